What follows belongs to an exercise in optimizing a design on an open flow for small area; a production flow would make more cautious choices. RTL that was checked went through simulation tests only; none was proved equivalent to the original. Runs are listed by start time; runs that overlapped did not see each other's results, and the first one shown may already differ from the original design. Not every run is shown, and edits may drop behaviour that the tests do not exercise. For run 5, only the layout was checked, not whether the RTL still works. The clock cells of runs 4 to 7 come from the design's own scripts or RTL, not from TritonCTS. The flow treats the clock pin as an ideal source. Dropping or thinning the clock tree relies on that and would not hold on a real chip. Power is estimated from default activity; no workload was simulated.

==> flow/config.mk <==
export PLATFORM = sky130hd
export DESIGN_NAME = tbot
export DESIGN_NICKNAME = tbot
export VERILOG_FILES = /design/flow/design.v
export SDC_FILE = /design/flow/constraint.sdc
export NUM_CORES = 4
export LEC_CHECK = 0
export ABC_AREA = 1
export CAP_MARGIN = 20
export CORE_MARGIN = 2
export CORE_UTILIZATION = 40
export PLACE_DENSITY = 0.6
export SLEW_MARGIN = 20
==> flow/constraint.sdc <==
create_clock -name core_clock -period 10.0 [get_ports {clock}]
set_input_delay 2.0000 -clock core_clock [delete_from_list [all_inputs] [get_ports {clock}]]
set_output_delay 2.0000 -clock core_clock [all_outputs]
set_load 0.01 [all_outputs]
==> flow/design.v <==
module signal(clk, reset, en, signal, led);
input clk, reset, en;
output reg signal;
output led;
localparam [9:0] CT_RST  = 10'b1010111110;
localparam [9:0] CT_MASK = 10'b1111111000;
localparam [9:0] CT_END  = 10'b1010101000;
reg [9:0] ct;
wire ct_end = ((ct & CT_MASK) == CT_END);
wire clr = ~reset | (~en & ct_end);
always @(posedge clk)
    if (clr)     ct <= CT_RST;
    else if (~en) ct <= {~ct[8:0], ~(ct[9] ^ ct[6])};
always @(posedge clk)
    if (~reset | en) signal <= 1'b0;
    else if (ct_end) signal <= ~signal;
assign led = signal;
endmodule
module stepper(clock, en, reset, dir, stepperPins);
input clock, reset, dir, en;
output reg [3:0] stepperPins;
localparam [9:0] C3_RST = 10'b0010100110;
localparam [9:0] C3_POL = 10'b1010101010;
reg [9:0] c3;
wire [9:0] s3 = c3 ^ C3_POL;           
wire z9 = (s3[8:0] == 9'd0);
wire ready = z9 & ~s3[9];               
wire fb = (s3[9] ^ s3[6]) & ~z9;
wire stp = ready & en;
wire clr = ~reset | stp;
always @(posedge clock)
    if (clr) c3 <= C3_RST;
    else     c3 <= {~c3[8:0], fb};
reg [2:0] step;
reg [2:0] up, dn;
always @(*)
    case (step)
        3'd0: begin up = 3'd1; dn = 3'd7; end
        3'd1: begin up = 3'd2; dn = 3'd0; end
        3'd2: begin up = 3'd3; dn = 3'd1; end
        3'd3: begin up = 3'd4; dn = 3'd2; end
        3'd4: begin up = 3'd5; dn = 3'd3; end
        3'd5: begin up = 3'd6; dn = 3'd4; end
        3'd6: begin up = 3'd7; dn = 3'd5; end
        default: begin up = 3'd0; dn = 3'd6; end
    endcase
always @(posedge clock)
    if (~reset)   step <= 3'd0;
    else if (stp) step <= dir ? up : dn;
always @(*)
    case (step)
        3'd0: stepperPins = 4'b1000;
        3'd1: stepperPins = 4'b1100;
        3'd2: stepperPins = 4'b0100;
        3'd3: stepperPins = 4'b0110;
        3'd4: stepperPins = 4'b0010;
        3'd5: stepperPins = 4'b0011;
        3'd6: stepperPins = 4'b0001;
        default: stepperPins = 4'b1001;
    endcase
endmodule
module tbot(clock, m1_en, reset, m1_dir, m1_led, m1_stepperPins, m2_en, m2_dir, m2_led, m2_stepperPins, machine_on, sig, led);
input clock, reset;
input m1_dir, m2_dir, m1_en, m2_en;
output [2:0] m1_led;
output [2:0] m2_led;
output [3:0] m1_stepperPins;
output [3:0] m2_stepperPins;
input machine_on;
output sig, led;
localparam [19:0] C1_RST  = 20'b11010111111111011001;
localparam [19:0] C1_MASK = 20'b11111111111110110110;
localparam [19:0] C1_END  = 20'b10101010101010100010;
reg [19:0] c1;
wire c1_end = ((c1 & C1_MASK) == C1_END);
wire c1_clr = ~reset | c1_end;
always @(posedge clock)
    if (c1_clr) c1 <= C1_RST;
    else        c1 <= {~c1[18:0], ~(c1[19] ^ c1[16])};
reg [2:0] sec_n;
wire sec_inc = c1_end | (sec_n == 3'b000);
always @(posedge clock)
    if (~reset)       sec_n <= 3'b111;
    else if (sec_inc) sec_n <= {sec_n[2] ^ ~(sec_n[1] | sec_n[0]), sec_n[1] ^ ~sec_n[0], ~sec_n[0]};
assign m1_led = sec_n;
assign m2_led = sec_n;
stepper s1(.clock(clock), .en(m1_en), .reset(reset), .dir(m1_dir), .stepperPins(m1_stepperPins));
stepper s2(.clock(clock), .en(m2_en), .reset(reset), .dir(m2_dir), .stepperPins(m2_stepperPins));
signal signal(.clk(clock), .reset(reset), .en(machine_on), .signal(sig), .led(led));
endmodule
==> flow/run.sh <==
#!/bin/bash
# synth_recipe.tcl (not shown) runs the flow's synth.tcl, then flattens the netlist and writes it again
# the make line also repeats each setting of config.mk as NAME=value (left out here)
make -C /OpenROAD-flow-scripts/flow DESIGN_CONFIG=/design/flow/config.mk WORK_HOME=/design/flow/orfs CLKGATE_MAP_FILE= SYNTH_SCRIPT=/design/flow/synth_recipe.tcl finish
==> run notes, run 1 <==
- Outcome: finished clean
- Critical path peak fanout: 4
- Cells after Synth: 286
- Row count: 27
- TritonCTS Buffers: 9
- Max Fclk: 0.255 GHz
- R2R depth: 9
- Clock transition at the registers of the reported paths: 70 ps
- CTS Buffer Depth: 2
- Detailed Routing Iterations Pass 1: 4
- Reg-to-reg endpoint: s2.c3[0]
- Switching share of power: 0.239
- Non-filler cells, final: 387
- Register area: 1200 um^2
- Sequential area share after synthesis: 0.524
- M1 GR Usage: 0.168
- Clock skew after layout: 6.37 ps
- Post-Place Cells: 371
- I/O Pins: 23
- P_sw: 119 uW
- GP Congestion: 0.748
- H-Tree Depth: 3
- Slew margin rel.: 0.481
- Cell variety after synth: 24
- Util after Layout: 0.497
- Critical path data required time: 8000 ps
- Die W: 79.7 um
- Startpoint types: flip-flop
- RR Startpoint: s2.c3[7]
- Yosys top cell area share: 0.524
- Total number of vias: 1,729
- Leak Pwr: 0.00125 uW
- Final hold violation count: 0
- Fin area: 2740 um^2
- Final setup fails: 0
- Initial antenna violation count: 0
- Met2 Resource Use GR: 0.214
- Clock tree sinks: 60
- Met3 Track Usage GR: 0.0622
- Post CTS Setup Buffer Count: 0
- Type of the worst min-delay path: reg2reg
- Chip Height: 79.7 um
- Final Cycle Share: 0.393
- Layer with the highest usage: met2
- Hold path startpoint: c1[6]
- Synthesized cell area: 2290 um^2
- Max Cap Viol: 0
- Endpoint, Worst Hold: c1[7]
- Buffers on Ports: 22
- Setup WS post-layout: 6070 ps
- Ant diodes: 0
- Setup TNS: 0 ps
- Ratio of cells with drive above 1 in the final layout: 0.0921
- Filler cell count: 557
- RSZ-0062 raised after global routing: no
- Max-slew violation total from the final report: 0
- Vias in the first global route: 1,628
- Area of the multi-input gates: 896 um^2
- Root Buffer: clkbuf_8
- Starting Density: 0.416
- Total grt overflow: 0
- Tmin final: 3930 ps
- Worst Setup End Kind: output pin
- Power density over the cells: 182 nW/um^2
- Initial drt markers: 47
- Final #Nets: 323
- Routed wire per std cell: 9.81 um
- Die area: 6350 um^2
- Routed WL: 3.80 mm
- Hpwl dp: 2.67 mm
- Syn-to-layout area delta: 19.4%
- Yosys reg bits: 60
- Worst VDD drop: 0.0994 mV
- Clk pwr share: 0.426
- Comb pwr share: 0.055
- Detail Route Antenna Nets: 0
- CTS tree: done
- Place WS: 6350 ps
- Power Internal: 379 uW
- Global-route wire length before repair: 6.81 mm
- Hold-fix buffers at CTS: 0
- Drt drc: 0
- Via density: 4.47
- Arr. time, crit path: 1930 ps
- Crit Path Category: reg2out
- Synth Area per Inst: 8.01 um^2
- Area post-placement: 2540 um^2
- Worst-margin pin slew: 776 ps
- PostCTS Resize Cnt: 0
- Depth of the worst hold-timing path: 1
- R2r setup slk: 8570 ps
- Synth top area cells: dfxtp_1 52%, nand2_1 9.2%, nor2_1 7.7%, inv_1 5.4%, nand3_1 4.4%
- Largest net degree at the start of global routing: 21
- Area leader, netlist: dfxtp_1
- Clock Latency Late Sink: 330 ps
- Ys Warns: 3
- Net Count, Synth: 299
- GRT Total Usage: 0.140
- Sequential share of power: 0.519
- Core area: 5510 um^2
## power by group through the flow
stage	Combinational, uW	Sequential, uW	Clock [uW]
3_3_place_gp	27.3	264	0
2_1_floorplan	21.1	262	0
6_report	27.4	259	212
3_5_place_dp	27.7	264	0
4_1_cts	28.0	259	219
5_1_grt	32.3	260	231
## cells by family (layout without fill, tap and decap cells)
logic type,Yosys count,in the layout,share of synthesized area
compound gates,23,23,0.0508
xor+xnor,6,6,0.0229
fa+ha+maj,6,6,0.0328
buf+inv,43,72,0.0847
flops,60,60,0.524
simple gates,148,148,0.285
## worst max path at each step
stage | slack [ps] | from | end
CTS | 6050 | s1.step[0] | m1_stepperPins[3]
floorplan | 7000 | s1.step[0] | m1_stepperPins[0]
global placement | 6350 | reset | s2.c3[0]
detailed placement | 6350 | reset | s2.c3[0]
finish | 6070 | s1.step[0] | m1_stepperPins[3]
global route | 5920 | s1.step[0] | m1_stepperPins[0]
## placed cells by master, fill, tap and decap left out, types with 2 or more instances in the layout
cell	synthesis	routed
xnor2_1	3	3
inv_6	0	2
nand2_2	8	8
a21oi_1	13	13
clkbuf_8	0	9
nor2_1	47	47
nand2_1	56	56
nor3_1	2	2
o21ai_0	9	9
xor2_1	3	3
nand3b_1	2	2
clkinvlp_4	0	3
or2_1	2	2
nand4_1	7	7
clkdlybuf4s50_1	0	22
ha_1	6	6
nor2_2	2	2
nand3_1	20	20
inv_1	33	33
dfxtp_1	60	60
## sequential cells by signal, summed over array words and instances (netlist names)
name           count
c1                20
s1.c3             10
s1.step            3
s2.c3             10
s2.step            3
sec_n              3
signal.ct         10
signal.signal      1
## critical path, cell delays in order (launching register included)
cell             delay, ps
dfxtp_1                390
inv_1                  100
ha_1                   260
inv_1                   70
nand4_1                120
o21ai_0                110
clkdlybuf4s50_1        560
## stage by stage
step                      total power (uW)  hold WS, ps
final                                  498          386
after floorplan                        283          358
after detailed placement               292          372
after global routing                   523          403
after global placement                 291          364
after CTS                              506          389
## cell type report
type	instances	area share
tap	72	0.0329
timing repair buffer	22	0.0805
inverter	34	0.0476
clock inverter	7	0.0274
clock buffer	9	0.0453
sequential	60	0.439
multi-input combinational	183	0.327
## cells in the mapped netlist
cell and instances:
xor2_1 3, nor2_2 2, a31oi_1 1, buf_8 1, xnor2_1 3, buf_2 3, inv_1 33, nor2_1 47
or2_1 2, nand3b_1 2, a21oi_1 13, buf_1 1, nor3_1 2, ha_1 6, nand2_4 1, o21ai_0 9
nand3_2 1, buf_4 4, dfxtp_1 60, nand4_1 7, nand3_1 20, inv_4 1, nand2_1 56, nand2_2 8
## routing by layer
| metal | routed length [um] | vias to the layer above |
|---|---|---|
| met5 | 0 | - |
| met2 | 1620 | 36 |
| met4 | 49 | 0 |
| met1 | 1940 | 749 |
| met3 | 189 | 4 |
| li1 | - | 940 |
==> run 2, diff against run 1 <==
==> flow/flow/run.sh (new file) <==
#!/bin/bash
# Own flow: the standard layout, logged to a file.
bash standard.sh > standard.log 2>&1
==> flow/standard.sh (new file) <==
#!/bin/bash
# synth_recipe.tcl (not shown) runs the flow's synth.tcl, then flattens the netlist and writes it again
# the make line also repeats each setting of config.mk as NAME=value (left out here)
make -C /OpenROAD-flow-scripts/flow DESIGN_CONFIG=/design/flow/config.mk WORK_HOME=/design/flow/orfs CLKGATE_MAP_FILE= SYNTH_SCRIPT=/design/flow/synth_recipe.tcl "${@:-finish}"
removed: flow/run.sh
==> run 2 against run 1 <==
First-iteration DRC count unchanged. Sequential share of layout area unchanged. Synthesized cell count unchanged. Critical endpoint unchanged. Die area unchanged. Via count unchanged. Final area unchanged. Final cell count unchanged. Still clean on timing, DRC and antenna. Critical path type unchanged.
==> run notes, run 2 <==
- Outcome: finished clean
- Starting Density: 0.416
- Setup TNS: 0 ps
- Detailed Routing Iterations Pass 1: 4
- GRT Total Usage: 0.140
- R2r setup slk: 8570 ps
- Worst-margin pin slew: 776 ps
- Hpwl dp: 2.67 mm
- Initial drt markers: 47
- Non-filler cells, final: 387
- Worst Setup End Kind: output pin
- Slew margin rel.: 0.481
- Routed wire per std cell: 9.81 um
- Ant diodes: 0
- Endpoint, Worst Hold: c1[7]
- Max-slew violation total from the final report: 0
- Ys async rst share: 0
- Worst VDD drop: 0.0994 mV
- Area of the multi-input gates: 896 um^2
- Tmin final: 3930 ps
- Synth top area cells: dfxtp_1 52%, nand2_1 9.2%, nor2_1 7.7%, inv_1 5.4%, nand3_1 4.4%
- Final setup fails: 0
- Chip Height: 79.7 um
- Final Cycle Share: 0.393
- Area leader, netlist: dfxtp_1
- Synthesized cell area: 2290 um^2
- Reg-to-reg endpoint: s2.c3[0]
- Total grt overflow: 0
- Post-synth EDFFs: 0
- Leak Pwr: 0.00125 uW
- Final #Nets: 323
- Ratio of cells with drive above 1 in the final layout: 0.0921
- TritonCTS Buffers: 9
- Clock transition at the registers of the reported paths: 70 ps
- Initial antenna violation count: 0
- Root Buffer: clkbuf_8
- R2R depth: 9
- Most used DFF post-synth: dfxtp_1
- RSZ-0062 raised after global routing: no
- Core area: 5510 um^2
- Register area: 1200 um^2
- Largest net degree at the start of global routing: 21
- Critical path data required time: 8000 ps
- Critical path peak fanout: 4
- Ys Warns: 3
- Net Count, Synth: 299
- Global-route wire length before repair: 6.81 mm
- CTS Buffer Depth: 2
- Drt drc: 0
- Detail Route Antenna Nets: 0
- Most common cell in the netlist: dfxtp_1
- H-Tree Depth: 3
- Hold-fix buffers at CTS: 0
- Cell variety after synth: 24
- Routed WL: 3.80 mm
- Sequential area share after synthesis: 0.524
- Startpoint types: flip-flop
- Max Fclk: 0.255 GHz
- Clock skew after layout: 6.37 ps
- Die area: 6350 um^2
- RR Startpoint: s2.c3[7]
- Max reg flops: 20
- Total number of vias: 1,729
- Final hold violation count: 0
- Die W: 79.7 um
- Syn-to-layout area delta: 19.4%
- Post CTS Setup Buffer Count: 0
- Depth of the worst hold-timing path: 1
- Yosys top cell area share: 0.524
- Post-Place Cells: 371
- PostCTS Resize Cnt: 0
- GP Congestion: 0.748
- Arr. time, crit path: 1930 ps
- Power density over the cells: 182 nW/um^2
- Most frequent cells in the layout: 60 x dfxtp_1, 56 x nand2_1, 47 x nor2_1, 33 x inv_1, 22 x clkdlybuf4s50_1
- Top reg by flops: c1
- Cells after Synth: 286
- Vias in the first global route: 1,628
- Buffers on Ports: 22
- Row count: 27
- I/O Pins: 23
- Yosys reg bits: 60
- Most frequent cells after synthesis: 60 x dfxtp_1, 56 x nand2_1, 47 x nor2_1, 33 x inv_1, 20 x nand3_1
- Filler cell count: 557
- Synth Area per Inst: 8.01 um^2
- Type of the worst min-delay path: reg2reg
- Crit Path Category: reg2out
- CTS tree: done
- Clock tree sinks: 60
- Hold path startpoint: c1[6]
- Clock Latency Late Sink: 330 ps
- Via density: 4.47
- Most common cell after layout, fill and taps aside: dfxtp_1
- Max Cap Viol: 0
-- run 2: cell counts after synthesis --
Identical to the previous run, type by type.
-- run 2: layout make-up --
type / instances / share of cell area
clock buffer: 9 / 0.0453
clock inverter: 7 / 0.0274
tap: 72 / 0.0329
timing repair buffer: 22 / 0.0805
inverter: 34 / 0.0476
multi-input combinational: 183 / 0.327
sequential: 60 / 0.439
-- run 2: worst max-delay path, stage by stage, from the launching register on --
cell             delay [ps]
dfxtp_1                 390
inv_1                   100
ha_1                    260
inv_1                    70
nand4_1                 120
o21ai_0                 110
clkdlybuf4s50_1         560
-- run 2: worst max path at each step --
stage | from | end | slack, ps | cells after the start
after floorplan | s1.step[0] | m1_stepperPins[0] | 7000 | 4
after global placement | reset | s2.c3[0] | 6350 | 5
after detailed placement | reset | s2.c3[0] | 6350 | 5
after CTS | s1.step[0] | m1_stepperPins[3] | 6050 | 6
after global routing | s1.step[0] | m1_stepperPins[0] | 5920 | 5
final | s1.step[0] | m1_stepperPins[3] | 6070 | 6
-- run 2: kinds of logic after synthesis --
family | Yosys count | synth area share
adder cells (fa/ha/maj) | 6 | 0.0328
AO/OA/AOI/OAI | 23 | 0.0508
buffers and inverters | 43 | 0.0847
flip-flops | 60 | 0.524
AND/OR/NAND/NOR | 148 | 0.285
XOR/XNOR | 6 | 0.0229
-- run 2: power by group --
part / leakage, uW / internal (uW) / switching, uW
combinational: 0.000667 / 11.9 / 15.6
clock: 0.0000923 / 116 / 96.0
sequential: 0.000496 / 251 / 7.29
total: 0.00125 / 379 / 119
-- run 2: layer usage --
layer,vias up,global-route usage,share of wire
li1,940,-,-
met1,749,0.168,0.51
met2,36,0.214,0.43
met3,4,0.0622,0.050
met4,0,0.0638,0.013
met5,-,0,0
-- run 2: metrics by stage --
stage / hold slack (ps) / util / worst slack, ps / total power (uW) / cell area [um^2]
after floorplan: 358 / - / 7000 / 283 / 2290
after global placement: 364 / 0.461 / 6350 / 291 / 2540
after detailed placement: 372 / 0.461 / 6350 / 292 / 2540
after CTS: 389 / 0.497 / 6050 / 506 / 2740
after global routing: 403 / 0.497 / 5920 / 523 / 2740
final: 386 / 0.497 / 6070 / 498 / 2740
==> run 3, diff against run 2 <==
==> flow/flow/run.sh (replaced) <==
#!/bin/bash
# Own flow: the standard layout (standard.sh) with three changes that only
# affect how the same design is laid out:
#  1. synthesis maps with an area-oriented ABC script (flow/abc_area2.script);
#     everything else in synthesis, flops included, is the standard synthesis.
#  2. port buffers are the minimum-size buffer (every port is still buffered).
#  3. the clock tree uses larger sink clusters and no dummy loads.
# Each tool's output goes to a log file in this folder (and ORFS's own logs).
set -euo pipefail
W=$PWD

# The standard flow's synthesis script, with ABC's script replaced
sed -e "s|^source \$::env(SCRIPTS_DIR)/synth_preamble.tcl\$|&\nset abc_args [lreplace \$abc_args 1 1 $W/flow/abc_area2.script]|" \
    "$FLOW_HOME/scripts/synth.tcl" > "$W/synth_mod.tcl"
grep -q abc_area2 "$W/synth_mod.tcl"
sed -e "s|^source \$::env(SCRIPTS_DIR)/synth.tcl\$|source $W/synth_mod.tcl|" \
    "$W/synth_recipe.tcl" > "$W/my_synth.tcl"
grep -q synth_mod "$W/my_synth.tcl"

export BUFFER_PORTS_ARGS="-buffer_cell sky130_fd_sc_hd__buf_1"
export CTS_ARGS="-sink_clustering_enable -repair_clock_nets -dont_use_dummy_load -sink_clustering_size 30 -sink_clustering_max_diameter 100 -buf_list sky130_fd_sc_hd__clkbuf_8"

bash standard.sh SYNTH_SCRIPT="$W/my_synth.tcl" finish > "$W/standard.log" 2>&1
==> flow/flow/abc_area2.script (new file) <==
strash
dch
amap
topo
==> run 3 against run 2 <==
Die area is 7.0% lower. Utilization is 3.0 points lower. Worst setup slack better by 180 ps. Worst hold slack worse by 12 ps. Area after synthesis is 7.3% lower. Final cell count is 16% lower. Register-to-register slack worse by 730 ps. Clock skew is 15 ps higher. Non-clock buffer count stayed put. Synthesized cell count is 21% lower.
==> run notes, run 3 <==
- Outcome: finished clean
- Ys async rst share: 0
- Routed wire per std cell: 10.8 um
- Slew margin rel.: 0.463
- Row count: 26
- Worst Setup End Kind: output pin
- Power density over the cells: 181 nW/um^2
- Global-route wire length before repair: 6.02 mm
- Ys Warns: 3
- Clock skew after layout: 21.4 ps
- Root Buffer: clkbuf_8
- TritonCTS Buffers: 9
- Drt drc: 0
- Total number of vias: 1,561
- Register area: 1200 um^2
- PostCTS Resize Cnt: 0
- Type of the worst min-delay path: reg2reg
- Synth top area cells: dfxtp_1 57%, nor2_1 5.8%, clkinv_1 5.3%, ha_1 3.5%, nand3_1 2.8%
- Tmin final: 3740 ps
- RSZ-0062 raised after global routing: no
- Max Fclk: 0.267 GHz
- Post CTS Setup Buffer Count: 0
- Hold-fix buffers at CTS: 0
- Top reg by flops: c1
- Most used DFF post-synth: dfxtp_1
- Die W: 76.9 um
- CTS tree: done
- RR Startpoint: c1[5]
- Largest net degree at the start of global routing: 21
- Crit Path Category: reg2out
- Vias in the first global route: 1,404
- Clock tree sinks: 60
- Max reg flops: 20
- Most frequent cells in the layout: 60 x dfxtp_1, 33 x nor2_1, 30 x clkinv_1, 22 x buf_1, 13 x nand2_1
- Final hold violation count: 0
- Worst VDD drop: 0.0991 mV
- GP Congestion: 0.696
- Final Cycle Share: 0.374
- Chip Height: 76.9 um
- Initial antenna violation count: 0
- Hpwl dp: 2.53 mm
- Leak Pwr: 0.000900 uW
- Cells after Synth: 227
- Sequential area share after synthesis: 0.566
- Detailed Routing Iterations Pass 1: 4
- Cell variety after synth: 27
- Util after Layout: 0.467
- Most common cell in the netlist: dfxtp_1
- Yosys reg bits: 60
- Starting Density: 0.416
- Clock Latency Late Sink: 330 ps
- Post-synth EDFFs: 0
- Detail Route Antenna Nets: 0
- Area leader, netlist: dfxtp_1
- Area of the multi-input gates: 779 um^2
- Core area: 5110 um^2
- Synthesized cell area: 2120 um^2
- Clock transition at the registers of the reported paths: 50 ps
- Startpoint types: flip-flop
- GRT Total Usage: 0.132
- Filler cell count: 506
- Syn-to-layout area delta: 12.4%
- Max Cap Viol: 0
- Ant diodes: 0
- H-Tree Depth: 3
- Worst-margin pin slew: 806 ps
- Yosys top cell area share: 0.566
- Routed WL: 3.51 mm
- Most common cell after layout, fill and taps aside: dfxtp_1
- Most frequent cells after synthesis: 60 x dfxtp_1, 33 x nor2_1, 30 x clkinv_1, 13 x nand2_1, 12 x nand3_1
- Die area: 5910 um^2
- Arr. time, crit path: 1740 ps
- CTS Buffer Depth: 2
- Setup TNS: 0 ps
- Via density: 4.82
- Final setup fails: 0
- Hold path startpoint: c1[6]
- Worst setup path start: s1.step[0]
- Ratio of cells with drive above 1 in the final layout: 0.0354
- Buffers on Ports: 22
- I/O Pins: 23
- Initial drt markers: 98
- Synth Area per Inst: 9.35 um^2
- Final #Nets: 269
- Critical path data required time: 8000 ps
- Critical path peak fanout: 4
- Max-slew violation total from the final report: 0
- Total grt overflow: 0
- Net Count, Synth: 240
[run 3: changes by cell type in the layout (fill, tap and decap cells not counted), moves of 9 or more]
| cell | delta |
|---|---|
| buf_1 | +22 |
| clkdlybuf4s50_1 | -22 |
| clkinv_1 | +30 |
| inv_1 | -33 |
| nand2_1 | -43 |
| nor2_1 | -14 |
| or2_0 | +9 |
[run 3: critical path, cell delays in order, from the launching register on]
cell      delay, ps
dfxtp_1         380
clkinv_1        140
ha_1            210
nor2_1          230
nand2_1         110
o22ai_1         190
buf_1           170
[run 3: cells by family after synthesis]
| logic type | after synthesis | synth area share |
|---|---|---|
| AND/OR/NAND/NOR | 86 | 0.194 |
| buffers and inverters | 34 | 0.0672 |
| adder cells (fa/ha/maj) | 6 | 0.0354 |
| AO/OA/AOI/OAI | 41 | 0.138 |
| flip-flops | 60 | 0.566 |
[run 3: stage by stage]
step	instances	setup slack (ps)	instance area, um^2	hold WS [ps]	total power [uW]
CTS	324	6240	2390	376	440
finish	324	6260	2390	374	433
global placement	315	6020	2260	359	284
global route	324	6050	2390	392	453
floorplan	227	6830	2120	356	276
detailed placement	315	5950	2260	368	284
[run 3: final cells by class]
type / count / share of cell area
clock buffers: 9 / 0.0519
inverters: 30 / 0.0472
multi-input cells: 133 / 0.327
flip-flops and latches: 60 / 0.503
well taps: 70 / 0.0367
repair buffers: 22 / 0.0346
[run 3: path summary, 6_finish.rpt]
path                                          end  slack (ps)  cells after the start
worst max-delay path            m1_stepperPins[0]        6260                      6
worst max register to register             c1[13]        7840                      5
worst min register to register              c1[7]         370                      1
worst min-delay path                        c1[7]         370                      1
[run 3: report_power, final]
group          total (uW)  leakage [uW]  internal, uW  switching, uW
clock network         154     0.0000647          79.6           74.7
logic                20.7      0.000340          8.17           12.5
registers             258      0.000496           252           6.42
[run 3: metal layers]
layer | global-route usage | routed length (um)
met2 | 0.192 | 1470
met1 | 0.160 | 1740
met5 | 0 | 0
met4 | 0.0709 | 72
met3 | 0.0612 | 229
==> run 4, diff against run 3 <==
==> flow/flow/run.sh (replaced) <==
#!/bin/bash
# Own flow: the standard layout (standard.sh) with changes that only
# affect how the same design is laid out:
#  1. synthesis maps with an area-oriented ABC script (flow/abc_area2.script);
#     everything else in synthesis, flops included, is the standard synthesis.
#  2. port buffers are the minimum-size buffer (every port is still buffered).
#  3. after CTS, the clock tree is rebuilt as CLK_LEAVES buffers fed by the
#     clock port, each driving an equal share of the flops (flow/build_clk.tcl).
# Each tool's output goes to a log file in this folder (and ORFS's own logs).
set -euo pipefail
W=$PWD
export FLOW_FLOW_DIR=$W/flow

# The standard flow's synthesis script, with ABC's script replaced
sed -e "s|^source \$::env(SCRIPTS_DIR)/synth_preamble.tcl\$|&\nset abc_args [lreplace \$abc_args 1 1 $W/flow/abc_area2.script]|" \
    "$FLOW_HOME/scripts/synth.tcl" > "$W/synth_mod.tcl"
grep -q abc_area2 "$W/synth_mod.tcl"
sed -e "s|^source \$::env(SCRIPTS_DIR)/synth.tcl\$|source $W/synth_mod.tcl|" \
    "$W/synth_recipe.tcl" > "$W/my_synth.tcl"
grep -q synth_mod "$W/my_synth.tcl"

export BUFFER_PORTS_ARGS="-buffer_cell sky130_fd_sc_hd__buf_1"
export CTS_ARGS="-sink_clustering_enable -repair_clock_nets -dont_use_dummy_load -buf_list sky130_fd_sc_hd__clkbuf_8"
export POST_CTS_TCL=$W/flow/post_cts.tcl
export CLK_LEAVES=${CLK_LEAVES:-3}
export CLK_LEAF_CELL=${CLK_LEAF_CELL:-sky130_fd_sc_hd__clkbuf_8}

bash standard.sh SYNTH_SCRIPT="$W/my_synth.tcl" finish > "$W/standard.log" 2>&1
==> flow/flow/build_clk.tcl (new file) <==
# Replace the clock tree with K leaf buffers driven straight from the clock
# port: the flops are split into K groups by position (balanced, sorted along
# the longer axis of the core), each group driven by one buffer at its centroid.
proc build_clock_tree {k cell} {
  set db [ord::get_db]
  set block [ord::get_db_block]
  set master [$db findMaster $cell]
  if {$master == "NULL"} { error "no master $cell" }
  set clkbt [$block findBTerm clock]
  set clknet [$clkbt getNet]
  # 1. remove any existing buffers in the clock network, moving their sinks up
  set changed 1
  while {$changed} {
    set changed 0
    foreach it [$clknet getITerms] {
      set inst [$it getInst]
      if {![string match clkbuf_* [$inst getName]]} continue
      set out [[$inst findITerm X] getNet]
      foreach s [$out getITerms] {
        if {[$s getInst] == $inst} continue
        $s disconnect
        $s connect $clknet
      }
      odb::dbInst_destroy $inst
      odb::dbNet_destroy $out
      set changed 1
      break
    }
  }
  # 2. the sinks: flip-flop clock pins
  set sinks {}
  foreach it [$clknet getITerms] {
    lappend sinks [list [lindex [$it getAvgXY] 1] [lindex [$it getAvgXY] 2] $it]
  }
  set n [llength $sinks]
  # split into k groups: sort by y, cut into rows of groups, then by x
  set sinks [lsort -real -index 1 $sinks]
  set groups {}
  set per [expr {int(ceil(double($n) / $k))}]
  for {set g 0} {$g < $k} {incr g} {
    lappend groups [lrange $sinks [expr {$g * $per}] [expr {($g + 1) * $per - 1}]]
  }
  set i 0
  foreach grp $groups {
    if {[llength $grp] == 0} continue
    set sx 0; set sy 0
    foreach s $grp { set sx [expr {$sx + [lindex $s 0]}]; set sy [expr {$sy + [lindex $s 1]}] }
    set cx [expr {int($sx / [llength $grp])}]
    set cy [expr {int($sy / [llength $grp])}]
    set inst [odb::dbInst_create $block $master clkbuf_leaf_$i]
    $inst setLocation $cx $cy
    $inst setPlacementStatus PLACED
    set net [odb::dbNet_create $block clknet_leaf_$i]
    $net setSigType CLOCK
    [$inst findITerm A] connect $clknet
    [$inst findITerm X] connect $net
    foreach s $grp {
      set it [lindex $s 2]
      $it disconnect
      $it connect $net
    }
    incr i
  }
  puts "build_clock_tree: $i buffers of $cell for $n sinks"
}
==> flow/flow/post_cts.tcl (new file) <==
# POST_CTS hook: replace TritonCTS's tree (an H-tree of 8 leaf buffers plus a
# root for only 60 flops) with a few leaf buffers driven from the clock port.
source $::env(FLOW_FLOW_DIR)/build_clk.tcl
build_clock_tree $::env(CLK_LEAVES) $::env(CLK_LEAF_CELL)
detailed_placement
check_placement -verbose
estimate_parasitics -placement
report_clock_skew
--- a/flow/config.mk
+++ b/flow/config.mk
@@ -8,6 +8,6 @@
 export ABC_AREA = 1
 export CAP_MARGIN = 20
 export CORE_MARGIN = 2
-export CORE_UTILIZATION = 40
-export PLACE_DENSITY = 0.6
+export CORE_UTILIZATION = 70
+export PLACE_DENSITY = 0.8
 export SLEW_MARGIN = 20
==> run 4 against run 3 <==
Die area fell by 41%. Sequential share of layout area grew 2.9 points. Final area down 5.5%. Synthesized cell count is the same. Via count rose by 3.5%. Critical path depth decreased by 2. Utilization grew 33 points. Maximum frequency is 2.1% lower. Flip-flop and latch count unchanged.
==> run notes, run 4 <==
- Detail Route Antenna Nets: 0
- Switching share of power: 0.210
- Most common cell in the netlist: dfxtp_1
- Sequential share of power: 0.710
- Synth top area cells: dfxtp_1 57%, nor2_1 5.8%, clkinv_1 5.3%, ha_1 3.5%, nand3_1 2.8%
- R2R depth: 5
- Crit Path Category: in2reg
- Tmin final: 3820 ps
- Slew margin rel.: 0.484
- Critical path data required time: 10,060 ps
- Clk pwr share: 0.231
- Max Cap Viol: 0
- Post-synth EDFFs: 0
- Most frequent cells in the layout: 60 x dfxtp_1, 33 x nor2_1, 30 x clkinv_1, 22 x buf_1, 13 x nand2_1
- P_sw: 76.3 uW
- Total grt overflow: 0
- Comb pwr share: 0.059
- Top reg by flops: c1
- Synthesized cell area: 2120 um^2
- Sequential area share after synthesis: 0.566
- Hpwl dp: 2.82 mm
- Clock skew after layout: 6.92 ps
- Final hold slack: 389 ps
- RSZ-0062 raised after global routing: no
- Routed wire per std cell: 14.2 um
- Drt drc: 0
- Clock Latency Late Sink: 170 ps
- Buffers on Ports: 22
- Total number of vias: 1,615
- Initial drt markers: 144
- Starting Density: 0.751
- Util after Layout: 0.797
- Die area: 3490 um^2
- Met3 Track Usage GR: 0.0284
- Most used DFF post-synth: dfxtp_1
- Ant diodes: 0
- Routed WL: 3.96 mm
- Final Cycle Share: 0.382
- Ratio of cells with drive above 1 in the final layout: 0.0121
- Type of the worst min-delay path: reg2reg
- Worst VDD drop: 0.135 mV
- Most frequent cells after synthesis: 60 x dfxtp_1, 33 x nor2_1, 30 x clkinv_1, 13 x nand2_1, 12 x nand3_1
- Yosys top cell area share: 0.566
- Final setup fails: 0
- Vias in the first global route: 1,575
- Non-filler cells, final: 279
- Max Fclk: 0.262 GHz
- GP Congestion: 0.770
- Setup TNS: 0 ps
- Worst Setup End Kind: flip-flop
- Depth of the worst hold-timing path: 1
- Place WS: 6030 ps
- Final #Nets: 263
- Area leader, netlist: dfxtp_1
- Setup WS post-layout: 6180 ps
- Critical path peak fanout: 20
- Max-slew violation total from the final report: 0
- Detailed Routing Iterations Pass 1: 4
- Post-Place Cells: 276
- Core area: 2830 um^2
- Power density over the cells: 161 nW/um^2
- Global-route wire length before repair: 6.61 mm
- Yosys reg bits: 60
- Startpoint types: input pin
- Row count: 19
- Arr. time, crit path: 3890 ps
- Die W: 59.1 um
- Most common cell after layout, fill and taps aside: dfxtp_1
- Ys async rst share: 0
- Via density: 5.79
- Largest net degree at the start of global routing: 21
- I/O Pins: 23
- Max reg flops: 20
- M1 GR Usage: 0.307
- Met2 Resource Use GR: 0.432
- Syn-to-layout area delta: 6.25%
- Worst-margin pin slew: 773 ps
- Final hold violation count: 0
- Initial antenna violation count: 0
- GRT Total Usage: 0.242
- Cell variety after synth: 27
- Layer with the highest usage: met2
- Power Internal: 287 uW
- Clock transition at the registers of the reported paths: 110 ps
- Leak Pwr: 0.000857 uW
- Chip Height: 59.1 um
- Cells after Synth: 227
- Synth Area per Inst: 9.35 um^2
- Outcome: finished clean
- Clock tree sinks: 60
- Net Count, Synth: 240
- Filler cell count: 197
- Ys Warns: 3
## run 4: cell counts after synthesis
Identical to the previous run, type by type.
## run 4: critical path: stages
cell,delay (ps)
buf_1,520
clkinv_1,440
or2_0,590
or2_0,330
## run 4: area by class of cell
| cell class | count | area (um^2) | share of cell area |
|---|---|---|---|
| Sequential cell | 60 | 1200 | 0.532 |
| Multi-Input combinational cell | 133 | 779 | 0.346 |
| Inverter | 30 | 113 | 0.0499 |
| Timing Repair Buffer | 22 | 82.6 | 0.0366 |
| Buffer | 3 | 41.3 | 0.0183 |
| Tap cell | 31 | 38.8 | 0.0172 |
## run 4: path summary, 6_finish.rpt
check	end	slack, ps	startpoint
max	c1[19]	6180	reset
min	c1[4]	390	c1[3]
max reg2reg	c1[19]	7810	c1[5]
min reg2reg	c1[4]	390	c1[3]
## run 4: logic make-up (layout without fill, tap and decap cells)
logic type | after synthesis | after routing | synth area share
AOI/OAI and AO/OA | 41 | 41 | 0.138
buffers and inverters | 34 | 55 | 0.0672
adders and majority gates | 6 | 6 | 0.0354
and+or+nand+nor | 86 | 86 | 0.194
DFF | 60 | 60 | 0.566
## run 4: stage by stage
stage,total power [uW],cell area (um^2)
floorplan,276,2120
global placement,282,2210
detailed placement,284,2210
global route,378,2260
finish,364,2260
## run 4: power by group through the flow
stage / combinational [uW] / sequential, uW / clock [uW]
6_report: 21.5 / 258 / 83.8
5_1_grt: 24.7 / 260 / 93.8
3_5_place_dp: 21.2 / 263 / 0
3_3_place_gp: 19.6 / 263 / 0
2_1_floorplan: 14.7 / 261 / 0
## run 4: layer usage
metal  up-vias  share of wire
met4         0          0.013
met1       757           0.44
met2        35           0.51
li1        818              -
met5         -              0
met3         5          0.035
==> run 5, diff against run 4 <==
==> flow/design.v (replaced) <==
module signal(clk, reset, en, signal, led);
input clk, reset, en;
output reg signal;
output led;
reg  [9:0] ct;
wire [9:0] ct_d;
wire hold, shift_n, fb_n, sig_d;
k_ct_ctl ctl(.q(ct), .en(en), .reset(reset), .t(signal), .hold(hold), .shift_n(shift_n), .fb_n(fb_n), .t_d(sig_d));
o2bb2aig ct_g_0(.A1_N(ct[0]), .A2_N(hold), .B1(shift_n), .B2(fb_n), .Y(ct_d[0]));
o2bb2aig ct_g_1(.A1_N(ct[1]), .A2_N(hold), .B1(shift_n), .B2(ct[0]), .Y(ct_d[1]));
o2bb2aig ct_g_2(.A1_N(ct[2]), .A2_N(hold), .B1(shift_n), .B2(ct[1]), .Y(ct_d[2]));
o2bb2aig ct_g_3(.A1_N(ct[3]), .A2_N(hold), .B1(shift_n), .B2(ct[2]), .Y(ct_d[3]));
o2bb2aig ct_g_4(.A1_N(ct[4]), .A2_N(hold), .B1(shift_n), .B2(ct[3]), .Y(ct_d[4]));
o2bb2aig ct_g_5(.A1_N(ct[5]), .A2_N(hold), .B1(shift_n), .B2(ct[4]), .Y(ct_d[5]));
o2bb2aig ct_g_6(.A1_N(ct[6]), .A2_N(hold), .B1(shift_n), .B2(ct[5]), .Y(ct_d[6]));
o2bb2aig ct_g_7(.A1_N(ct[7]), .A2_N(hold), .B1(shift_n), .B2(ct[6]), .Y(ct_d[7]));
o2bb2aig ct_g_8(.A1_N(ct[8]), .A2_N(hold), .B1(shift_n), .B2(ct[7]), .Y(ct_d[8]));
o2bb2aig ct_g_9(.A1_N(ct[9]), .A2_N(hold), .B1(shift_n), .B2(ct[8]), .Y(ct_d[9]));
always @(posedge clk) begin
    ct <= ct_d;
    signal <= sig_d;
end
assign led = signal;
endmodule
module k_ct_ctl(input [9:0] q, input en, input reset, input t, output hold, output shift_n, output fb_n, output t_d);
wire ct_end = q[9] & q[8] & q[7] & q[6] & ~q[5] & q[3] & q[2] & ~q[1];    
assign hold = en & reset;
assign shift_n = en | ~reset | ct_end;
assign fb_n = ~(q[9] ^ q[6]);
assign t_d = reset & ~en & (t ^ ct_end);
endmodule
module stepper(clock, en, reset, dir, stepperPins);
input clock, reset, dir, en;
output [3:0] stepperPins;
reg  [9:0] c3;
wire [9:0] c3_d;
wire stp, clr, clr_n, fb_n;
k_c3_ctl ctl(.q(c3), .en(en), .reset(reset), .stp(stp), .clr(clr), .clr_n(clr_n), .fb_n(fb_n));
nor2g  c3_g_0(.A(fb_n), .B(clr), .Y(c3_d[0]));
nand2g c3_g_1(.A(c3[0]), .B(clr_n), .Y(c3_d[1]));
nand2g c3_g_2(.A(c3[1]), .B(clr_n), .Y(c3_d[2]));
nor2g  c3_g_3(.A(c3[2]), .B(clr), .Y(c3_d[3]));
nor2g  c3_g_4(.A(c3[3]), .B(clr), .Y(c3_d[4]));
nand2g c3_g_5(.A(c3[4]), .B(clr_n), .Y(c3_d[5]));
nor2g  c3_g_6(.A(c3[5]), .B(clr), .Y(c3_d[6]));
nand2g c3_g_7(.A(c3[6]), .B(clr_n), .Y(c3_d[7]));
nor2g  c3_g_8(.A(c3[7]), .B(clr), .Y(c3_d[8]));
nor2g  c3_g_9(.A(c3[8]), .B(clr), .Y(c3_d[9]));
always @(posedge clock)
    c3 <= c3_d;
reg  [2:0] step;
wire [2:0] step_d;
k_pos pos(.step(step), .stp(stp), .dir(dir), .reset(reset), .d(step_d), .pins(stepperPins));
always @(posedge clock)
    step <= step_d;
endmodule
module k_c3_ctl(input [9:0] q, input en, input reset, output stp, output clr, output clr_n, output fb_n);
wire [9:0] s = q ^ 10'b1010101010;    
wire z9 = ~|s[8:0];
wire ready = z9 & ~s[9];                    
wire fb = (s[9] ^ s[6]) & ~z9;              
assign stp = ready & en;
assign clr = ~reset | stp;
assign clr_n = ~clr;
assign fb_n = ~(fb ^ 0);
endmodule
module k_pos(input [2:0] step, input stp, input dir, input reset, output [2:0] d, output reg [3:0] pins);
reg [2:0] up, dn;
always @(*)
    case (step)
        3'd0:    begin up = 3'd3; dn = 3'd4; pins = 4'b1000; end   
        3'd1:    begin up = 3'd2; dn = 3'd5; pins = 4'b0010; end   
        3'd2:    begin up = 3'd6; dn = 3'd1; pins = 4'b0011; end   
        3'd3:    begin up = 3'd7; dn = 3'd0; pins = 4'b1100; end   
        3'd4:    begin up = 3'd0; dn = 3'd6; pins = 4'b1001; end   
        3'd5:    begin up = 3'd1; dn = 3'd7; pins = 4'b0110; end   
        3'd6:    begin up = 3'd4; dn = 3'd2; pins = 4'b0001; end   
        default: begin up = 3'd5; dn = 3'd3; pins = 4'b0100; end   
    endcase
assign d = ~reset ? 3'd0 : stp ? (dir ? up : dn) : step;
endmodule
module tbot(clock, m1_en, reset, m1_dir, m1_led, m1_stepperPins, m2_en, m2_dir, m2_led, m2_stepperPins, machine_on, sig, led);
input clock, reset;
input m1_dir, m2_dir, m1_en, m2_en;
output [2:0] m1_led;
output [2:0] m2_led;
output [3:0] m1_stepperPins;
output [3:0] m2_stepperPins;
input machine_on;
output sig, led;
reg  [19:0] c1;
wire [19:0] c1_d;
wire c1_end_n, c1_clr;
k_c1_end c1_e(.q(c1), .end_n(c1_end_n));             
nand2g   c1_c(.A(reset), .B(c1_end_n), .Y(c1_clr));   
nor2g  c1_g_0(.A(c1_fb_n), .B(c1_clr), .Y(c1_d[0]));
nor2g  c1_g_1(.A(c1[0]), .B(c1_clr), .Y(c1_d[1]));
nor2g  c1_g_2(.A(c1[1]), .B(c1_clr), .Y(c1_d[2]));
nor2g  c1_g_3(.A(c1[2]), .B(c1_clr), .Y(c1_d[3]));
nor2g  c1_g_4(.A(c1[3]), .B(c1_clr), .Y(c1_d[4]));
nor2g  c1_g_5(.A(c1[4]), .B(c1_clr), .Y(c1_d[5]));
nor2g  c1_g_6(.A(c1[5]), .B(c1_clr), .Y(c1_d[6]));
nor2g  c1_g_7(.A(c1[6]), .B(c1_clr), .Y(c1_d[7]));
nor2g  c1_g_8(.A(c1[7]), .B(c1_clr), .Y(c1_d[8]));
nor2g  c1_g_9(.A(c1[8]), .B(c1_clr), .Y(c1_d[9]));
nor2g  c1_g_10(.A(c1[9]), .B(c1_clr), .Y(c1_d[10]));
nor2g  c1_g_11(.A(c1[10]), .B(c1_clr), .Y(c1_d[11]));
nor2g  c1_g_12(.A(c1[11]), .B(c1_clr), .Y(c1_d[12]));
nor2g  c1_g_13(.A(c1[12]), .B(c1_clr), .Y(c1_d[13]));
nor2g  c1_g_14(.A(c1[13]), .B(c1_clr), .Y(c1_d[14]));
nor2g  c1_g_15(.A(c1[14]), .B(c1_clr), .Y(c1_d[15]));
nor2g  c1_g_16(.A(c1[15]), .B(c1_clr), .Y(c1_d[16]));
nor2g  c1_g_17(.A(c1[16]), .B(c1_clr), .Y(c1_d[17]));
nor2g  c1_g_18(.A(c1[17]), .B(c1_clr), .Y(c1_d[18]));
nor2g  c1_g_19(.A(c1[18]), .B(c1_clr), .Y(c1_d[19]));
wire c1_fb_n = ~(c1[19] ^ c1[16]);
always @(posedge clock)
    c1 <= c1_d;
reg  [2:0] sec_n;
wire [2:0] sec_d;
k_sec sec(.sec_n(sec_n), .c1_end_n(c1_end_n), .reset(reset), .d(sec_d));
always @(posedge clock)
    sec_n <= sec_d;
assign m1_led = sec_n;
assign m2_led = sec_n;
stepper s1(.clock(clock), .en(m1_en), .reset(reset), .dir(m1_dir), .stepperPins(m1_stepperPins));
stepper s2(.clock(clock), .en(m2_en), .reset(reset), .dir(m2_dir), .stepperPins(m2_stepperPins));
signal signal(.clk(clock), .reset(reset), .en(machine_on), .signal(sig), .led(led));
endmodule
module k_c1_end(input [19:0] q, output end_n);
assign end_n = ~(q[19] & q[18] & q[17] & q[16] & q[15] & ~q[14] & q[13] & ~q[12] & ~q[11] & q[10] & q[9] & ~q[8] & q[7] & ~q[6] & q[5] & q[4] & ~q[3] & ~q[2] & q[1]);
endmodule
module k_sec(input [2:0] sec_n, input c1_end_n, input reset, output [2:0] d);
wire inc = ~c1_end_n | (sec_n == 3'b000);
assign d = ~reset ? 3'b111 : inc ? sec_n - 3'd1 : sec_n;
endmodule
module nor2g(input A, input B, output Y);
assign Y = ~(A | B);
endmodule
module nand2g(input A, input B, output Y);
assign Y = ~(A & B);
endmodule
module o2bb2aig(input A1_N, input A2_N, input B1, input B2, output Y);
assign Y = ~((~A1_N | ~A2_N) & (B1 | B2));
endmodule
--- a/flow/flow/run.sh
+++ b/flow/flow/run.sh
@@ -1,8 +1,11 @@
 #!/bin/bash
 # Own flow: the standard layout (standard.sh) with changes that only
 # affect how the same design is laid out:
-#  1. synthesis maps with an area-oriented ABC script (flow/abc_area2.script);
-#     everything else in synthesis, flops included, is the standard synthesis.
+#  1. synthesis: the standard synthesis, except that the small
+#     combinational modules of the design (k_* and the single gates *g) are
+#     mapped one by one (kept as hierarchy until the standard flow's final flatten), and
+#     ABC maps with an area-oriented script (flow/abc_area2.script).  The
+#     flops are the standard synthesis's.
 #  2. port buffers are the minimum-size buffer (every port is still buffered).
 #  3. after CTS, the clock tree is rebuilt as CLK_LEAVES buffers fed by the
 #     clock port, each driving an equal share of the flops (flow/build_clk.tcl).
@@ -19,10 +22,15 @@
     "$W/synth_recipe.tcl" > "$W/my_synth.tcl"
 grep -q synth_mod "$W/my_synth.tcl"
 
+# the design's modules to keep through mapping
+yosys -p "read_verilog -sv $FLOW_DESIGN; hierarchy -top $FLOW_TOP; ls" > "$W/modules.log" 2>&1
+KEEP=$(sed -n '/modules:/,$p' "$W/modules.log" | awk 'NF==1{print $1}' | grep -E '^(k_[A-Za-z0-9_]*|nor2g|nand2g|o2bb2aig|a2bb2oig)$' | tr '\n' ' ')
+echo "kept modules: $KEEP" > "$W/keep.log"
+
 export BUFFER_PORTS_ARGS="-buffer_cell sky130_fd_sc_hd__buf_1"
 export CTS_ARGS="-sink_clustering_enable -repair_clock_nets -dont_use_dummy_load -buf_list sky130_fd_sc_hd__clkbuf_8"
 export POST_CTS_TCL=$W/flow/post_cts.tcl
 export CLK_LEAVES=${CLK_LEAVES:-3}
 export CLK_LEAF_CELL=${CLK_LEAF_CELL:-sky130_fd_sc_hd__clkbuf_8}
 
-bash standard.sh SYNTH_SCRIPT="$W/my_synth.tcl" finish > "$W/standard.log" 2>&1
+bash standard.sh SYNTH_SCRIPT="$W/my_synth.tcl" SYNTH_KEEP_MODULES="$KEEP" finish > "$W/standard.log" 2>&1
==> flow/flow/abc_area2.script (replaced) <==
strash
 dc2
 dch
 amap
 topo
==> run 5 against run 4 <==
Still clean on timing, DRC and antenna. Flip-flop and latch count unchanged. Final area is 7.5% lower. Global-route usage shrank 2.0 points. Largest cell class unchanged.
==> run notes, run 5 <==
- Max reg flops: 20
- Final hold violation count: 0
- Global-route wire length before repair: 5.75 mm
- Filler cell count: 198
- RSZ-0062 raised after global routing: no
- Startpoint types: input pin
- Most used DFF post-synth: dfxtp_1
- Vias in the first global route: 1,387
- Setup TNS: 0 ps
- Util after Layout: 0.770
- Total number of vias: 1,444
- Synthesized cell area: 1950 um^2
- Outcome: finished clean
- Non-filler cells, final: 262
- Drt drc: 0
- Critical path data required time: 10,090 ps
- Leak Pwr: 0.000793 uW
- Ys Warns: 4
- Routed WL: 3.32 mm
- Clock tree sinks: 60
- Syn-to-layout area delta: 6.79%
- GP Congestion: 0.782
- Die W: 56.8 um
- Initial antenna violation count: 0
- Clock Latency Late Sink: 170 ps
- Sequential area share after synthesis: 0.615
- Critical path peak fanout: 13
- Most common cell in the netlist: dfxtp_1
- Routed wire per std cell: 12.7 um
- Net Count, Synth: 219
- Final Cycle Share: 0.320
- Power density over the cells: 174 nW/um^2
- Ratio of cells with drive above 1 in the final layout: 0.0130
- Synth top area cells: dfxtp_1 61%, nor2_1 7.5%, nand2_1 5.2%, o21ai_0 4.6%, clkinv_1 3.6%
- Tmin final: 3200 ps
- Ys async rst share: 0
- Synth Area per Inst: 9.31 um^2
- Clock transition at the registers of the reported paths: 110 ps
- Slew margin rel.: 0.482
- Hpwl dp: 2.37 mm
- Crit Path Category: in2reg
- Row count: 19
- GRT Total Usage: 0.222
- Worst-margin pin slew: 769 ps
- Ant diodes: 0
- Worst Setup End Kind: flip-flop
- Type of the worst min-delay path: reg2reg
- Via density: 5.51
- R2R depth: 7
- Clock skew after layout: 8.30 ps
- Post-synth EDFFs: 0
- Cells after Synth: 210
- Yosys top cell area share: 0.615
- Chip Height: 56.8 um
- Max-slew violation total from the final report: 0
- Depth of the worst hold-timing path: 1
- Initial drt markers: 34
- Final hold slack: 394 ps
- Arr. time, crit path: 3280 ps
- Final #Nets: 242
- Cell variety after synth: 23
- Die area: 3230 um^2
- Area of the multi-input gates: 652 um^2
- Buffers on Ports: 22
- Most frequent cells after synthesis: 60 x dfxtp_1, 39 x nor2_1, 27 x nand2_1, 19 x clkinv_1, 18 x o21ai_0
- Final setup fails: 0
- Detailed Routing Iterations Pass 1: 4
- Core area: 2710 um^2
- Register area: 1200 um^2
- Starting Density: 0.721
- I/O Pins: 23
- Largest net degree at the start of global routing: 21
- Area leader, netlist: dfxtp_1
- Detail Route Antenna Nets: 0
- Total grt overflow: 0
- Yosys reg bits: 60
- Max Fclk: 0.313 GHz
- Max Cap Viol: 0
- Worst VDD drop: 0.197 mV
- Most common cell after layout, fill and taps aside: dfxtp_1
- Post-Place Cells: 259
- Top reg by flops: c1
- Most frequent cells in the layout: 60 x dfxtp_1, 39 x nor2_1, 27 x nand2_1, 22 x buf_1, 19 x clkinv_1
## run 5: changes by cell type in the layout (fill, tap and decap cells not counted), moves of 3 or more
| cell | previous run | this run |
|---|---|---|
| nand3_1 | 12 | 4 |
| ha_1 | 6 | 2 |
| o32ai_1 | 3 | 0 |
| a221oi_1 | 4 | 0 |
| o21ai_0 | 7 | 18 |
| nand2_1 | 13 | 27 |
| nand2b_1 | 7 | 0 |
| nor3_1 | 4 | 0 |
| or2_0 | 9 | 0 |
| nor2_1 | 33 | 39 |
| clkinv_1 | 30 | 19 |
| o211ai_1 | 5 | 0 |
## run 5: final timing paths
check                start      endpoint  slack, ps
setup / recovery     reset  signal.ct[3]       6800
hold / removal       c1[0]         c1[1]        390
setup reg to reg  s2.c3[0]      s2.c3[7]       7810
hold reg to reg      c1[0]         c1[1]        390
## run 5: critical path, cell delays in order
cell and delay [ps]:
buf_1 360, clkinv_1 180, or3_1 520, o21ai_0 210
## run 5: power breakdown
group,switching (uW),internal [uW],leakage [uW]
clock network,55.5,28.1,0.0000216
registers,8.50,253,0.000498
logic,10.7,6.70,0.000273
total,74.7,288,0.000793
## run 5: per-layer routing
| layer | global-route usage | share of wire | vias up |
|---|---|---|---|
| met5 | 0 | 0 | - |
| met3 | 0.0207 | 0.027 | 5 |
| met1 | 0.279 | 0.45 | 667 |
| li1 | - | - | 750 |
| met2 | 0.400 | 0.51 | 22 |
| met4 | 0.0698 | 0.010 | 0 |
## run 5: cell families after synthesis
| kind of cell | share of synthesized area |
|---|---|
| flip-flops | 0.615 |
| buffers and inverters | 0.0519 |
| AO/OA/AOI/OAI | 0.133 |
| adder cells (fa/ha/maj) | 0.0128 |
| AND/OR/NAND/NOR | 0.188 |
## run 5: layout make-up
| class | count | area share |
|---|---|---|
| plain buffers | 3 | 0.0198 |
| inverters | 19 | 0.0342 |
| multi-input cells | 127 | 0.312 |
| flip-flops and latches | 60 | 0.576 |
| well taps | 31 | 0.0186 |
| repair buffers | 22 | 0.0396 |
## run 5: stage by stage
step                      cell area, um^2  total power [uW]  setup WS, ps
after floorplan                      1950               276          7130
after global placement               2050               281          6700
after detailed placement             2050               284          6610
after global routing                 2090               374          6550
final                                2090               362          6800
## run 5: modules after synthesis (local to each module, per instance), a selection
| module | times used | flops+latches | cells inside | cell area (um^2) |
|---|---|---|---|---|
| nand2g | 9 | 0 | 1 | 3.75 |
| k_c1_end | 1 | 0 | 7 | 53.8 |
| o2bb2aig | 10 | 0 | 2 | 8.76 |
| tbot | 1 | 60 | 66 | 1240 |
| nor2g | 32 | 0 | 1 | 3.75 |
| k_sec | 1 | 0 | 10 | 72.6 |
| k_ct_ctl | 1 | 0 | 10 | 53.8 |
==> run 6, diff against run 5 <==
--- a/flow/design.v
+++ b/flow/design.v
@@ -5,7 +5,13 @@
 reg  [9:0] ct;
 wire [9:0] ct_d;
 wire hold, shift_n, fb_n, sig_d;
-k_ct_ctl ctl(.q(ct), .en(en), .reset(reset), .t(signal), .hold(hold), .shift_n(shift_n), .fb_n(fb_n), .t_d(sig_d));
+wire ct_end;    
+wire ct_m_0, ct_m_1, ct_m_2;
+nand3g ct_m_0_g(.A(ct[9]), .B(ct[7]), .C(ct[3]), .Y(ct_m_0));
+nand3g ct_m_1_g(.A(ct[8]), .B(ct[6]), .C(ct[2]), .Y(ct_m_1));
+nor4g ct_m_2_g(.A(ct[5]), .B(ct[1]), .C(ct_m_0), .D(ct_m_1), .Y(ct_m_2));
+assign ct_end = ct_m_2;
+k_ct_ctl ctl(.qa(ct[9]), .qb(ct[6]), .ct_end(ct_end), .en(en), .reset(reset), .t(signal), .hold(hold), .shift_n(shift_n), .fb_n(fb_n), .t_d(sig_d));
 o2bb2aig ct_g_0(.A1_N(ct[0]), .A2_N(hold), .B1(shift_n), .B2(fb_n), .Y(ct_d[0]));
 o2bb2aig ct_g_1(.A1_N(ct[1]), .A2_N(hold), .B1(shift_n), .B2(ct[0]), .Y(ct_d[1]));
 o2bb2aig ct_g_2(.A1_N(ct[2]), .A2_N(hold), .B1(shift_n), .B2(ct[1]), .Y(ct_d[2]));
@@ -22,11 +28,10 @@
 end
 assign led = signal;
 endmodule
-module k_ct_ctl(input [9:0] q, input en, input reset, input t, output hold, output shift_n, output fb_n, output t_d);
-wire ct_end = q[9] & q[8] & q[7] & q[6] & ~q[5] & q[3] & q[2] & ~q[1];    
+module k_ct_ctl(input qa, input qb, input ct_end, input en, input reset, input t, output hold, output shift_n, output fb_n, output t_d);
 assign hold = en & reset;
 assign shift_n = en | ~reset | ct_end;
-assign fb_n = ~(q[9] ^ q[6]);
+assign fb_n = ~(qa ^ qb);
 assign t_d = reset & ~en & (t ^ ct_end);
 endmodule
 module stepper(clock, en, reset, dir, stepperPins);
@@ -35,7 +40,15 @@
 reg  [9:0] c3;
 wire [9:0] c3_d;
 wire stp, clr, clr_n, fb_n;
-k_c3_ctl ctl(.q(c3), .en(en), .reset(reset), .stp(stp), .clr(clr), .clr_n(clr_n), .fb_n(fb_n));
+wire z9;    
+wire c3_m_0, c3_m_1, c3_m_2, c3_m_3, c3_m_4;
+nor3g c3_m_0_g(.A(c3[8]), .B(c3[4]), .C(c3[0]), .Y(c3_m_0));
+nor2g c3_m_1_g(.A(c3[6]), .B(c3[2]), .Y(c3_m_1));
+nand3g c3_m_2_g(.A(c3[7]), .B(c3[3]), .C(c3_m_0), .Y(c3_m_2));
+nand3g c3_m_3_g(.A(c3[5]), .B(c3[1]), .C(c3_m_1), .Y(c3_m_3));
+nor2g c3_m_4_g(.A(c3_m_2), .B(c3_m_3), .Y(c3_m_4));
+assign z9 = c3_m_4;
+k_c3_ctl ctl(.q9(c3[9]), .qa(c3[6]), .z9(z9), .en(en), .reset(reset), .stp(stp), .clr(clr), .clr_n(clr_n), .fb_n(fb_n));
 nor2g  c3_g_0(.A(fb_n), .B(clr), .Y(c3_d[0]));
 nand2g c3_g_1(.A(c3[0]), .B(clr_n), .Y(c3_d[1]));
 nand2g c3_g_2(.A(c3[1]), .B(clr_n), .Y(c3_d[2]));
@@ -54,11 +67,10 @@
 always @(posedge clock)
     step <= step_d;
 endmodule
-module k_c3_ctl(input [9:0] q, input en, input reset, output stp, output clr, output clr_n, output fb_n);
-wire [9:0] s = q ^ 10'b1010101010;    
-wire z9 = ~|s[8:0];
-wire ready = z9 & ~s[9];                    
-wire fb = (s[9] ^ s[6]) & ~z9;              
+module k_c3_ctl(input q9, input qa, input z9, input en, input reset, output stp, output clr, output clr_n, output fb_n);
+wire s9 = q9 ^ 1, sa = qa ^ 0;    
+wire ready = z9 & ~s9;                           
+wire fb = (s9 ^ sa) & ~z9;                       
 assign stp = ready & en;
 assign clr = ~reset | stp;
 assign clr_n = ~clr;
@@ -91,7 +103,15 @@
 reg  [19:0] c1;
 wire [19:0] c1_d;
 wire c1_end_n, c1_clr;
-k_c1_end c1_e(.q(c1), .end_n(c1_end_n));             
+wire c1_m_0, c1_m_1, c1_m_2, c1_m_3, c1_m_4, c1_m_5, c1_m_6;
+nand4g c1_m_0_g(.A(c1[19]), .B(c1[16]), .C(c1[10]), .D(c1[5]), .Y(c1_m_0));
+nand4g c1_m_1_g(.A(c1[18]), .B(c1[15]), .C(c1[9]), .D(c1[4]), .Y(c1_m_1));
+nand4g c1_m_2_g(.A(c1[17]), .B(c1[13]), .C(c1[7]), .D(c1[1]), .Y(c1_m_2));
+nor4g c1_m_3_g(.A(c1[14]), .B(c1[8]), .C(c1[2]), .D(c1_m_2), .Y(c1_m_3));
+nor3g c1_m_4_g(.A(c1[12]), .B(c1[6]), .C(c1_m_0), .Y(c1_m_4));
+nor3g c1_m_5_g(.A(c1[11]), .B(c1[3]), .C(c1_m_1), .Y(c1_m_5));
+nand3g c1_m_6_g(.A(c1_m_3), .B(c1_m_4), .C(c1_m_5), .Y(c1_m_6));
+assign c1_end_n = c1_m_6;
 nand2g   c1_c(.A(reset), .B(c1_end_n), .Y(c1_clr));   
 nor2g  c1_g_0(.A(c1_fb_n), .B(c1_clr), .Y(c1_d[0]));
 nor2g  c1_g_1(.A(c1[0]), .B(c1_clr), .Y(c1_d[1]));
@@ -127,12 +147,12 @@
 stepper s2(.clock(clock), .en(m2_en), .reset(reset), .dir(m2_dir), .stepperPins(m2_stepperPins));
 signal signal(.clk(clock), .reset(reset), .en(machine_on), .signal(sig), .led(led));
 endmodule
-module k_c1_end(input [19:0] q, output end_n);
-assign end_n = ~(q[19] & q[18] & q[17] & q[16] & q[15] & ~q[14] & q[13] & ~q[12] & ~q[11] & q[10] & q[9] & ~q[8] & q[7] & ~q[6] & q[5] & q[4] & ~q[3] & ~q[2] & q[1]);
-endmodule
 module k_sec(input [2:0] sec_n, input c1_end_n, input reset, output [2:0] d);
-wire inc = ~c1_end_n | (sec_n == 3'b000);
-assign d = ~reset ? 3'b111 : inc ? sec_n - 3'd1 : sec_n;
+wire inc = ~c1_end_n | ~(sec_n[0] | sec_n[1] | sec_n[2]);
+wire inc0 = inc & ~sec_n[0];
+assign d[0] = ~reset | (sec_n[0] ^ inc);
+assign d[1] = ~reset | (sec_n[1] ^ inc0);
+assign d[2] = ~reset | (sec_n[2] ^ (inc0 & ~sec_n[1]));
 endmodule
 module nor2g(input A, input B, output Y);
 assign Y = ~(A | B);
@@ -140,6 +160,21 @@
 module nand2g(input A, input B, output Y);
 assign Y = ~(A & B);
 endmodule
+module invg(input A, output Y);
+assign Y = ~A;
+endmodule
+module nand3g(input A, input B, input C, output Y);
+assign Y = ~(A & B & C);
+endmodule
+module nand4g(input A, input B, input C, input D, output Y);
+assign Y = ~(A & B & C & D);
+endmodule
+module nor3g(input A, input B, input C, output Y);
+assign Y = ~(A | B | C);
+endmodule
+module nor4g(input A, input B, input C, input D, output Y);
+assign Y = ~(A | B | C | D);
+endmodule
 module o2bb2aig(input A1_N, input A2_N, input B1, input B2, output Y);
 assign Y = ~((~A1_N | ~A2_N) & (B1 | B2));
 endmodule
--- a/flow/flow/run.sh
+++ b/flow/flow/run.sh
@@ -24,7 +24,7 @@
 
 # the design's modules to keep through mapping
 yosys -p "read_verilog -sv $FLOW_DESIGN; hierarchy -top $FLOW_TOP; ls" > "$W/modules.log" 2>&1
-KEEP=$(sed -n '/modules:/,$p' "$W/modules.log" | awk 'NF==1{print $1}' | grep -E '^(k_[A-Za-z0-9_]*|nor2g|nand2g|o2bb2aig|a2bb2oig)$' | tr '\n' ' ')
+KEEP=$(sed -n '/modules:/,$p' "$W/modules.log" | awk 'NF==1{print $1}' | grep -E '^(k_[A-Za-z0-9_]*|nor2g|nand2g|o2bb2aig|a2bb2oig|invg|nand3g|nand4g|nor3g|nor4g)$' | tr '\n' ' ')
 echo "kept modules: $KEEP" > "$W/keep.log"
 
 export BUFFER_PORTS_ARGS="-buffer_cell sky130_fd_sc_hd__buf_1"
--- a/flow/config.mk
+++ b/flow/config.mk
@@ -7,7 +7,7 @@
 export LEC_CHECK = 0
 export ABC_AREA = 1
 export CAP_MARGIN = 20
-export CORE_MARGIN = 2
-export CORE_UTILIZATION = 70
+export CORE_AREA = 2 2 60 60
+export DIE_AREA = 0 0 62 62
 export PLACE_DENSITY = 0.8
 export SLEW_MARGIN = 20
==> run 6 against run 5 <==
Still clean on timing, DRC and antenna. Critical path depth did not move. Utilization down 14 points. Total power is essentially flat. Die area up 19%. First-iteration DRC count up 59%. Synthesized cell count did not move. Area after synthesis decreased by 1.4%. Final area shrank 0.42%. Flip-flop and latch count unchanged. Critical endpoint unchanged.
==> run notes, run 6 <==
- Arr. time, crit path: 3290 ps
- Synth Area in Simple Gates: 0.189
- Clock Latency Late Sink: 170 ps
- Ordered cell list for the critical path: buf_1, clkinv_1, or3_1, o21ai_0
- Power density over the cells: 174 nW/um^2
- Ant diodes: 0
- Critical path peak fanout: 13
- Area leader, netlist: dfxtp_1
- Global-route wire length before repair: 5.08 mm
- Routed WL: 3.08 mm
- Sequential area share after synthesis: 0.623
- Yosys top cell area share: 0.623
- Synth Area per Inst: 9.18 um^2
- Row count: 21
- Critical path data required time: 10,100 ps
- Routed wire per std cell: 11.1 um
- Buffers on Ports: 22
- Most common cell after layout, fill and taps aside: dfxtp_1
- Post-synthesis xor/xnor area fraction: 0
- Synthesized cell area: 1930 um^2
- I/O Pins: 23
- Synth Area in Compound Gates: 0.126
- Syn-to-layout area delta: 7.86%
- Setup TNS: 0 ps
- Cells after Synth: 210
- Synth Area in Adders: 0.0130
- Cell variety after synth: 21
- Starting Density: 0.587
- Clock tree sinks: 60
- Initial antenna violation count: 0
- Hpwl dp: 2.25 mm
- Largest net degree at the start of global routing: 21
- Outcome: finished clean
- Ys Warns: 4
- Fin area: 2080 um^2
- Post-synth EDFFs: 0
- Detailed Routing Iterations Pass 1: 4
- Initial drt markers: 54
- Detail Route Antenna Nets: 0
- Max incr delay on CP: 530 ps
- Type of the worst min-delay path: reg2reg
- Drt drc: 0
- Die W: 62 um
- Total grt overflow: 0
- Net Count, Synth: 219
- Startpoint types: input pin
- Max Fclk: 0.313 GHz
- Clock transition at the registers of the reported paths: 110 ps
- GRT Total Usage: 0.173
- Die area: 3840 um^2
- Filler cell count: 286
- Total number of vias: 1,410
- Worst-margin pin slew: 600 ps
- Most used DFF post-synth: dfxtp_1
- Leak Pwr: 0.000800 uW
- Tot Pwr: 362 uW
- Slew margin rel.: 0.599
- RSZ-0062 raised after global routing: no
- Final setup fails: 0
- Yosys reg bits: 60
- Worst VDD drop: 0.0819 mV
- Most frequent cells in the layout: 60 x dfxtp_1, 39 x nor2_1, 25 x nand2_1, 22 x buf_1, 18 x o21ai_0
- Via density: 5.09
- Vias in the first global route: 1,188
- Area post-placement: 2040 um^2
- Core area: 3280 um^2
- Tmin final: 3190 ps
- Final #Nets: 242
- Chip Height: 62 um
- Worst Setup End Kind: flip-flop
- Post-synthesis mux area share: 0
- GP Congestion: 0.797
- Largest family of logic cells by synthesized area: simple AND/OR/NAND/NOR gates
- Top reg by flops: c1
- Max Cap Viol: 0
- Ys async rst share: 0
- Synth top area cells: dfxtp_1 62%, nor2_1 7.6%, nand2_1 4.9%, o21ai_0 4.7%, clkinv_1 3.3%
- Max reg flops: 20
- Final Cycle Share: 0.319
- Final hold violation count: 0
- Ratio of cells with drive above 1 in the final layout: 0.0130
- Most frequent cells after synthesis: 60 x dfxtp_1, 39 x nor2_1, 25 x nand2_1, 18 x o21ai_0, 17 x clkinv_1
- Most common cell in the netlist: dfxtp_1
- Max-slew violation total from the final report: 0
- Crit Path Category: in2reg
- Clock skew after layout: 5.56 ps
- Crit-path slowest cell: or3_1
[run 6: cell count changes after synthesis, moves of 2 or more]
cell / previous run / this run
nor3_1: 0 / 4
clkinv_1: 19 / 17
and3_1: 0 / 2
nand2_1: 27 / 25
o221ai_1: 7 / 3
nand3_1: 4 / 7
a21oi_1: 8 / 10
nor4b_1: 2 / 0
[run 6: modules after synthesis, one instance, submodules excluded, excerpt]
module    cells inside  times used  flops+latches
tbot                66           1             60
k_pos               17           2              0
k_sec               10           1              0
k_ct_ctl             7           1              0
o2bb2aig             2          10              0
nand4g               1           3              0
nor2g                1          36              0
nand2g               1           9              0
[run 6: logic make-up (layout without fill, tap and decap cells)]
group / Yosys count / in the layout
AO/OA/AOI/OAI: 41 / 41
adder cells (fa/ha/maj): 2 / 2
buffers and inverters: 21 / 42
flip-flops: 60 / 60
AND/OR/NAND/NOR: 86 / 86
[run 6: layout make-up]
class                           instances  area (um^2)  area share
Buffer                                  3         41.3      0.0199
Sequential cell                        60         1200       0.578
Tap cell                               46         57.6      0.0277
Multi-Input combinational cell        129          632       0.304
Timing Repair Buffer                   22         82.6      0.0397
Inverter                               17         63.8      0.0307
[run 6: metal layers]
layer  global-route usage  part of all wire
met1                0.257              0.50
met4               0.0365            0.0052
met3               0.0352             0.034
met2                0.262              0.46
met5                    0                 0
[run 6: stage by stage]
| stage | instances | worst slack (ps) | utilization | hold slack, ps |
|---|---|---|---|---|
| final | 277 | 6810 | 0.633 | 402 |
| after floorplan | 210 | 7210 | - | 363 |
| after detailed placement | 274 | 6610 | 0.620 | 380 |
| after global routing | 277 | 6630 | 0.633 | 405 |
| after global placement | 274 | 6660 | 0.620 | 372 |
[run 6: final timing paths]
kind,from,to,slack (ps),depth (start not counted)
setup reg to reg,s1.c3[4],s1.step[0],8390,8
setup / recovery,reset,signal.ct[3],6810,4
hold reg to reg,s2.c3[1],s2.c3[2],400,1
hold / removal,s2.c3[1],s2.c3[2],400,1
[run 6: report_power, final]
part	internal, uW	switching [uW]	total, uW
clock	28.1	56.3	84.3
combinational	6.42	9.87	16.3
sequential	253	8.63	261
[run 6: critical path: cells and delay by family]
kind                   cells  cell delay, ps
AOI/OAI and AO/OA          1             210
buffers and inverters      2             550
and+or+nand+nor            1             530
==> run 7, diff against run 6 <==
--- a/flow/design.v
+++ b/flow/design.v
@@ -80,16 +80,16 @@
 reg [2:0] up, dn;
 always @(*)
     case (step)
-        3'd0:    begin up = 3'd3; dn = 3'd4; pins = 4'b1000; end   
-        3'd1:    begin up = 3'd2; dn = 3'd5; pins = 4'b0010; end   
-        3'd2:    begin up = 3'd6; dn = 3'd1; pins = 4'b0011; end   
-        3'd3:    begin up = 3'd7; dn = 3'd0; pins = 4'b1100; end   
-        3'd4:    begin up = 3'd0; dn = 3'd6; pins = 4'b1001; end   
-        3'd5:    begin up = 3'd1; dn = 3'd7; pins = 4'b0110; end   
-        3'd6:    begin up = 3'd4; dn = 3'd2; pins = 4'b0001; end   
-        default: begin up = 3'd5; dn = 3'd3; pins = 4'b0100; end   
+        3'd0:    begin up = 3'd1; dn = 3'd2; pins = 4'b0100; end   
+        3'd1:    begin up = 3'd7; dn = 3'd0; pins = 4'b0110; end   
+        3'd2:    begin up = 3'd0; dn = 3'd3; pins = 4'b1100; end   
+        3'd3:    begin up = 3'd2; dn = 3'd5; pins = 4'b1000; end   
+        3'd4:    begin up = 3'd5; dn = 3'd6; pins = 4'b0001; end   
+        3'd5:    begin up = 3'd3; dn = 3'd4; pins = 4'b1001; end   
+        3'd6:    begin up = 3'd4; dn = 3'd7; pins = 4'b0011; end   
+        default: begin up = 3'd6; dn = 3'd1; pins = 4'b0010; end   
     endcase
-assign d = ~reset ? 3'd0 : stp ? (dir ? up : dn) : step;
+assign d = ~reset ? 3'd3 : stp ? (dir ? up : dn) : step;
 endmodule
 module tbot(clock, m1_en, reset, m1_dir, m1_led, m1_stepperPins, m2_en, m2_dir, m2_led, m2_stepperPins, machine_on, sig, led);
 input clock, reset;
@@ -148,11 +148,11 @@
 signal signal(.clk(clock), .reset(reset), .en(machine_on), .signal(sig), .led(led));
 endmodule
 module k_sec(input [2:0] sec_n, input c1_end_n, input reset, output [2:0] d);
-wire inc = ~c1_end_n | ~(sec_n[0] | sec_n[1] | sec_n[2]);
-wire inc0 = inc & ~sec_n[0];
-assign d[0] = ~reset | (sec_n[0] ^ inc);
-assign d[1] = ~reset | (sec_n[1] ^ inc0);
-assign d[2] = ~reset | (sec_n[2] ^ (inc0 & ~sec_n[1]));
+wire z = ~(sec_n[0] | sec_n[1] | sec_n[2]);    
+wire inc_n = c1_end_n & ~z;
+assign d[0] = ~reset | ~(sec_n[0] ^ inc_n);
+assign d[1] = ~reset | (inc_n ? sec_n[1] : (sec_n[1] ^ ~sec_n[0]));
+assign d[2] = ~reset | (inc_n ? sec_n[2] : (sec_n[2] ^ ~(sec_n[0] | sec_n[1])));
 endmodule
 module nor2g(input A, input B, output Y);
 assign Y = ~(A | B);
--- a/flow/flow/run.sh
+++ b/flow/flow/run.sh
@@ -5,7 +5,8 @@
 #     combinational modules of the design (k_* and the single gates *g) are
 #     mapped one by one (kept as hierarchy until the standard flow's final flatten), and
 #     ABC maps with an area-oriented script (flow/abc_area2.script).  The
-#     flops are the standard synthesis's.
+#     flops are the standard synthesis's. Adders are left to ABC (no
+#     ADDER_MAP_FILE), as the design has no arithmetic.
 #  2. port buffers are the minimum-size buffer (every port is still buffered).
 #  3. after CTS, the clock tree is rebuilt as CLK_LEAVES buffers fed by the
 #     clock port, each driving an equal share of the flops (flow/build_clk.tcl).
@@ -33,4 +34,4 @@
 export CLK_LEAVES=${CLK_LEAVES:-3}
 export CLK_LEAF_CELL=${CLK_LEAF_CELL:-sky130_fd_sc_hd__clkbuf_8}
 
-bash standard.sh SYNTH_SCRIPT="$W/my_synth.tcl" SYNTH_KEEP_MODULES="$KEEP" finish > "$W/standard.log" 2>&1
+bash standard.sh SYNTH_SCRIPT="$W/my_synth.tcl" ADDER_MAP_FILE= SYNTH_KEEP_MODULES="$KEEP" finish > "$W/standard.log" 2>&1
==> run 7 against run 6 <==
Still clean. Register-to-register slack lost 30 ps. Sequential power hardly changed. Utilization shrank 0.80 points. Maximum frequency shrank 0.88%. Clock skew down 2.8 ps. Routed wire length is 0.97% lower. Die area unchanged. Synthesized cell count decreased by 1.4%. Flip-flop and latch count unchanged. Combinational power up 3%. Clock power barely moved. Largest cell class unchanged. Highest routed layer unchanged.
==> run notes, run 7 <==
- Outcome: finished clean
- GP Congestion: 0.756
- Final setup fails: 0
- Buffers on Ports: 22
- Tmin final: 3220 ps
- Net Count, Synth: 214
- Met3 Track Usage GR: 0.0311
- Die W: 62 um
- Tot Pwr: 362 uW
- Core area: 3280 um^2
- Final #Nets: 237
- Met2 Resource Use GR: 0.290
- Startpoint types: input pin
- Total grt overflow: 0
- Area leader, netlist: dfxtp_1
- Slew margin rel.: 0.582
- Filler cell count: 279
- Starting Density: 0.579
- R2R depth: 5
- Ratio of cells with drive above 1 in the final layout: 0.0132
- Detailed Routing Iterations Pass 1: 4
- Crit Path Category: in2reg
- Synth top area cells: dfxtp_1 63%, nor2_1 7.9%, nand2_1 4.9%, o21ai_0 4.5%, clkinv_1 2.8%
- Ys Warns: 4
- Ys async rst share: 0
- Clock Latency Late Sink: 160 ps
- Most frequent cells after synthesis: 60 x dfxtp_1, 40 x nor2_1, 25 x nand2_1, 17 x o21ai_0, 14 x clkinv_1
- Util after Layout: 0.625
- Synth Area in Adders: 0
- Max reg flops: 20
- Drt drc: 0
- Post-synth EDFFs: 0
- Layer with the highest usage: met2
- Final Cycle Share: 0.322
- Non-filler cells, final: 274
- Largest family of logic cells by synthesized area: simple AND/OR/NAND/NOR gates
- Comb pwr share: 0.046
- Critical path peak fanout: 11
- Critical path data required time: 10,090 ps
- Routed WL: 3.05 mm
- Switching share of power: 0.206
- Total number of vias: 1,380
- I/O Pins: 23
- Final hold slack: 384 ps
- Chip Height: 62 um
- Post-Place Cells: 271
- Global-route wire length before repair: 4.98 mm
- Synthesized cell area: 1900 um^2
- Sequential share of power: 0.721
- Synth Area in Simple Gates: 0.199
- Most common cell in the netlist: dfxtp_1
- Worst-margin pin slew: 626 ps
- Hpwl dp: 2.19 mm
- Most used DFF post-synth: dfxtp_1
- Row count: 21
- Synth Area per Inst: 9.18 um^2
- Leak Pwr: 0.000765 uW
- Type of the worst min-delay path: reg2reg
- Yosys top cell area share: 0.632
- Routed wire per std cell: 11.1 um
- Power Internal: 287 uW
- Max-slew violation total from the final report: 0
- Synth Area in Compound Gates: 0.125
- Max Cap Viol: 0
- Worst VDD drop: 0.0733 mV
- M1 GR Usage: 0.234
- Depth of the worst hold-timing path: 1
- Largest net degree at the start of global routing: 21
- Cells after Synth: 207
- Arr. time, crit path: 3310 ps
- Max Fclk: 0.311 GHz
- Ant diodes: 0
- Most common cell after layout, fill and taps aside: dfxtp_1
- P_sw: 74.7 uW
- Detail Route Antenna Nets: 0
- Cell variety after synth: 20
- Sequential area share after synthesis: 0.632
- Setup TNS: 0 ps
- Die area: 3840 um^2
- Most frequent cells in the layout: 60 x dfxtp_1, 40 x nor2_1, 25 x nand2_1, 22 x buf_1, 17 x o21ai_0
- Clock transition at the registers of the reported paths: 110 ps
- RSZ-0062 raised after global routing: no
- Syn-to-layout area delta: 7.97%
- Initial antenna violation count: 0
- Worst Setup End Kind: flip-flop
- Post-synthesis mux area share: 0
- GRT Total Usage: 0.174
- Vias in the first global route: 1,216
- Power density over the cells: 176 nW/um^2
- Via density: 5.04
- Clock tree sinks: 60
- Initial drt markers: 116
- Clk pwr share: 0.232
- Final hold violation count: 0
- Post-synthesis xor/xnor area fraction: 0
- Top reg by flops: c1
- Clock skew after layout: 2.81 ps
- Yosys reg bits: 60
-- run 7: cell types whose count changed in the layout (fill, tap and decap cells not counted), sizes merged, moves of 2 or more --
cell,change
o211ai,+4
clkinv,-3
a22oi,-2
ha,-2
o211a,-2
-- run 7: power groups by stage --
| stage | Clock [uW] | Combinational [uW] | Sequential (uW) |
|---|---|---|---|
| floorplan | 0 | 12.1 | 264 |
| global route | 95.0 | 19.9 | 263 |
| global placement | 0 | 15.9 | 266 |
| detailed placement | 0 | 16.7 | 267 |
| finish | 84.1 | 16.8 | 261 |
-- run 7: modules after synthesis (local to each module, per instance) --
| module | times used | flip-flops and latches | cells | cell area (um^2) |
|---|---|---|---|---|
| nor2g | 36 | 0 | 1 | 3.75 |
| k_pos | 2 | 0 | 16 | 87.6 |
| nor4g | 2 | 0 | 1 | 6.26 |
| nand3g | 7 | 0 | 1 | 5.00 |
| nor3g | 4 | 0 | 1 | 5.00 |
| k_c3_ctl | 2 | 0 | 6 | 30.0 |
| k_sec | 1 | 0 | 9 | 45.0 |
| o2bb2aig | 10 | 0 | 2 | 8.76 |
| nand2g | 9 | 0 | 1 | 3.75 |
| k_ct_ctl | 1 | 0 | 7 | 37.5 |
| tbot | 1 | 60 | 66 | 1240 |
| nand4g | 3 | 0 | 1 | 6.26 |
-- run 7: critical path: stages --
cell      delay (ps)
buf_1            330
clkinv_1         190
nor2b_1          540
nand2_1          130
o21ai_0          120
-- run 7: area by class of cell --
| class | count | area [um^2] | area share |
|---|---|---|---|
| Inverter | 14 | 52.6 | 0.0256 |
| Sequential cell | 60 | 1200 | 0.585 |
| Multi-Input combinational cell | 129 | 617 | 0.301 |
| Timing Repair Buffer | 22 | 82.6 | 0.0402 |
| Buffer | 3 | 41.3 | 0.0201 |
| Tap cell | 46 | 57.6 | 0.0280 |
-- run 7: per-layer routing --
metal / share of wire / vias up
met5: 0 / -
met4: 0.012 / 0
met3: 0.038 / 3
met2: 0.42 / 28
met1: 0.52 / 612
li1: - / 737
-- run 7: path summary, 6_finish.rpt --
| path | from | slack, ps | endpoint |
|---|---|---|---|
| setup / recovery | reset | 6780 | signal.ct[6] |
| hold / removal | c1[0] | 380 | c1[1] |
| setup reg to reg | c1[13] | 8360 | c1[17] |
| hold reg to reg | c1[0] | 380 | c1[1] |
-- run 7: kinds of logic after synthesis --
| logic type | after synthesis |
|---|---|
| buffers and inverters | 18 |
| AND/OR/NAND/NOR | 89 |
| AO/OA/AOI/OAI | 40 |
| flip-flops | 60 |
-- run 7: stage by stage --
stage	worst slack (ps)	area, um^2
final	6780	2050
after global routing	6630	2050
after detailed placement	6620	2010
after floorplan	7210	1900
after global placement	6720	2010

==> static timing again, ports no longer ideal <==
Ports are ideal in the flow. The routed layouts listed here were re-timed in OpenROAD.
Step 1 assumes that a clkbuf_16 drives the clock port and a buf_2 every other input.
Step 2 adds t to the input delays and takes it off the output delays; t is the mean of the earliest and latest rising clock arrival at the registers after step 1. Input paths then give back, and output paths get back, about the clock's delay inside the block.
a / b / c = no drivers / after step 1 / after step 2; a / b = the first two.
run	t, ns	slack for setup (ns)	hold WS [ns]	worst setup path after step 2
run 1	0.357	6.074 / 6.048 / 6.337	0.386 / 0.386 / 0.386	input to register
run 2	0.357	6.074 / 6.048 / 6.337	0.386 / 0.386 / 0.386	input to register
run 3	0.351	6.257 / 6.231 / 6.027	0.374 / 0.374 / 0.374	input to register
run 4	0.204	6.176 / 6.191 / 5.987	0.389 / 0.389 / 0.389	input to register
run 5	0.204	6.804 / 6.819 / 6.615	0.394 / 0.394 / 0.394	input to register
run 6	0.204	6.809 / 6.823 / 6.619	0.402 / 0.402 / 0.402	input to register
run 7	0.204	6.780 / 6.796 / 6.593	0.384 / 0.384 / 0.384	input to register
After both steps every run listed still meets setup and hold. For run 3, which loses most, drivers alone change the setup slack by -0.026 ns; drivers and shift together by -0.230 ns.
